This is an optimization exercise on Yosys and OpenROAD, whose aim is small area, not a production implementation. Where RTL was checked, it was by simulation tests only, not by an equivalence proof against the original. The runs stand in the order in which they began. Some may have run side by side, so a run need not build on the results above it, and the first need not be the original design. The series may have gaps, and a smaller design here may also do less where the tests do not look. Only the layout flow was run in runs 2 and 3; the RTL was not checked for function there. Power figures rest on the tool's default switching activity, not on a simulated workload. The flow treats the clock pin as an ideal source, which a real chip does not have.

==> config.mk <==
export PLATFORM = sky130hd
export DESIGN_NAME = tcam_pmt
export DESIGN_NICKNAME = tcam_pmt
export VERILOG_FILES = /design/flow/design.v
export SDC_FILE = /design/flow/constraint.sdc
export NUM_CORES = 4
export LEC_CHECK = 0
export CAP_MARGIN = 20
export CORE_MARGIN = 2
export CORE_UTILIZATION = 35
export SLEW_MARGIN = 20
==> constraint.sdc <==
create_clock -name core_clock -period 5.0 [get_ports {clk}]
set_input_delay 1.0000 -clock core_clock [delete_from_list [all_inputs] [get_ports {clk}]]
set_output_delay 1.0000 -clock core_clock [all_outputs]
set_load 0.01 [all_outputs]
==> design.v <==
`timescale 1 ns/1 ps
module tcam_pmt #(
    parameter DATA_WIDTH = 32,       
    parameter ADDR_WIDTH = 5,        
    parameter DEPTH = 32             
) (
    input  wire                      clk,
    input  wire                      rst_n,
    input  wire                      wr_en,
    input  wire [ADDR_WIDTH-1:0]     wr_addr,
    input  wire [DATA_WIDTH-1:0]     wr_data,       
    input  wire [DATA_WIDTH-1:0]     wr_mask,       
    input  wire                      search_en,
    input  wire [DATA_WIDTH-1:0]     search_key,
    output reg  [DEPTH-1:0]          matchlines,    
    output reg                       match_found,
    output reg  [ADDR_WIDTH-1:0]     match_addr,    
    output wire [DEPTH-1:0]          entry_valid    
);
    reg [DATA_WIDTH-1:0] tcam_data [0:DEPTH-1];
    reg [DATA_WIDTH-1:0] tcam_mask [0:DEPTH-1];
    reg [DEPTH-1:0] valid_bits;
    wire [DEPTH-1:0] match_vector;
    integer i, j;
    always @(posedge clk or negedge rst_n) begin
        if (!rst_n) begin
            valid_bits <= {DEPTH{1'b0}};
            for (i = 0; i < DEPTH; i = i + 1) begin
                tcam_data[i] <= {DATA_WIDTH{1'b0}};
                tcam_mask[i] <= {DATA_WIDTH{1'b0}};
            end
        end else begin
            if (wr_en) begin
                tcam_data[wr_addr] <= wr_data;
                tcam_mask[wr_addr] <= wr_mask;
                valid_bits[wr_addr] <= 1'b1;
            end
        end
    end
    genvar k;
    generate
        for (k = 0; k < DEPTH; k = k + 1) begin : gen_match
            wire [DATA_WIDTH-1:0] xor_result;
            wire [DATA_WIDTH-1:0] masked_xor;
            wire entry_match;
            assign xor_result = search_key ^ tcam_data[k];
            assign masked_xor = xor_result & tcam_mask[k];
            assign entry_match = (masked_xor == {DATA_WIDTH{1'b0}}) && valid_bits[k];
            assign match_vector[k] = entry_match;
        end
    endgenerate
    always @(posedge clk or negedge rst_n) begin
        if (!rst_n) begin
            matchlines <= {DEPTH{1'b0}};
        end else begin
            if (search_en) begin
                matchlines <= match_vector;
            end else begin
                matchlines <= {DEPTH{1'b0}};
            end
        end
    end
    always @(posedge clk or negedge rst_n) begin
        if (!rst_n) begin
            match_found <= 1'b0;
            match_addr  <= {ADDR_WIDTH{1'b0}};
        end else begin
            match_found <= |matchlines;   
            match_addr <= {ADDR_WIDTH{1'b0}};
            for (j = DEPTH-1; j >= 0; j = j - 1) begin
                if (matchlines[j]) begin
                    match_addr <= j[ADDR_WIDTH-1:0];
                end
            end
        end
    end
    assign entry_valid = valid_bits;
endmodule
module priority_encoder #(
    parameter WIDTH = 32,
    parameter ADDR_WIDTH = 5
) (
    input  wire [WIDTH-1:0]      matchlines,
    output reg  [ADDR_WIDTH-1:0] match_addr,
    output wire                  match_found
);
    integer i;
    assign match_found = |matchlines;
    always @(*) begin
        match_addr = {ADDR_WIDTH{1'b0}};
        for (i = WIDTH-1; i >= 0; i = i - 1) begin
            if (matchlines[i]) begin
                match_addr = i[ADDR_WIDTH-1:0];
            end
        end
    end
endmodule
==> run.sh <==
#!/bin/bash
# synth_recipe.tcl (not shown) runs the flow's synth.tcl, then flattens the netlist and writes it again
# the make line also repeats each setting of config.mk as NAME=value (left out here)
make -C /OpenROAD-flow-scripts/flow DESIGN_CONFIG=/design/flow/config.mk WORK_HOME=/design/flow/orfs CLKGATE_MAP_FILE= SYNTH_SCRIPT=/design/flow/synth_recipe.tcl finish
==> results of run 1 <==
worst min path at each step:
stage                                          to                          start  slack [ps]
finish              tcam_mask[21][24]$_DFFE_PN0P_                          rst_n         110
global route        tcam_mask[21][24]$_DFFE_PN0P_                          rst_n         120
CTS                 tcam_mask[21][24]$_DFFE_PN0P_                          rst_n         100
detailed placement  tcam_mask[26][16]$_DFFE_PN0P_  tcam_mask[26][16]$_DFFE_PN0P_         480
global placement    tcam_mask[26][19]$_DFFE_PN0P_  tcam_mask[26][19]$_DFFE_PN0P_         470
floorplan           tcam_mask[26][16]$_DFFE_PN0P_  tcam_mask[26][16]$_DFFE_PN0P_         460
per-stage QoR:
| stage | hold slack, ps | setup slack (ps) | cell area [um2] | cells |
|---|---|---|---|---|
| 2_1_floorplan | 458 | 2130 | 93700 | 6540 |
| 3_3_place_gp | 471 | 722 | 99500 | 9940 |
| 3_5_place_dp | 476 | 709 | 99500 | 9940 |
| 4_1_cts | 95.3 | 1630 | 107000 | 10300 |
| 5_1_grt | 121 | 1450 | 107000 | 10400 |
| 6_report | 114 | 1500 | 107000 | 10400 |
cells by family (layout without fill, tap and decap cells):
family / Yosys count / in the layout
other: 0 / 23
adders and majority gates: 6 / 6
xor gates and xnor gates: 1029 / 1029
DFF: 2118 / 2118
muxes: 2048 / 2048
AOI/OAI and AO/OA: 536 / 536
buffers and inverters: 533 / 805
and+or+nand+nor: 270 / 270
report_power, final:
group | internal (uW) | total [uW] | switching, uW
logic | 4390 | 8450 | 4050
clock network | 9710 | 16800 | 7070
registers | 20500 | 22700 | 2220
total | 34600 | 47900 | 13300
metal layers:
layer  vias up  GRT usage (%)
met5         -              0
li1      23500              -
met4        22           6.95
met3       396           2.85
met1     30300           29.4
met2      1334           34.8
registers in the layout (all words and copies together), names as in the netlist:
name and count:
tcam_data 1024, tcam_mask 1024, matchlines 32, valid_bits 32, match_addr 5, match_found 1
placed cells by master (no fill, tap or decap), types with 4 or more instances in the layout:
cell type / n
a21oi_1: 6
nor3_1: 42
o21bai_1: 20
buf_4: 185
a22oi_1: 64
clkbuf_1: 57
a222oi_1: 32
diode_2: 23
a221oi_1: 194
nand2_1: 52
a21o_1: 12
nor4_1: 6
buf_12: 42
mux2_1: 28
a22o_1: 192
ha_1: 6
mux2_2: 2020
o21ai_0: 5
dfrtp_1: 2118
nand4_1: 97
clkbuf_16: 225
clkinv_2: 33
xor2_1: 1027
nor2_1: 24
clkdlybuf4s50_1: 118
buf_2: 45
nor2_4: 12
nand2_4: 18
clkbuf_8: 62
inv_6: 4
inv_1: 9
clkinv_8: 4
bufinv_16: 10
cell type report:
type / count / area, um2
fill: 24400 / 159000
clock buffer: 344 / 6700
antenna: 23 / 57.6
multi-input combinational: 3889 / 38400
timing repair buffer: 392 / 3690
clock inverter: 60 / 741
tap: 3533 / 4420
sequential: 2118 / 53000
inverter: 9 / 33.8
worst register-to-register path: stages, from the launching register on:
cell	delay [ps]
dfrtp_1	390
xor2_1	140
a22o_1	250
a221oi_1	390
nand4_1	520
nor3_1	740
==> run_results.csv, run 1 <==
group,metric,value,unit
cts,cts_tree,"yes",
layout,layout.nets,6745,
synthesis,synthMuxAreaShare,24.6,%
global_route,grt_first_pass_wirelength,421000,um
timing,slew_violations,0,
worst_setup_path,critPathMaxFanout,64,
synthesis,yosysTopAreaCellShare,56.6,%
cts,post_cts_resize_count,0,
synthesis,yosys-top-cells-area,"dfrtp_1 (57%), mux2_2 (24%), xor2_1 (9.6%), a221oi_1 (1.8%), a22o_1 (1.8%)",
pwr,total_power,47900,uW
floorplanning,die_w,521,um
worst_setup_path,ff2ff_path_depth,5,
timing,max_freq,286,MHz
timing,tightest_slew,1180,ps
global_route,grt_overflow,0,
route,dr.pass1.iters,6,
worst_setup_path,required,5720,ps
worst_setup_path,r2r_start,"tcam_data[14][23]$_DFFE_PN0P_",
synthesis,ys_warn_count,3,
route,wl,293000,um
worst_setup_path,r2r-end,"matchlines[14]$_DFF_PN0_",
worst_setup_path,crit_start,"wr_addr[3]",
worst_setup_path,crit_end,"tcam_mask[12][2]$_DFFE_PN0P_",
worst_setup_path,crit_chain,"clkdlybuf4s50_1 -> nand2_1 -> nor2_1 -> nand2_4 -> mux2_2",
route,drc,0,
synthesis,yosys.area.top_type,"dfrtp_1",
timing,rsz0062_at_grt,"false",
synthesis,async_reset_ff_share,100,%
route,dr_total_vias,55500,
synthesis,ys_top_cells_by_count,"dfrtp_1 (2,118), mux2_2 (2,020), xor2_1 (1,027)",
worst_setup_path,path_class,"in2reg",
synthesis,synth_top_family_by_area,"multiplexers",
route,postRouteAntennaNets,0,
route,viasPerCell,5.35,
floorplanning,rows,189,
synthesis,synthFlopType,"dfrtp_1",
timing,period_share,69.9,%
timing,fin_worst_skew,40.4,ps
route,m1WireLength,131000,um
timing,finalSetupViolCount,0,
route,route.detailed.wl_per_inst,28.2,um
cts,cts_hold_buffers,0,
floorplanning,start_util,35.3,%
synthesis,synth-compound-area-share,4.88,%
route,met2_length,139000,um
route,routed-wl-met3,13500,um
global_route,grt_usage,21.3,%
cts,clkLatencyLatePin,890,ps
cts,postCtsSetupRepairBufs,0,
floorplanning,io_pins,175,
timing,relSlewSlack,20.6,%
synthesis,synth_xor_area_share,9.62,%
cts,clockRootBuffer,"clkbuf_16",
layout,drive_gt1_share,39.3,%
timing,setup_tns,0,ps
route,drt_iter0_markers,3962,
synthesis,synth_fa_ha_area_share,0.0802,%
synthesis,seq_area_frac_synth,56.6,%
placement,placement.io_buffers,174,
cts,cts_made_buffers,224,
pwr,ir_worst_vdd,323,uV
cts,h-tree-depth,4,
layout,syn_to_final_growth,14.2,%
worst_setup_path,endpoint_kind,"flop",
global_route,grt_start_max_net_pins,138,
synthesis,syn_avg_cell_area,14.3,um2
global_route,antenna_found_initial,61,
cts,clk_pin_slew,60,ps
synthesis,synthSimpleGateAreaFrac,1.56,%
global_route,first_global_vias,57700,
status,outcome,"no timing/DRC/antenna violations",
worst_setup_path,slowest_stage,"nor2_1",
floorplanning,core_area,0.266,mm2
worst_setup_path,cp.arrival,4220,ps
timing,final-hold-violation-count,0,
layout,utilization,40.3,%
worst_setup_path,cpPeakStageDelay,800,ps
synthesis,synth.distinct_cells,46,
min_path,hp-class,"in2async",
route,top_layer,"met5",
pwr,p_leak,0.0496,uW
job,drv_cap,0,
floorplanning,die_h,521,um
worst_setup_path,critPathTopFamily,"simple AND/OR/NAND/NOR gates",
synthesis,synthCells,6540,
pwr,power_density,448,mW/mm2
placement,gp_congestion,0.839,
synthesis,synth_area,0.0937,mm2
cts,cts_sinks,2118,
cts,cts.path.max_buffers,3,
synthesis,synth_seq_cells,2118,
synthesis,synth.most_common_cell,"dfrtp_1",
worst_setup_path,reg2reg_setup_slack,2390,ps
worst_setup_path,path_depth,5,
synthesis,synth-edff-count,0,
floorplanning,die-area,0.272,mm2
timing,period_needed,3500,ps
worst_setup_path,cp_num_buf_inv,1,
synthesis,syn_nets,6651,
worst_setup_path,worst_setup_path_start_kind,"input pin",
placement,dpl.hpwl,184000,um
==> run 2, diff against run 1 <==
==> design.v (replaced) <==
`timescale 1 ns/1 ps
module tcam_pmt #(
    parameter DATA_WIDTH = 32,
    parameter ADDR_WIDTH = 5,
    parameter DEPTH = 32
) (
    input  wire                      clk,
    input  wire                      rst_n,
    input  wire                      wr_en,
    input  wire [ADDR_WIDTH-1:0]     wr_addr,
    input  wire [DATA_WIDTH-1:0]     wr_data,
    input  wire [DATA_WIDTH-1:0]     wr_mask,
    input  wire                      search_en,
    input  wire [DATA_WIDTH-1:0]     search_key,
    output reg  [DEPTH-1:0]          matchlines,
    output reg                       match_found,
    output reg  [ADDR_WIDTH-1:0]     match_addr,
    output wire [DEPTH-1:0]          entry_valid
);
    reg [DATA_WIDTH-1:0] no1 [0:DEPTH-1];
    reg [DATA_WIDTH-1:0] no0 [0:DEPTH-1];
    reg [DEPTH-1:0]      valid_bits;
    wire [DATA_WIDTH-1:0] wr_no1 = ~(wr_mask &  wr_data);
    wire [DATA_WIDTH-1:0] wr_no0 = ~(wr_mask & ~wr_data);
    integer i, j;
    always @(posedge clk) begin
        if (wr_en) begin
            no1[wr_addr] <= wr_no1;
            no0[wr_addr] <= wr_no0;
        end
    end
    always @(posedge clk or negedge rst_n) begin
        if (!rst_n)
            valid_bits <= {DEPTH{1'b0}};
        else if (wr_en)
            valid_bits[wr_addr] <= 1'b1;
    end
    wire [DEPTH-1:0] match_vector;
    wire [DATA_WIDTH-1:0] key_n = ~search_key;
    genvar k;
    generate
        for (k = 0; k < DEPTH; k = k + 1) begin : gen_match
            tcam_entry_cmp #(.W(DATA_WIDTH)) u_cmp (
                .no1(no1[k]), .no0(no0[k]), .key(search_key), .key_n(key_n),
                .valid(valid_bits[k]), .match(match_vector[k]));
        end
    endgenerate
    always @(posedge clk or negedge rst_n) begin
        if (!rst_n)
            matchlines <= {DEPTH{1'b0}};
        else
            matchlines <= search_en ? match_vector : {DEPTH{1'b0}};
    end
    always @(posedge clk or negedge rst_n) begin
        if (!rst_n) begin
            match_found <= 1'b0;
            match_addr  <= {ADDR_WIDTH{1'b0}};
        end else begin
            match_found <= |matchlines;
            match_addr <= {ADDR_WIDTH{1'b0}};
            for (j = DEPTH-1; j >= 0; j = j - 1)
                if (matchlines[j])
                    match_addr <= j[ADDR_WIDTH-1:0];
        end
    end
    assign entry_valid = valid_bits;
endmodule
module tcam_entry_cmp #(
    parameter W = 32
) (
    input  wire [W-1:0] no1,
    input  wire [W-1:0] no0,
    input  wire [W-1:0] key,
    input  wire [W-1:0] key_n,
    input  wire         valid,
    output wire         match
);
    wire [W-1:0]    miss;
    wire [W/16-1:0] miss16;
    genvar b;
    generate
        for (b = 0; b < W; b = b + 1) begin : gen_bit
            tcam_bit_miss u_bit (
                .no1(no1[b]), .no0(no0[b]), .key(key[b]), .key_n(key_n[b]),
                .miss(miss[b]));
        end
        for (b = 0; b < W/16; b = b + 1) begin : gen_blk
            tcam_any16 u_blk (.miss(miss[16*b+:16]), .any(miss16[b]));
        end
    endgenerate
    assign match = valid & ~|miss16;
endmodule
module tcam_bit_miss (
    input  wire no1,
    input  wire no0,
    input  wire key,
    input  wire key_n,
    output wire miss
);
    assign miss = ~((no1 | key) & (no0 | key_n));
endmodule
module tcam_any16 (
    input  wire [15:0] miss,
    output wire        any
);
    assign any = |miss;
endmodule
--- a/config.mk
+++ b/config.mk
@@ -9,3 +9,6 @@
 export CORE_MARGIN = 2
-export CORE_UTILIZATION = 35
+export CORE_UTILIZATION = 60
+export CTS_BUF_LIST = sky130_fd_sc_hd__clkbuf_8
+export CTS_CLUSTER_SIZE = 20
 export SLEW_MARGIN = 20
+export SYNTH_HIERARCHICAL = 1
==> run_results.csv, run 2 <==
group,metric,value,unit
min_path,hp-class,"in2async",
timing,tightest_slew,1330,ps
layout,top_regs,"no0 (1024), no1 (1024)",
floorplanning,die_h,355,um
cts,cts.path.max_buffers,4,
worst_setup_path,reg2reg_setup_slack,2680,ps
layout,stdcell_area,0.0865,mm2
global_route,antenna_found_initial,12,
cts,h-tree-depth,5,
worst_setup_path,cp_num_buf_inv,1,
worst_setup_path,r2r_start,"matchlines[11]$_DFF_PN0_",
pwr,p_leak,0.0302,uW
timing,period_share,70.1,%
layout,fillers,7661,
cts,cts_made_buffers,337,
timing,relSlewSlack,10.6,%
floorplanning,die_w,355,um
synthesis,synth.most_common_cell,"edfxtp_1",
layout,drive_gt1_share,17.3,%
worst_setup_path,crit_start,"matchlines[14]$_DFF_PN0_",
placement,placement.io_buffers,174,
cts,cts_sinks,2118,
placement,dpl-instance-area,0.0807,mm2
timing,hold_ws,421,ps
timing,max_freq,285,MHz
synthesis,syn_nets,3923,
placement,dpl.hpwl,135000,um
cts,post_cts_resize_count,0,
worst_setup_path,crit_chain,"clkdlybuf4s50_1",
pwr,power_density,402,mW/mm2
job,drv_cap,0,
worst_setup_path,cp.arrival,2500,ps
global_route,grt_usage,35.5,%
worst_setup_path,critPathTopFamily,"flip-flops",
synthesis,ys_top_cells_by_count,"edfxtp_1 (2,048), o22ai_1 (1,024), nor4_1 (263)",
layout,syn_to_final_growth,17.1,%
route,dr.pass1.iters,6,
layout,layout.nets,4761,
worst_setup_path,required,4000,ps
worst_setup_path,worst_setup_path_start_kind,"flop",
synthesis,yosysTopAreaCellShare,83.3,%
timing,slew_violations,0,
synthesis,yosys-top-cells-area,"edfxtp_1 (83%), o22ai_1 (8.7%), dfrtp_1 (2.4%), nor4_1 (2.2%), nor3b_2 (0.56%)",
cts,cts_hold_buffers,0,
layout,layout_commonest_cell,"edfxtp_1",
route,viasPerCell,6.80,
status,outcome,"no timing/DRC/antenna violations",
cts,cts_tree,"yes",
global_route,grt_start_max_net_pins,71,
layout,final_cell_mix,"edfxtp_1 (2,048), o22ai_1 (1,024), clkbuf_8 (352), buf_4 (311), nor4_1 (254)",
global_route,grt_first_pass_wirelength,310000,um
global_route,first_global_vias,42500,
timing,rsz0062_at_grt,"false",
route,route.detailed.wl_per_inst,34.5,um
floorplanning,core_area,0.122,mm2
route,wl,224000,um
timing,finalSetupViolCount,0,
floorplanning,io_pins,175,
worst_setup_path,endpoint_kind,"output pin",
worst_setup_path,critPathMaxFanout,6,
route,postRouteAntennaNets,0,
synthesis,syn_avg_cell_area,19.4,um2
pwr,ir_worst_vdd,322,uV
synthesis,synth_seq_cells,2118,
synthesis,ys_warn_count,7,
synthesis,synth_area,0.0738,mm2
synthesis,async_reset_ff_share,3.31,%
worst_setup_path,slowest_stage,"dfrtp_1",
global_route,grt_overflow,0,
placement,gp_congestion,0.976,
synthesis,yosys.area.top_type,"edfxtp_1",
floorplanning,start_util,60.6,%
placement,post-place-ws,800,ps
timing,period_needed,3500,ps
cts,clockRootBuffer,"clkbuf_8",
worst_setup_path,cpPeakStageDelay,800,ps
worst_setup_path,path_class,"reg2out",
pwr,total_power,34800,uW
floorplanning,rows,128,
timing,setup_slack,1500,ps
layout,seqCellArea,0.0633,mm2
route,drc,0,
synthesis,synthFlopType,"edfxtp_1",
timing,setup_tns,0,ps
synthesis,synth.distinct_cells,47,
synthesis,synthCells,3814,
cts,clkLatencyLatePin,1020,ps
route,drt_iter0_markers,6271,
route,dr_total_vias,44300,
timing,final-hold-violation-count,0,
cts,postCtsSetupRepairBufs,0,
timing,fin_worst_skew,39.5,ps
floorplanning,die-area,0.126,mm2
cts,clk_pin_slew,60,ps
layout,multi_input_area,0.0107,mm2
synthesis,seq_area_frac_synth,85.7,%
synthesis,synth-edff-count,2048,
-- run 2: changes by cell type in the layout (fill, tap and decap cells not counted), moves of 225 or more --
cell | before | now
clkbuf_16 | 225 | 0
clkbuf_8 | 62 | 352
dfrtp_1 | 2118 | 70
edfxtp_1 | 0 | 2048
mux2_2 | 2020 | 0
nor4_1 | 6 | 254
o22ai_1 | 0 | 1024
xor2_1 | 1027 | 0
-- run 2: layer usage --
layer | share of wire [%] | track usage, % | vias up
met3 | 13 | 11.1 | 410
met5 | 0.033 | 0 | -
met2 | 45 | 52.8 | 3056
met4 | 4.8 | 16.2 | 4
li1 | - | - | 18300
met1 | 37 | 48.8 | 22500
-- run 2: modules after synthesis, one instance, submodules excluded, a selection --
module,copies in the design,flops+latches
tcam_pmt,1,2118
tcam_any16,64,0
tcam_bit_miss,1024,0
-- run 2: worst paths after layout --
path | end | depth (start not counted)
min reg2reg | valid_bits[23]$_DFFE_PN0P_ | 1
max | matchlines[14] | 1
max reg2reg | match_addr[4]$_DFF_PN0_ | 3
min in group core_clock | matchlines[21]$_DFF_PN0_ | 2
min | valid_bits[21]$_DFFE_PN0P_ | 2
max in group asynchronous | valid_bits[13]$_DFFE_PN0P_ | 3
-- run 2: final cells by class --
| cell class | count | share of cell area [%] |
|---|---|---|
| antenna | 4 | 0.0116 |
| clock buffer | 352 | 5.60 |
| clock inverter | 221 | 1.05 |
| inverter | 43 | 0.187 |
| multi-input combinational | 1643 | 12.4 |
| sequential | 2118 | 73.1 |
| tap | 1625 | 2.35 |
| timing repair buffer | 509 | 5.27 |
-- run 2: cells by family (layout without fill, tap and decap cells) --
family | count (synthesis) | count (layout) | share of synthesized area [%]
other | 0 | 4 | 0
AOI/OAI and AO/OA | 1083 | 1083 | 9.27
and+or+nand+nor | 555 | 555 | 4.70
DFF | 2118 | 2118 | 85.7
adders and majority gates | 4 | 4 | 0.0678
xor gates and xnor gates | 1 | 1 | 0.0119
buffers and inverters | 53 | 1125 | 0.293
-- run 2: stage by stage --
stage	utilization, %	cells
floorplan	-	3814
global placement	66.2	5936
detailed placement	66.2	5936
CTS	70.9	6509
global route	71.0	6512
finish	71.0	6515
-- run 2: where the power goes --
part           total [uW]  internal [uW]  switching (uW)
logic                1850            635            1210
registers           20100          19700             331
clock network       12900           6510            6350
total               34800          26900            7890
==> run 3, diff against run 2 <==
--- a/config.mk
+++ b/config.mk
@@ -9,5 +9,6 @@
 export CORE_MARGIN = 2
-export CORE_UTILIZATION = 60
-export CTS_BUF_LIST = sky130_fd_sc_hd__clkbuf_8
-export CTS_CLUSTER_SIZE = 20
+export CORE_UTILIZATION = 70
+export CTS_BUF_LIST = sky130_fd_sc_hd__clkbuf_4
+export CTS_CLUSTER_SIZE = 16
+export PLACE_DENSITY = 0.8
 export SLEW_MARGIN = 20
==> run_results.csv, run 3 <==
group,metric,value,unit
status,outcome,"no timing/DRC/antenna violations",
pwr,power_density,408,mW/mm2
worst_setup_path,ff2ff_path_depth,5,
pwr,switchingPower,8010,uW
route,drc,0,
pwr,clock_power_share,37.5,%
route,route.detailed.wl_per_inst,33.3,um
global_route,first_global_vias,45700,
worst_setup_path,worst_setup_path_start_kind,"flop",
synthesis,synth.distinct_cells,47,
synthesis,synth.most_common_cell,"edfxtp_1",
worst_setup_path,cp.arrival,2670,ps
synthesis,synth_seq_cells,2118,
pwr,ir_worst_vdd,298,uV
layout,fillers,4718,
pwr,total_power,35000,uW
route,drt_iter0_markers,7817,
layout,drive_gt1_share,22.1,%
pwr,switching_share,22.9,%
timing,finalSetupViolCount,0,
timing,period_needed,3670,ps
layout,syn_to_final_growth,16.3,%
cts,postCtsSetupRepairBufs,0,
synthesis,ys_warn_count,7,
layout,stdcell_area,0.0859,mm2
floorplanning,die_h,329,um
timing,tightest_slew,1290,ps
synthesis,syn_avg_cell_area,19.4,um2
synthesis,synth-edff-count,2048,
worst_setup_path,required,4000,ps
placement,post-place-ws,652,ps
cts,clockRootBuffer,"clkbuf_4",
worst_setup_path,r2r_start,"matchlines[31]$_DFF_PN0_",
cts,cts_hold_buffers,1,
pwr,p_comb_share,5.2,%
pwr,power.share.sequential,57.2,%
worst_setup_path,cpPeakStageDelay,690,ps
worst_setup_path,crit_end,"matchlines[4]",
pwr,p_int,27000,uW
floorplanning,die-area,0.108,mm2
worst_setup_path,crit_start,"matchlines[4]$_DFF_PN0_",
global_route,grt_usage,40.6,%
worst_setup_path,critPathTopFamily,"flip-flops",
cts,cts_sinks,2118,
timing,rsz0062_at_grt,"false",
global_route,grt_start_max_net_pins,71,
layout,final_cell_mix,"edfxtp_1 (2,048), o22ai_1 (1,024), clkbuf_4 (709), buf_4 (273), nor4_1 (262)",
timing,final-hold-violation-count,0,
route,viasPerCell,7.18,
placement,dpl.hpwl,126000,um
cts,h-tree-depth,5,
min_path,hp-class,"in2reg",
global_route,grt_first_pass_wirelength,307000,um
worst_setup_path,reg2reg_setup_slack,2250,ps
floorplanning,core_area,0.105,mm2
layout,layout.nets,4860,
placement,dp_cells,5655,
synthesis,ys_top_cells_by_count,"edfxtp_1 (2,048), o22ai_1 (1,024), nor4_1 (263)",
worst_setup_path,crit_chain,"clkdlybuf4s50_1",
worst_setup_path,critPathMaxFanout,5,
route,wl,217000,um
timing,period_share,73.4,%
floorplanning,die_w,329,um
floorplanning,io_pins,175,
cts,clk_pin_slew,70,ps
timing,max_freq,272,MHz
synthesis,async_reset_ff_share,3.31,%
synthesis,syn_nets,3923,
worst_setup_path,cp_num_buf_inv,1,
global_route,grt_overflow,0,
cts,cts_made_buffers,484,
layout,layout_commonest_cell,"edfxtp_1",
worst_setup_path,slowest_stage,"dfrtp_1",
floorplanning,start_util,70.3,%
route,dr_total_vias,46800,
synthesis,synthFlopType,"edfxtp_1",
timing,relSlewSlack,13.2,%
cts,cts.path.max_buffers,4,
worst_setup_path,r2r-end,"match_addr[0]$_DFF_PN0_",
layout,top_regs,"no0 (1024), no1 (1024)",
cts,clkLatencyLatePin,1280,ps
cts,post_cts_resize_count,0,
synthesis,yosysTopAreaCellShare,83.3,%
global_route,antenna_found_initial,11,
timing,setup_slack,1330,ps
placement,dpl-instance-area,0.0798,mm2
timing,fin_worst_skew,116,ps
synthesis,synthCells,3814,
layout,fin_cells,6518,
timing,slew_violations,0,
floorplanning,rows,119,
synthesis,yosys.area.top_type,"edfxtp_1",
pwr,p_leak,0.0300,uW
job,drv_cap,0,
route,postRouteAntennaNets,0,
worst_setup_path,path_class,"reg2out",
placement,placement.io_buffers,174,
synthesis,yosys-top-cells-area,"edfxtp_1 (83%), o22ai_1 (8.7%), dfrtp_1 (2.4%), nor4_1 (2.2%), nor3b_2 (0.56%)",
cts,cts_tree,"yes",
worst_setup_path,endpoint_kind,"output pin",
synthesis,seq_area_frac_synth,85.7,%
route,dr.pass1.iters,9,
worst_setup_path,path_depth,1,
synthesis,synth_area,0.0738,mm2
placement,gp_congestion,0.976,
timing,setup_tns,0,ps
-- run 3: cell counts after synthesis --
No cell type changed its count.
-- run 3: worst min path at each step --
stage / slack (ps) / start / depth (start not counted) / endpoint
3_3_place_gp: 600 / valid_bits[18]$_DFFE_PN0P_ / 1 / valid_bits[18]$_DFFE_PN0P_
6_report: 200 / search_en / 3 / matchlines[4]$_DFF_PN0_
4_1_cts: 100 / search_en / 3 / matchlines[4]$_DFF_PN0_
3_5_place_dp: 610 / valid_bits[15]$_DFFE_PN0P_ / 1 / valid_bits[15]$_DFFE_PN0P_
5_1_grt: 140 / search_en / 3 / matchlines[4]$_DFF_PN0_
2_1_floorplan: 500 / valid_bits[13]$_DFFE_PN0P_ / 1 / valid_bits[13]$_DFFE_PN0P_
-- run 3: area by class of cell --
cell class / instances / area, um2 / share of cell area (%)
Antenna cell: 5 / 12.5 / 0.0146
Clock inverter: 148 / 681 / 0.793
Clock buffer: 709 / 5320 / 6.20
Timing Repair Buffer: 461 / 4040 / 4.71
Inverter: 43 / 161 / 0.188
Tap cell: 1391 / 1740 / 2.03
Multi-Input combinational cell: 1643 / 10700 / 12.4
Sequential cell: 2118 / 63300 / 73.7
-- run 3: kinds of logic after synthesis --
kind of cell / after synthesis / synth area share [%]
flops: 2118 / 85.7
buf+inv: 53 / 0.293
compound gates: 1083 / 9.27
simple gates: 555 / 4.70
xor+xnor: 1 / 0.0119
fa+ha+maj: 4 / 0.0678
-- run 3: modules after synthesis, one instance, submodules excluded, excerpt --
module         cell area, um2  cells inside  copies in the design
tcam_pmt                65000          2438                     1
tcam_any16               31.3             5                    64
tcam_bit_miss            6.26             1                  1024
-- run 3: power groups by stage --
stage | combinational, uW | sequential [uW] | clock, uW
6_report | 1840 | 20000 | 13100
4_1_cts | 1780 | 20000 | 13200
5_1_grt | 1890 | 20000 | 14100
3_3_place_gp | 1720 | 20400 | 0
3_5_place_dp | 1770 | 20400 | 0
2_1_floorplan | 710 | 20200 | 0
-- run 3: through the flow --
step | utilization (%) | hold WS, ps
after detailed placement | 76.1 | 611
after global routing | 81.8 | 141
after CTS | 81.8 | 103
after global placement | 76.0 | 599
after floorplan | - | 503
final | 81.8 | 199
-- run 3: metal layers --
metal  global-route usage (%)  wire [um]
met1                     52.3      66700
met3                     13.8      35100
met2                     59.0      97400
met5                    0.932        225
met4                     28.1      17500
==> run 4, diff against run 3 <==
--- a/design.v
+++ b/design.v
@@ -19,14 +19,25 @@
 );
-    reg [DATA_WIDTH-1:0] no1 [0:DEPTH-1];
-    reg [DATA_WIDTH-1:0] no0 [0:DEPTH-1];
-    reg [DEPTH-1:0]      valid_bits;
-    wire [DATA_WIDTH-1:0] wr_no1 = ~(wr_mask &  wr_data);
-    wire [DATA_WIDTH-1:0] wr_no0 = ~(wr_mask & ~wr_data);
-    integer i, j;
-    always @(posedge clk) begin
-        if (wr_en) begin
-            no1[wr_addr] <= wr_no1;
-            no0[wr_addr] <= wr_no0;
+    reg  [DEPTH-1:0]      valid_bits;
+    wire [DEPTH-1:0]      match_vector;
+    wire [2*DATA_WIDTH-1:0] wr_word = {~(wr_mask & ~wr_data), ~(wr_mask & wr_data)};
+    wire [DATA_WIDTH-1:0]   key_n   = ~search_key;
+    integer j;
+    genvar k;
+    generate
+        for (k = 0; k < DEPTH; k = k + 1) begin : gen_ent
+            reg  [2*DATA_WIDTH-1:0] pattern;
+            wire [2*DATA_WIDTH-1:0] pattern_d;
+            wire load = wr_en && (wr_addr == k);
+            tcam_hold #(.W(2*DATA_WIDTH)) u_hold (
+                .q(pattern), .keep(~load), .load(load), .w(wr_word),
+                .d(pattern_d));
+            always @(posedge clk)
+                pattern <= pattern_d;
+            wire [1:0] miss;
+            tcam_entry_cmp #(.W(DATA_WIDTH)) u_cmp (
+                .no1(pattern[DATA_WIDTH-1:0]), .no0(pattern[2*DATA_WIDTH-1:DATA_WIDTH]),
+                .key(search_key), .key_n(key_n), .miss(miss));
+            assign match_vector[k] = valid_bits[k] & ~|miss;
         end
-    end
+    endgenerate
     always @(posedge clk or negedge rst_n) begin
@@ -37,12 +48,2 @@
     end
-    wire [DEPTH-1:0] match_vector;
-    wire [DATA_WIDTH-1:0] key_n = ~search_key;
-    genvar k;
-    generate
-        for (k = 0; k < DEPTH; k = k + 1) begin : gen_match
-            tcam_entry_cmp #(.W(DATA_WIDTH)) u_cmp (
-                .no1(no1[k]), .no0(no0[k]), .key(search_key), .key_n(key_n),
-                .valid(valid_bits[k]), .match(match_vector[k]));
-        end
-    endgenerate
     always @(posedge clk or negedge rst_n) begin
@@ -67,2 +68,27 @@
 endmodule
+module tcam_hold #(
+    parameter W = 64
+) (
+    input  wire [W-1:0] q,
+    input  wire         keep,
+    input  wire         load,
+    input  wire [W-1:0] w,
+    output wire [W-1:0] d
+);
+    genvar b;
+    generate
+        for (b = 0; b < W; b = b + 1) begin : gen_bit
+            tcam_hold_bit u_bit (.q(q[b]), .keep(keep), .load(load), .w(w[b]), .d(d[b]));
+        end
+    endgenerate
+endmodule
+module tcam_hold_bit (
+    input  wire q,
+    input  wire keep,
+    input  wire load,
+    input  wire w,
+    output wire d
+);
+    assign d = (q & keep) | (w & load);
+endmodule
 module tcam_entry_cmp #(
@@ -74,7 +100,5 @@
     input  wire [W-1:0] key_n,
-    input  wire         valid,
-    output wire         match
+    output wire [1:0]   miss
 );
-    wire [W-1:0]    miss;
-    wire [W/16-1:0] miss16;
+    wire [W-1:0] bit_miss;
     genvar b;
@@ -84,9 +108,8 @@
                 .no1(no1[b]), .no0(no0[b]), .key(key[b]), .key_n(key_n[b]),
-                .miss(miss[b]));
+                .miss(bit_miss[b]));
         end
-        for (b = 0; b < W/16; b = b + 1) begin : gen_blk
-            tcam_any16 u_blk (.miss(miss[16*b+:16]), .any(miss16[b]));
+        for (b = 0; b < 2; b = b + 1) begin : gen_blk
+            tcam_any16 u_blk (.miss(bit_miss[16*b+:16]), .any(miss[b]));
         end
     endgenerate
-    assign match = valid & ~|miss16;
 endmodule
==> config.mk (replaced) <==
export PLATFORM = sky130hd
export DESIGN_NAME = tcam_pmt
export DESIGN_NICKNAME = tcam_pmt
export VERILOG_FILES = /design/flow/design.v
export SDC_FILE = /design/flow/constraint.sdc
export NUM_CORES = 4
export LEC_CHECK = 0
export CAP_MARGIN = 0
export CORE_MARGIN = 2
export CORE_UTILIZATION = 60
export CTS_BUF_LIST = sky130_fd_sc_hd__clkbuf_16
export CTS_CLUSTER_DIAMETER = 50
export CTS_CLUSTER_SIZE = 20
export SLEW_MARGIN = 0
export SYNTH_HIERARCHICAL = 1
==> run_results.csv, run 4 <==
group,metric,value,unit
synthesis,synth_seq_cells,2118,
route,m1WireLength,109000,um
worst_setup_path,crit_start,"matchlines[8]$_DFF_PN0_",
worst_setup_path,r2r_start,"matchlines[8]$_DFF_PN0_",
route,met2_length,115000,um
layout,drive_gt1_share,10.8,%
timing,finalSetupViolCount,0,
floorplanning,core_area,0.118,mm2
synthesis,synth.distinct_cells,41,
timing,rsz0062_at_grt,"false",
global_route,grt_usage,45.0,%
layout,utilization,70.7,%
cts,cts_sinks,2118,
placement,placement.io_buffers,174,
floorplanning,start_util,60.4,%
layout,stdcell_area,0.0832,mm2
layout,layout.nets,6654,
route,dr.pass1.iters,6,
placement,dpl.hpwl,168000,um
floorplanning,die_h,348,um
global_route,grt_first_pass_wirelength,401000,um
worst_setup_path,r2r-end,"match_addr[0]$_DFF_PN0_",
worst_setup_path,worst_setup_path_start_kind,"flop",
synthesis,syn_avg_cell_area,12.1,um2
global_route,antenna_found_initial,13,
worst_setup_path,cpPeakStageDelay,880,ps
layout,top_register,"gen_ent.pattern",
route,route.detailed.wl_per_inst,34.4,um
floorplanning,die-area,0.121,mm2
worst_setup_path,endpoint_kind,"flop",
timing,fin_worst_skew,26.3,ps
floorplanning,die_w,348,um
pwr,p_leak,0.0326,uW
synthesis,ys_top_cells_by_count,"a22o_1 (2,048), dfxtp_1 (2,048), o22ai_1 (1,024)",
synthesis,async_reset_ff_share,3.31,%
worst_setup_path,crit_chain,"nor3_1 -> buf_4 -> o21a_1 -> o2111ai_1 -> a221oi_1",
synthesis,synth-edff-count,0,
synthesis,ys_warn_count,7,
worst_setup_path,reg2reg_setup_slack,1440,ps
cts,cts.path.max_buffers,3,
pwr,power_density,526,mW/mm2
timing,period_share,71.2,%
route,top_layer,"met5",
job,drv_cap,1,
placement,gp_congestion,0.996,
cts,clkLatencyLatePin,810,ps
cts,cts_made_buffers,155,
timing,max_freq,281,MHz
route,wl,283000,um
worst_setup_path,path_class,"reg2reg",
cts,h-tree-depth,4,
synthesis,synth_area,0.0711,mm2
min_path,hp-class,"in2async",
timing,slew_violations,1,
cts,clk_pin_slew,80,ps
timing,setup_tns,0,ps
worst_setup_path,critPathMaxFanout,5,
global_route,first_global_vias,58300,
synthesis,syn_nets,5974,
pwr,ir_worst_vdd,391,uV
layout,largest_register_ffs,2048,
layout,top_regs,"gen_ent.pattern (2048), matchlines (32), valid_bits (32)",
cts,clockRootBuffer,"clkbuf_16",
worst_setup_path,ff2ff_path_depth,5,
global_route,grt_start_max_net_pins,65,
floorplanning,io_pins,175,
status,outcome,"finished with violations",
synthesis,yosys.area.top_type,"dfxtp_1",
route,postRouteAntennaNets,0,
floorplanning,rows,126,
cts,cts_tree,"yes",
synthesis,yosysTopAreaCellShare,57.7,%
route,routed-wl-met3,44900,um
cts,post_cts_resize_count,0,
worst_setup_path,crit_end,"match_addr[0]$_DFF_PN0_",
route,drt_iter0_markers,9057,
synthesis,seq_area_frac_synth,60.1,%
worst_setup_path,slowest_stage,"o2111ai_1",
worst_setup_path,cp.arrival,4200,ps
synthesis,synthCells,5863,
worst_setup_path,cp_num_buf_inv,1,
layout,syn_to_final_growth,17.0,%
layout,final_cell_mix,"a22o_1 (2,048), dfxtp_1 (2,048), o22ai_1 (1,024), buf_4 (337), nor4_1 (259)",
route,dr_total_vias,62800,
layout,fillers,8736,
synthesis,yosys-top-cells-area,"dfxtp_1 (58%), a22o_1 (25%), o22ai_1 (9.0%), dfrtp_1 (2.5%), nor4_1 (2.3%)",
worst_setup_path,critPathTopFamily,"compound AO/OA/AOI/OAI gates",
timing,period_needed,3560,ps
worst_setup_path,required,5630,ps
route,viasPerCell,7.65,
route,drc,0,
synthesis,synthFlopType,"dfxtp_1",
cts,postCtsSetupRepairBufs,0,
global_route,grt_overflow,0,
placement,dpl-instance-area,0.0780,mm2
timing,tightest_slew,1490,ps
worst_setup_path,path_depth,5,
status,so_faults,"max-capacitance violations",
cts,cts_hold_buffers,0,
timing,relSlewSlack,-0.0619,%
timing,final-hold-violation-count,0,
[run 4: changes by cell type in the layout (fill, tap and decap cells not counted), moves of 34 or more]
cell and delta:
a22o_1 +2048, buf_4 +64, clkbuf_16 +162, clkbuf_4 -709, clkinv_1 -115, dfxtp_1 +2048
edfxtp_1 -2048, nor2_4 -34
[run 4: area by class of cell]
| type | instances | area [um2] | share of cell area (%) |
|---|---|---|---|
| Multi-Input combinational cell | 3661 | 28300 | 34.0 |
| Clock inverter | 111 | 1160 | 1.40 |
| Inverter | 73 | 274 | 0.329 |
| Antenna cell | 13 | 32.5 | 0.0391 |
| Sequential cell | 2118 | 42800 | 51.4 |
| Timing Repair Buffer | 534 | 4710 | 5.66 |
| Tap cell | 1536 | 1920 | 2.31 |
| Clock buffer | 162 | 4050 | 4.87 |
[run 4: worst register-to-register path: stages (launching register included)]
cell	delay, ps
dfrtp_1	690
nor3_1	270
buf_4	240
o21a_1	580
o2111ai_1	880
a221oi_1	730
[run 4: metrics by stage]
stage               setup slack [ps]  std cells  power (uW)  hold WS, ps
global placement                 898       7922       30200          466
finish                          1440       8208       43800         84.5
global route                    1450       8203       45300         94.9
floorplan                        615       5863       28200          456
CTS                             1730       8195       43500         63.3
detailed placement               856       7922       30600          471
[run 4: worst min path at each step]
stage	end	slack, ps	cells after the start	start
floorplan	gen_ent[0].pattern[32]$_DFF_P_	460	1	gen_ent[0].pattern[32]$_DFF_P_
global placement	gen_ent[26].pattern[62]$_DFF_P_	470	1	gen_ent[26].pattern[62]$_DFF_P_
detailed placement	gen_ent[12].pattern[52]$_DFF_P_	470	1	gen_ent[12].pattern[52]$_DFF_P_
CTS	matchlines[0]$_DFF_PN0_	60	1	rst_n
global route	valid_bits[6]$_DFFE_PN0P_	90	1	rst_n
finish	matchlines[0]$_DFF_PN0_	80	1	rst_n
[run 4: cell families (layout without fill, tap and decap cells)]
kind of cell	count (synthesis)	in the layout	synth area share (%)
compound gates	3126	3126	34.8
xor+xnor	5	5	0.0616
fa+ha+maj	6	6	0.106
buf+inv	84	880	0.454
flops	2118	2118	60.1
mux	1	1	0.0141
other cells	0	13	0
simple gates	523	523	4.45
[run 4: modules after synthesis (local to each module, per instance), a selection]
| module | flops+latches | copies in the design | area, um2 |
|---|---|---|---|
| tcam_any16 | 0 | 64 | 31.3 |
| tcam_bit_miss | 0 | 1024 | 6.26 |
| tcam_hold_bit | 0 | 2048 | 8.76 |
| tcam_pmt | 2118 | 1 | 44800 |
[run 4: power by group]
part           internal [uW]  leakage (uW)  switching [uW]
Combinational           4400        0.0119            2840
Clock                   6740       0.00258            6490
Sequential             21000        0.0181            2340
Total                  32100        0.0326           11700
[run 4: routing by layer]
layer / vias up / track usage (%)
li1: 26300 / -
met1: 31200 / 60.9
met2: 4524 / 63.1
met3: 778 / 17.5
met4: 6 / 20.3
met5: - / 1.56
==> run 5, diff against run 4 <==
--- a/config.mk
+++ b/config.mk
@@ -7,3 +7,3 @@
 export LEC_CHECK = 0
-export CAP_MARGIN = 0
+export CAP_MARGIN = 20
 export CORE_MARGIN = 2
@@ -11,5 +11,5 @@
 export CTS_BUF_LIST = sky130_fd_sc_hd__clkbuf_16
-export CTS_CLUSTER_DIAMETER = 50
-export CTS_CLUSTER_SIZE = 20
-export SLEW_MARGIN = 0
+export CTS_CLUSTER_DIAMETER = 60
+export CTS_CLUSTER_SIZE = 30
+export SLEW_MARGIN = 20
 export SYNTH_HIERARCHICAL = 1
==> run_results.csv, run 5 <==
group,metric,value,unit
synthesis,yosysTopAreaCellShare,57.7,%
timing,relSlewSlack,15.9,%
layout,final_cell_mix,"a22o_1 (2,048), dfxtp_1 (2,048), o22ai_1 (1,024), buf_4 (337), nor4_1 (255)",
worst_setup_path,endpoint_kind,"flop",
synthesis,synthCells,5863,
synthesis,yosys-top-cells-area,"dfxtp_1 (58%), a22o_1 (25%), o22ai_1 (9.0%), dfrtp_1 (2.5%), nor4_1 (2.3%)",
worst_setup_path,r2r-end,"match_addr[0]$_DFF_PN0_",
worst_setup_path,r2r_start,"matchlines[8]$_DFF_PN0_",
synthesis,synthMuxAreaShare,0.0141,%
global_route,antenna_found_initial,17,
route,drt_iter0_markers,8723,
synthesis,synth_top_family_by_area,"compound AO/OA/AOI/OAI gates",
pwr,total_power,43200,uW
status,outcome,"no timing/DRC/antenna violations",
timing,period_needed,3610,ps
global_route,grt_overflow,0,
layout,top_regs,"gen_ent.pattern (2048), matchlines (32), valid_bits (32)",
placement,dpl.hpwl,168000,um
layout,syn_to_final_growth,16.6,%
global_route,grt_usage,44.9,%
global_route,grt_first_pass_wirelength,400000,um
job,drv_cap,0,
timing,rsz0062_at_grt,"false",
synthesis,yosys.area.top_type,"dfxtp_1",
floorplanning,start_util,60.4,%
worst_setup_path,ff2ff_path_depth,5,
timing,setup_tns,0,ps
synthesis,async_reset_ff_share,3.31,%
layout,layout.nets,6639,
layout,drive_gt1_share,10.7,%
timing,period_share,72.1,%
synthesis,ys_top_cells_by_count,"a22o_1 (2,048), dfxtp_1 (2,048), o22ai_1 (1,024)",
synthesis,synthFlopType,"dfxtp_1",
synthesis,syn_avg_cell_area,12.1,um2
timing,slew_violations,0,
synthesis,syn_nets,5974,
layout,largest_register_ffs,2048,
floorplanning,die_w,348,um
pwr,power_density,521,mW/mm2
worst_setup_path,cp.arrival,4370,ps
route,drc,0,
timing,tightest_slew,1250,ps
cts,cts_made_buffers,139,
route,postRouteAntennaNets,0,
cts,cts_tree,"yes",
layout,seqCellArea,0.0428,mm2
floorplanning,die-area,0.121,mm2
floorplanning,io_pins,175,
layout,utilization,70.4,%
placement,placement.io_buffers,174,
cts,cts_hold_buffers,0,
route,dr_total_vias,62600,
synthesis,synth-compound-area-share,34.8,%
route,route.detailed.wl_per_inst,34.5,um
floorplanning,core_area,0.118,mm2
timing,fin_worst_skew,24.3,ps
synthesis,synth_area,0.0711,mm2
timing,final-hold-violation-count,0,
route,dr.pass1.iters,10,
layout,top_register,"gen_ent.pattern",
pwr,ir_worst_vdd,406,uV
cts,clkLatencyLatePin,810,ps
pwr,p_leak,0.0324,uW
floorplanning,die_h,348,um
synthesis,synth_fa_ha_area_share,0.106,%
cts,h-tree-depth,4,
cts,cts_sinks,2118,
placement,gp_congestion,0.996,
floorplanning,rows,126,
layout,fillers,8789,
cts,clk_pin_slew,100,ps
global_route,first_global_vias,58100,
global_route,grt_start_max_net_pins,65,
layout,multi_input_area,0.0284,mm2
cts,cts.path.max_buffers,3,
cts,post_cts_resize_count,0,
route,viasPerCell,7.66,
timing,setup_slack,1390,ps
worst_setup_path,reg2reg_setup_slack,1770,ps
synthesis,ys_warn_count,7,
worst_setup_path,critPathMaxFanout,33,
worst_setup_path,required,5760,ps
cts,clockRootBuffer,"clkbuf_16",
min_path,hp-class,"in2async",
cts,postCtsSetupRepairBufs,0,
synthesis,synth_xor_area_share,0.0616,%
synthesis,synth_seq_cells,2118,
route,wl,282000,um
synthesis,synthSimpleGateAreaFrac,4.45,%
timing,finalSetupViolCount,0,
placement,post-place-ws,856,ps
synthesis,synth-edff-count,0,
synthesis,seq_area_frac_synth,60.1,%
synthesis,synth.distinct_cells,41,
timing,max_freq,277,MHz
worst_setup_path,worst_setup_path_start_kind,"input pin",
worst_setup_path,path_class,"in2reg",
## run 5: cell counts after synthesis
Identical to the previous run, type by type.
## run 5: worst max path at each step
| stage | endpoint | start | depth (start not counted) |
|---|---|---|---|
| global route | matchlines[24]$_DFF_PN0_ | search_key[20] | 8 |
| floorplan | gen_ent[2].pattern[0]$_DFF_P_ | wr_en | 6 |
| global placement | matchlines[18]$_DFF_PN0_ | search_key[4] | 7 |
| detailed placement | matchlines[24]$_DFF_PN0_ | search_key[20] | 8 |
| finish | matchlines[24]$_DFF_PN0_ | search_key[20] | 8 |
| CTS | matchlines[24]$_DFF_PN0_ | search_key[20] | 8 |
## run 5: through the flow
step	instances	cell area [um2]	hold slack [ps]
after detailed placement	7922	78000	471
final	8178	82900	73.6
after global placement	7922	78000	466
after CTS	8168	82800	53.2
after floorplan	5863	71100	456
after global routing	8170	82900	66.7
## run 5: logic make-up (layout without fill, tap and decap cells)
logic type,after synthesis,in the layout
other cells,0,9
fa+ha+maj,6,6
flops,2118,2118
buf+inv,84,854
simple gates,523,523
compound gates,3126,3126
mux,1,1
xor+xnor,5,5
## run 5: final cells by class
type,count,share of cell area (%)
Sequential cell,2118,51.6
Antenna cell,9,0.0272
Inverter,73,0.330
Tap cell,1536,2.32
Multi-Input combinational cell,3661,34.2
Clock buffer,144,4.35
Timing Repair Buffer,535,5.70
Clock inverter,102,1.50
## run 5: per-module statistics from Yosys, one instance, submodules excluded, excerpt
module,times used,cells,flops+latches
tcam_hold_bit,2048,1,0
tcam_bit_miss,1024,1,0
tcam_pmt,1,2471,2118
tcam_any16,64,5,0
## run 5: worst max-delay path: stages
cell and delay [ps]:
buf_2 430, inv_1 200, buf_4 500, o22ai_1 160
nor4_1 1060, nand4_1 370, nor4bb_1 430, buf_4 170
## run 5: per-layer routing
layer	GRT usage (%)	wire (um)	up-vias	part of all wire, %
met1	59.9	108000	31100	38
met5	0	168	-	0.060
met2	63.0	114000	4465	40
met3	19.3	45900	827	16
met4	20.1	14100	8	5.0
li1	-	-	26300	-
## run 5: where the power goes
| group | internal, uW | switching (uW) |
|---|---|---|
| clock network | 6220 | 6420 |
| registers | 21000 | 2330 |
| logic | 4410 | 2840 |
==> run 6, diff against run 5 <==
--- a/design.v
+++ b/design.v
@@ -35,3 +35,3 @@
                 pattern <= pattern_d;
-            wire [1:0] miss;
+            wire [3:0] miss;
             tcam_entry_cmp #(.W(DATA_WIDTH)) u_cmp (
@@ -100,5 +100,6 @@
     input  wire [W-1:0] key_n,
-    output wire [1:0]   miss
+    output wire [3:0]   miss
 );
-    wire [W-1:0] bit_miss;
+    wire [W-1:0]   bit_miss;
+    wire [W/2-1:0] none2;
     genvar b;
@@ -110,4 +111,7 @@
         end
-        for (b = 0; b < 2; b = b + 1) begin : gen_blk
-            tcam_any16 u_blk (.miss(bit_miss[16*b+:16]), .any(miss[b]));
+        for (b = 0; b < W/2; b = b + 1) begin : gen_pair
+            tcam_none2 u_pair (.miss(bit_miss[2*b+:2]), .none(none2[b]));
+        end
+        for (b = 0; b < 4; b = b + 1) begin : gen_blk
+            tcam_any8 u_blk (.none2(none2[4*b+:4]), .any(miss[b]));
         end
@@ -124,7 +128,13 @@
 endmodule
-module tcam_any16 (
-    input  wire [15:0] miss,
-    output wire        any
+module tcam_none2 (
+    input  wire [1:0] miss,
+    output wire       none
 );
-    assign any = |miss;
+    assign none = ~|miss;
 endmodule
+module tcam_any8 (
+    input  wire [3:0] none2,
+    output wire       any
+);
+    assign any = ~&none2;
+endmodule
==> run_results.csv, run 6 <==
group,metric,value,unit
worst_setup_path,path_class,"in2reg",
placement,dpl.hpwl,164000,um
route,viasPerCell,7.46,
timing,setup_tns,0,ps
cts,cts_hold_buffers,0,
pwr,p_leak,0.0325,uW
job,drv_cap,0,
synthesis,synthFlopType,"dfxtp_1",
cts,cts_tree,"yes",
layout,final_cell_mix,"a22o_1 (2,048), dfxtp_1 (2,048), o22ai_1 (1,024), nor2_1 (533), buf_4 (174)",
timing,tightest_slew,1250,ps
worst_setup_path,crit_chain,"clkdlybuf4s50_1 -> inv_1 -> ha_1 -> nand2_2 -> buf_4 -> clkinv_2 -> a22o_1",
route,drc,0,
cts,clk_pin_slew,90,ps
route,dr.pass1.iters,5,
synthesis,async_reset_ff_share,3.31,%
layout,top_register,"gen_ent.pattern",
worst_setup_path,endpoint_kind,"flop",
cts,h-tree-depth,4,
worst_setup_path,cpPeakStageDelay,970,ps
global_route,antenna_found_initial,26,
cts,cts_sinks,2118,
timing,rsz0062_at_grt,"false",
placement,dpl-instance-area,0.0777,mm2
floorplanning,io_pins,175,
worst_setup_path,cp_num_buf_inv,4,
floorplanning,die-area,0.123,mm2
synthesis,yosys-top-cells-area,"dfxtp_1 (57%), a22o_1 (25%), o22ai_1 (8.9%), nor2_1 (2.8%), dfrtp_1 (2.4%)",
worst_setup_path,critPathMaxFanout,65,
worst_setup_path,required,5680,ps
layout,drive_gt1_share,9.23,%
timing,max_freq,271,MHz
worst_setup_path,cp.arrival,4370,ps
route,postRouteAntennaNets,0,
cts,post_cts_resize_count,0,
route,route.detailed.wl_per_inst,33.5,um
placement,post-place-ws,982,ps
pwr,ir_worst_vdd,425,uV
placement,placement.io_buffers,174,
global_route,grt_first_pass_wirelength,401000,um
synthesis,synth_seq_cells,2118,
route,wl,284000,um
layout,layout.nets,6831,
placement,gp_congestion,0.960,
layout,syn_to_final_growth,14.8,%
timing,final-hold-violation-count,0,
timing,period_share,73.7,%
timing,relSlewSlack,16.8,%
worst_setup_path,r2r-end,"match_addr[0]$_DFF_PN0_",
pwr,power_density,525,mW/mm2
synthesis,syn_avg_cell_area,11.6,um2
floorplanning,rows,127,
worst_setup_path,ff2ff_path_depth,4,
synthesis,synth-edff-count,0,
floorplanning,die_h,351,um
placement,dp_cells,8189,
synthesis,yosysTopAreaCellShare,56.9,%
layout,largest_register_ffs,2048,
timing,finalSetupViolCount,0,
layout,stdcell_area,0.0827,mm2
synthesis,yosys.area.top_type,"dfxtp_1",
timing,fin_worst_skew,47.7,ps
global_route,first_global_vias,58400,
cts,postCtsSetupRepairBufs,0,
synthesis,synthCells,6213,
synthesis,synth.distinct_cells,41,
floorplanning,die_w,351,um
route,dr_total_vias,63100,
timing,slew_violations,0,
global_route,grt_start_max_net_pins,71,
worst_setup_path,r2r_start,"matchlines[8]$_DFF_PN0_",
layout,top_regs,"gen_ent.pattern (2048), matchlines (32), valid_bits (32)",
cts,cts_made_buffers,139,
route,drt_iter0_markers,8382,
synthesis,seq_area_frac_synth,59.3,%
worst_setup_path,reg2reg_setup_slack,1760,ps
synthesis,syn_nets,6324,
synthesis,ys_warn_count,7,
worst_setup_path,critPathTopFamily,"buffers and inverters",
layout,fin_cells,8454,
worst_setup_path,worst_setup_path_start_kind,"input pin",
timing,period_needed,3690,ps
floorplanning,core_area,0.119,mm2
timing,setup_slack,1310,ps
cts,cts.path.max_buffers,3,
worst_setup_path,slowest_stage,"clkinv_2",
synthesis,ys_top_cells_by_count,"a22o_1 (2,048), dfxtp_1 (2,048), o22ai_1 (1,024)",
floorplanning,start_util,60.3,%
cts,clockRootBuffer,"clkbuf_16",
status,outcome,"no timing/DRC/antenna violations",
global_route,grt_overflow,0,
global_route,grt_usage,44.7,%
cts,clkLatencyLatePin,830,ps
synthesis,synth_area,0.0721,mm2
timing,hold_ws,185,ps
min_path,hp-class,"in2async",
==> run 6: worst max-delay path by stage <==
stage / startpoint / endpoint / cells past startpoint / slack [ps]
3_5_place_dp: search_key[3] / matchlines[2]$_DFF_PN0_ / 7 / 980
3_3_place_gp: wr_addr[2] / gen_ent[4].pattern[12]$_DFF_P_ / 6 / 960
6_report: wr_addr[1] / gen_ent[28].pattern[44]$_DFF_P_ / 7 / 1310
5_1_grt: wr_addr[1] / gen_ent[28].pattern[42]$_DFF_P_ / 7 / 1240
2_1_floorplan: wr_en / gen_ent[2].pattern[0]$_DFF_P_ / 6 / 620
4_1_cts: valid_bits[20]$_DFFE_PN0P_ / entry_valid[20] / 1 / 1700
==> run 6: report_power, final <==
| group | switching (uW) | leakage (uW) | total, uW | internal (uW) |
|---|---|---|---|---|
| registers | 2460 | 0.0181 | 23400 | 21000 |
| clock network | 6480 | 0.00239 | 12800 | 6280 |
| logic | 2840 | 0.0120 | 7240 | 4400 |
| total | 11800 | 0.0325 | 43400 | 31700 |
==> run 6: routing by layer <==
| metal | GRT usage, % | wire length [um] | share of wire [%] |
|---|---|---|---|
| met5 | 0 | 335 | 0.12 |
| met1 | 59.5 | 109000 | 38 |
| met3 | 16.4 | 42600 | 15 |
| met2 | 63.8 | 116000 | 41 |
| met4 | 22.1 | 15700 | 5.5 |
==> run 6: area by class of cell <==
class                      instances  area, um2
tap                             1612       2020
clock inverter                   104       1160
multi-input combinational       4011      29300
sequential                      2118      42800
clock buffer                     150       3750
fill                            9108      36800
timing repair buffer             377       3480
inverter                          73        275
antenna                            9       22.5
==> run 6: through the flow <==
step	utilization [%]	total power [uW]
4_1_cts	69.1	43100
2_1_floorplan	-	28300
5_1_grt	69.2	44900
3_5_place_dp	65.0	30700
6_report	69.2	43400
3_3_place_gp	65.0	30400
==> run 6: kinds of logic after synthesis <==
| family | share of synthesized area, % |
|---|---|
| flops | 59.3 |
| fa+ha+maj | 0.104 |
| xor+xnor | 0.0608 |
| compound gates | 34.3 |
| buf+inv | 0.448 |
| mux | 0.0139 |
| simple gates | 5.72 |
==> run 6: Yosys stat by module (local to each module, per instance), excerpt <==
module | flip-flops and latches | cell area [um2]
tcam_hold_bit | 0 | 8.76
tcam_pmt | 2118 | 45000
tcam_none2 | 0 | 3.75
tcam_bit_miss | 0 | 6.26
tcam_any8 | 0 | 6.26
==> run 7, diff against run 6 <==
==> flow/run.sh (new file) <==
#!/bin/bash
# Layout flow: the standard ORFS flow (standard.sh, with the standard
# synthesis unchanged), with two changes passed to ORFS as its own variables:
#  - port buffers use a small buffer cell (buffer_ports -buffer_cell); every
#    input and output port still gets its buffer;
#  - clock tree synthesis runs without dummy loads, with the sink clustering
#    given here.
# make's full output goes to flow_make.log in the work folder; ORFS writes each
# step's own log under orfs/logs/.
set -euo pipefail
export BUFFER_PORTS_ARGS="-buffer_cell sky130_fd_sc_hd__buf_2"
export CTS_ARGS="-sink_clustering_enable -repair_clock_nets -sink_clustering_size 30 -sink_clustering_max_diameter 60 -buf_list sky130_fd_sc_hd__clkbuf_16 -dont_use_dummy_load"
bash standard.sh > flow_make.log 2>&1
==> standard.sh (new file) <==
#!/bin/bash
# synth_recipe.tcl (not shown) runs the flow's synth.tcl, then flattens the netlist and writes it again
# the make line also repeats each setting of config.mk as NAME=value (left out here)
make -C /OpenROAD-flow-scripts/flow DESIGN_CONFIG=/design/flow/config.mk WORK_HOME=/design/flow/orfs CLKGATE_MAP_FILE= SYNTH_SCRIPT=/design/flow/synth_recipe.tcl "${@:-finish}"
removed: run.sh
==> run_results.csv, run 7 <==
group,metric,value,unit
layout,drive_gt1_share,9.77,%
cts,postCtsSetupRepairBufs,0,
floorplanning,io_pins,175,
pwr,p_int,30200,uW
pwr,power_density,513,mW/mm2
cts,post_cts_resize_count,0,
layout,largest_register_ffs,2048,
synthesis,synthFlopType,"dfxtp_1",
worst_setup_path,worst_setup_path_start_kind,"input pin",
worst_setup_path,cpPeakStageDelay,990,ps
synthesis,ys_warn_count,7,
synthesis,synth_fa_ha_area_share,0.104,%
worst_setup_path,required,5690,ps
cts,h-tree-depth,4,
synthesis,synthCells,6213,
worst_setup_path,cp.arrival,4320,ps
layout,top_register,"gen_ent.pattern",
synthesis,yosys-top-cells-area,"dfxtp_1 (57%), a22o_1 (25%), o22ai_1 (8.9%), nor2_1 (2.8%), dfrtp_1 (2.4%)",
synthesis,yosysTopAreaCellShare,56.9,%
floorplanning,core_area,0.119,mm2
synthesis,synth_seq_cells,2118,
global_route,grt_usage,43.8,%
route,wl,279000,um
cts,cts.path.max_buffers,3,
worst_setup_path,slowest_stage,"or4b_2",
cts,cts_tree,"yes",
synthesis,synth_area,0.0721,mm2
worst_setup_path,crit_chain,"buf_2 -> inv_1 -> buf_4 -> buf_4 -> o22ai_1 -> nor2_1 -> nand4_1 -> or4b_2 -> nor3b_1",
floorplanning,die_h,351,um
layout,final_cell_mix,"a22o_1 (2,048), dfxtp_1 (2,048), o22ai_1 (1,024), nor2_1 (533), buf_2 (173)",
layout,top_regs,"gen_ent.pattern (2048), matchlines (32), valid_bits (32)",
timing,setup_tns,0,ps
cts,clockRootBuffer,"clkbuf_16",
timing,slew_violations,0,
timing,rsz0062_at_grt,"false",
job,drv_cap,0,
route,route.detailed.wl_per_inst,33.5,um
worst_setup_path,endpoint_kind,"flop",
status,outcome,"no timing/DRC/antenna violations",
placement,gp_congestion,1.02,
floorplanning,die_w,351,um
synthesis,ys_top_cells_by_count,"a22o_1 (2,048), dfxtp_1 (2,048), o22ai_1 (1,024)",
route,postRouteAntennaNets,0,
layout,layout.nets,6809,
timing,finalSetupViolCount,0,
cts,clk_pin_slew,90,ps
synthesis,synth-compound-area-share,34.3,%
worst_setup_path,cp_num_buf_inv,4,
pwr,p_comb_share,17.3,%
floorplanning,die-area,0.123,mm2
cts,cts_hold_buffers,0,
synthesis,synthSimpleGateAreaFrac,5.72,%
pwr,p_leak,0.0317,uW
placement,placement.io_buffers,174,
synthesis,synth_top_family_by_area,"compound AO/OA/AOI/OAI gates",
worst_setup_path,path_common_cell,"buf_4",
timing,relSlewSlack,19.2,%
global_route,grt_overflow,0,
timing,period_share,72.5,%
synthesis,seq_area_frac_synth,59.3,%
cts,cts_sinks,2118,
worst_setup_path,reg2reg_setup_slack,2280,ps
worst_setup_path,ff2ff_path_depth,5,
pwr,clock_power_share,25.6,%
floorplanning,start_util,60.3,%
floorplanning,rows,127,
timing,fin_worst_skew,52.8,ps
min_path,hp-class,"in2async",
cts,clkLatencyLatePin,820,ps
pwr,switchingPower,10900,uW
synthesis,synth_xor_area_share,0.0608,%
global_route,grt_first_pass_wirelength,396000,um
global_route,antenna_found_initial,34,
pwr,ir_worst_vdd,401,uV
global_route,grt_start_max_net_pins,66,
timing,final-hold-violation-count,0,
synthesis,yosys.area.top_type,"dfxtp_1",
cts,cts_made_buffers,140,
pwr,total_power,41100,uW
synthesis,synthMuxAreaShare,0.0139,%
worst_setup_path,r2r_start,"gen_ent[1].pattern[1]$_DFF_P_",
synthesis,syn_avg_cell_area,11.6,um2
route,drc,0,
synthesis,synth-edff-count,0,
timing,max_freq,276,MHz
placement,dpl.hpwl,166000,um
synthesis,synth.distinct_cells,41,
worst_setup_path,path_class,"in2reg",
route,viasPerCell,7.53,
timing,tightest_slew,1210,ps
worst_setup_path,critPathMaxFanout,19,
pwr,switching_share,26.5,%
worst_setup_path,critPathTopFamily,"simple AND/OR/NAND/NOR gates",
synthesis,syn_nets,6324,
route,dr_total_vias,62600,
route,dr.pass1.iters,8,
pwr,power.share.sequential,57.1,%
worst_setup_path,r2r-end,"matchlines[1]$_DFF_PN0_",
timing,period_needed,3620,ps
global_route,first_global_vias,58200,
synthesis,async_reset_ff_share,3.31,%
layout,syn_to_final_growth,11.3,%
route,drt_iter0_markers,8485,
## run 7: changes by cell type in the layout (fill, tap and decap cells not counted), sizes merged
cell | before | now
clkbuf | 150 | 141
clkdlybuf4s50 | 141 | 0
bufinv | 11 | 0
diode | 9 | 13
clkinvlp | 13 | 0
inv | 121 | 71
buf | 236 | 353
clkinv | 32 | 2
## run 7: worst max-delay path by stage
stage / from / endpoint / slack, ps / depth (start not counted)
global placement: search_key[4] / matchlines[1]$_DFF_PN0_ / 860 / 9
finish: search_key[4] / matchlines[1]$_DFF_PN0_ / 1380 / 9
global route: search_key[4] / matchlines[1]$_DFF_PN0_ / 1390 / 9
floorplan: wr_en / gen_ent[2].pattern[0]$_DFF_P_ / 620 / 6
detailed placement: search_key[4] / matchlines[1]$_DFF_PN0_ / 800 / 9
CTS: search_key[4] / matchlines[1]$_DFF_PN0_ / 1620 / 9
## run 7: cell families (layout without fill, tap and decap cells)
logic type | Yosys count | count (layout)
compound gates | 3126 | 3126
flops | 2118 | 2118
simple gates | 873 | 873
buf+inv | 84 | 567
fa+ha+maj | 6 | 6
xor+xnor | 5 | 5
mux | 1 | 1
other cells | 0 | 13
## run 7: worst reg2reg max path, cell delays in order, from the launching register on
cell	delay, ps
dfxtp_1	340
o22ai_1	80
nor2_1	330
nand4_1	620
or4b_2	990
nor3b_1	250
## run 7: Yosys stat by module, one instance, submodules excluded, excerpt
module | cells inside | cell area (um2) | copies in the design
tcam_any8 | 1 | 6.26 | 128
tcam_bit_miss | 1 | 6.26 | 1024
tcam_hold_bit | 1 | 8.76 | 2048
tcam_none2 | 1 | 3.75 | 512
tcam_pmt | 2501 | 45000 | 1
## run 7: metal layers
| layer | routed length [um] | vias up | GRT usage [%] | share of wire (%) |
|---|---|---|---|---|
| li1 | - | 26400 | - | - |
| met1 | 109000 | 31200 | 58.4 | 39 |
| met2 | 113000 | 4161 | 62.3 | 41 |
| met3 | 40500 | 800 | 16.5 | 15 |
| met4 | 15000 | 40 | 20.9 | 5.4 |
| met5 | 416 | - | 0.824 | 0.15 |
## run 7: layout make-up
cell class	instances	area (um2)
Multi-Input combinational cell	4011	29200
Antenna cell	13	32.5
Timing Repair Buffer	354	2360
Fill cell	9490	39300
Sequential cell	2118	42800
Clock buffer	140	3500
Tap cell	1612	2020
Inverter	73	279
## run 7: metrics by stage
step | hold WS [ps] | cell area [um2] | setup WS, ps | cells | utilization [%]
final | 219 | 80200 | 1380 | 8321 | 67.1
after global routing | 253 | 80200 | 1390 | 8311 | 67.1
after CTS | 211 | 80100 | 1620 | 8305 | 67.0
after detailed placement | 471 | 76600 | 801 | 8165 | 64.1
after global placement | 466 | 76600 | 865 | 8164 | 64.1
after floorplan | 456 | 72100 | 615 | 6213 | -
## run 7: power by group through the flow
stage | registers [uW] | logic [uW] | clock network [uW]
after detailed placement | 23600 | 6950 | 0
after global placement | 23500 | 6740 | 0
after CTS | 23300 | 6960 | 10500
final | 23500 | 7100 | 10500
after global routing | 23900 | 7590 | 11100
after floorplan | 22900 | 5390 | 0
==> run 8, diff against run 7 <==
--- a/config.mk
+++ b/config.mk
@@ -9,3 +9,3 @@
 export CORE_MARGIN = 2
-export CORE_UTILIZATION = 60
+export CORE_UTILIZATION = 72
 export CTS_BUF_LIST = sky130_fd_sc_hd__clkbuf_16
==> run_results.csv, run 8 <==
group,metric,value,unit
timing,finalSetupViolCount,0,
placement,dpl-instance-area,0.0762,mm2
worst_setup_path,endpoint_kind,"flop",
cts,cts_made_buffers,133,
layout,largest_register_ffs,2048,
placement,gp_congestion,0.981,
timing,max_freq,270,MHz
layout,final_cell_mix,"a22o_1 (2,048), dfxtp_1 (2,048), o22ai_1 (1,024), nor2_1 (533), buf_2 (173)",
route,viasPerCell,8.02,
synthesis,syn_avg_cell_area,11.6,um2
placement,dpl.hpwl,153000,um
synthesis,yosysTopAreaCellShare,56.9,%
timing,setup_slack,1300,ps
floorplanning,start_util,72.3,%
global_route,grt_first_pass_wirelength,386000,um
synthesis,ys_warn_count,7,
route,postRouteAntennaNets,0,
timing,fin_worst_skew,49.8,ps
layout,syn_to_final_growth,10.4,%
timing,tightest_slew,1240,ps
placement,post-place-ws,814,ps
layout,layout.nets,6795,
global_route,first_global_vias,60600,
timing,relSlewSlack,17.5,%
synthesis,synth-edff-count,0,
route,dr_total_vias,64100,
global_route,grt_usage,50.4,%
timing,slew_violations,0,
synthesis,yosys.area.top_type,"dfxtp_1",
layout,top_regs,"gen_ent.pattern (2048), matchlines (32), valid_bits (32)",
synthesis,syn_nets,6324,
timing,rsz0062_at_grt,"false",
cts,post_cts_resize_count,0,
worst_setup_path,slowest_stage,"or4b_2",
route,wl,268000,um
floorplanning,die_w,320,um
route,dr.pass1.iters,7,
worst_setup_path,critPathMaxFanout,33,
pwr,p_leak,0.0316,uW
worst_setup_path,ff2ff_path_depth,5,
synthesis,synthCells,6213,
worst_setup_path,cpPeakStageDelay,830,ps
global_route,grt_overflow,0,
placement,placement.io_buffers,174,
synthesis,synth.distinct_cells,41,
worst_setup_path,r2r-end,"matchlines[3]$_DFF_PN0_",
global_route,grt_start_max_net_pins,66,
min_path,hp-class,"in2async",
floorplanning,die_h,320,um
worst_setup_path,crit_chain,"buf_2 -> inv_1 -> buf_4 -> o22ai_1 -> nor2_1 -> nand4_1 -> or4b_2 -> nor3b_1",
worst_setup_path,required,5680,ps
layout,drive_gt1_share,9.23,%
layout,utilization,79.8,%
status,outcome,"no timing/DRC/antenna violations",
cts,cts_hold_buffers,0,
floorplanning,core_area,0.0997,mm2
pwr,ir_worst_vdd,417,uV
pwr,power_density,511,mW/mm2
timing,final-hold-violation-count,0,
job,drv_cap,0,
cts,cts_sinks,2118,
cts,cts.path.max_buffers,3,
floorplanning,rows,116,
timing,setup_tns,0,ps
cts,cts_tree,"yes",
synthesis,seq_area_frac_synth,59.3,%
timing,period_share,74.0,%
synthesis,synth_seq_cells,2118,
synthesis,yosys-top-cells-area,"dfxtp_1 (57%), a22o_1 (25%), o22ai_1 (8.9%), nor2_1 (2.8%), dfrtp_1 (2.4%)",
layout,stdcell_area,0.0795,mm2
synthesis,synth_area,0.0721,mm2
worst_setup_path,reg2reg_setup_slack,2380,ps
route,drc,0,
worst_setup_path,cp.arrival,4380,ps
global_route,antenna_found_initial,21,
cts,clockRootBuffer,"clkbuf_16",
cts,clk_pin_slew,110,ps
cts,postCtsSetupRepairBufs,0,
worst_setup_path,r2r_start,"gen_ent[3].pattern[1]$_DFF_P_",
layout,top_register,"gen_ent.pattern",
floorplanning,io_pins,175,
worst_setup_path,worst_setup_path_start_kind,"input pin",
timing,period_needed,3700,ps
synthesis,ys_top_cells_by_count,"a22o_1 (2,048), dfxtp_1 (2,048), o22ai_1 (1,024)",
route,route.detailed.wl_per_inst,33.6,um
worst_setup_path,path_class,"in2reg",
synthesis,async_reset_ff_share,3.31,%
cts,h-tree-depth,4,
route,drt_iter0_markers,9811,
cts,clkLatencyLatePin,780,ps
floorplanning,die-area,0.103,mm2
synthesis,synthFlopType,"dfxtp_1",
==> run 8: cell counts after synthesis <==
Identical to the previous run, type by type.
==> run 8: logic make-up (layout without fill, tap and decap cells) <==
kind of cell | after synthesis | count (layout) | synth area share (%)
AOI/OAI and AO/OA | 3126 | 3126 | 34.3
DFF | 2118 | 2118 | 59.3
and+or+nand+nor | 873 | 873 | 5.72
buffers and inverters | 84 | 553 | 0.448
adders and majority gates | 6 | 6 | 0.104
xor gates and xnor gates | 5 | 5 | 0.0608
muxes | 1 | 1 | 0.0139
other | 0 | 8 | 0
==> run 8: how the worst max path moves through the flow <==
| stage | from | end | slack [ps] | cells after the start |
|---|---|---|---|---|
| after floorplan | wr_en | gen_ent[2].pattern[0]$_DFF_P_ | 620 | 6 |
| after global placement | search_key[27] | matchlines[10]$_DFF_PN0_ | 850 | 8 |
| after detailed placement | search_key[30] | matchlines[0]$_DFF_PN0_ | 810 | 8 |
| after CTS | search_key[30] | matchlines[18]$_DFF_PN0_ | 1580 | 8 |
| after global routing | search_key[30] | matchlines[18]$_DFF_PN0_ | 1350 | 8 |
| final | search_key[30] | matchlines[18]$_DFF_PN0_ | 1300 | 8 |
==> run 8: cell type report <==
type	instances	area, um2
diodes	8	20.0
flip-flops and latches	2118	42800
inverters	73	278
multi-input cells	4011	29200
repair buffers	347	2360
fillers	6360	20200
well taps	1298	1620
clock buffers	133	3330
==> run 8: through the flow <==
stage | instances | hold slack (ps) | power, uW
after global routing | 7981 | 228 | 42100
final | 7988 | 229 | 40700
after detailed placement | 7846 | 471 | 30500
after global placement | 7846 | 466 | 30000
after floorplan | 6213 | 456 | 28300
after CTS | 7979 | 207 | 40300
==> run 8: worst max-delay path: cells and delay by family <==
family          cells  cell delay [ps]
compound gates      1              170
buf+inv             3             1430
simple gates        4             1750
==> run 8: layer usage <==
layer | routed length [um] | share of wire [%] | up-vias | global-route usage (%)
met5 | 637 | 0.24 | - | 2.65
li1 | - | - | 26400 | -
met4 | 21300 | 7.9 | 38 | 34.1
met3 | 44500 | 17 | 1289 | 20.6
met1 | 93500 | 35 | 31100 | 62.4
met2 | 108000 | 40 | 5241 | 71.9
==> run 8: per-module statistics from Yosys, one instance, submodules excluded, excerpt <==
module | cells inside | area [um2] | copies in the design | flip-flops and latches
tcam_none2 | 1 | 3.75 | 512 | 0
tcam_any8 | 1 | 6.26 | 128 | 0
tcam_pmt | 2501 | 45000 | 1 | 2118
tcam_hold_bit | 1 | 8.76 | 2048 | 0
tcam_bit_miss | 1 | 6.26 | 1024 | 0
==> run 8: where the power goes <==
part	switching (uW)	internal [uW]	total [uW]
clock	5400	4720	10100
sequential	2410	21000	23400
combinational	2880	4270	7160
total	10700	30000	40700
==> run 9, diff against run 8 <==
--- a/flow/run.sh
+++ b/flow/run.sh
@@ -11,3 +11,3 @@
 export BUFFER_PORTS_ARGS="-buffer_cell sky130_fd_sc_hd__buf_2"
-export CTS_ARGS="-sink_clustering_enable -repair_clock_nets -sink_clustering_size 30 -sink_clustering_max_diameter 60 -buf_list sky130_fd_sc_hd__clkbuf_16 -dont_use_dummy_load"
+export CTS_ARGS="-sink_clustering_enable -repair_clock_nets -sink_clustering_size 32 -sink_clustering_max_diameter 66 -buf_list sky130_fd_sc_hd__clkbuf_16 -dont_use_dummy_load"
 bash standard.sh > flow_make.log 2>&1
--- a/config.mk
+++ b/config.mk
@@ -9,3 +9,3 @@
 export CORE_MARGIN = 2
-export CORE_UTILIZATION = 72
+export CORE_UTILIZATION = 60
 export CTS_BUF_LIST = sky130_fd_sc_hd__clkbuf_16
==> run_results.csv, run 9 <==
group,metric,value,unit
status,outcome,"no timing/DRC/antenna violations",
worst_setup_path,required,5670,ps
cts,clkLatencyLatePin,820,ps
worst_setup_path,critPathMaxFanout,19,
cts,cts_sinks,2118,
route,route.detailed.wl_per_inst,33.4,um
worst_setup_path,crit_start,"search_key[4]",
timing,setup_tns,0,ps
synthesis,ys_top_cells_by_count,"a22o_1 (2,048), dfxtp_1 (2,048), o22ai_1 (1,024)",
global_route,grt_overflow,0,
pwr,ir_worst_vdd,406,uV
synthesis,synth_seq_cells,2118,
timing,fin_worst_skew,49.7,ps
cts,h-tree-depth,4,
floorplanning,rows,127,
timing,final-hold-violation-count,0,
synthesis,ys_warn_count,7,
layout,top_regs,"gen_ent.pattern (2048), matchlines (32), valid_bits (32)",
worst_setup_path,path_class,"in2reg",
worst_setup_path,worst_setup_path_start_kind,"input pin",
layout,top_register,"gen_ent.pattern",
timing,max_freq,277,MHz
placement,dpl-instance-area,0.0766,mm2
layout,layout.nets,6799,
timing,period_share,72.3,%
synthesis,async_reset_ff_share,3.31,%
synthesis,yosys-top-cells-area,"dfxtp_1 (57%), a22o_1 (25%), o22ai_1 (8.9%), nor2_1 (2.8%), dfrtp_1 (2.4%)",
route,viasPerCell,7.55,
cts,clk_pin_slew,80,ps
cts,post_cts_resize_count,0,
synthesis,syn_nets,6324,
synthesis,synth_area,0.0721,mm2
pwr,p_leak,0.0316,uW
floorplanning,core_area,0.119,mm2
job,drv_cap,0,
synthesis,seq_area_frac_synth,59.3,%
floorplanning,die_w,351,um
worst_setup_path,endpoint_kind,"flop",
global_route,grt_usage,43.8,%
cts,cts.path.max_buffers,3,
route,drt_iter0_markers,8346,
global_route,first_global_vias,58000,
worst_setup_path,reg2reg_setup_slack,2070,ps
timing,hold_ws,223,ps
worst_setup_path,r2r-end,"match_addr[0]$_DFF_PN0_",
synthesis,synth-edff-count,0,
worst_setup_path,cp.arrival,4290,ps
synthesis,synthFlopType,"dfxtp_1",
cts,clockRootBuffer,"clkbuf_16",
min_path,hp-class,"in2async",
placement,placement.io_buffers,174,
route,drc,0,
cts,postCtsSetupRepairBufs,0,
worst_setup_path,crit_end,"matchlines[1]$_DFF_PN0_",
layout,drive_gt1_share,9.63,%
layout,largest_register_ffs,2048,
route,wl,278000,um
placement,post-place-ws,801,ps
layout,stdcell_area,0.0800,mm2
timing,slew_violations,0,
global_route,grt_start_max_net_pins,66,
cts,cts_tree,"yes",
floorplanning,start_util,60.3,%
placement,dpl.hpwl,166000,um
synthesis,yosysTopAreaCellShare,56.9,%
timing,relSlewSlack,9.06,%
synthesis,synth.distinct_cells,41,
route,dr.pass1.iters,6,
synthesis,synthCells,6213,
placement,gp_congestion,1.02,
route,dr_total_vias,62800,
cts,cts_made_buffers,131,
worst_setup_path,ff2ff_path_depth,5,
pwr,power_density,509,mW/mm2
floorplanning,die_h,351,um
timing,period_needed,3620,ps
timing,rsz0062_at_grt,"false",
timing,setup_slack,1380,ps
synthesis,syn_avg_cell_area,11.6,um2
cts,cts_hold_buffers,0,
global_route,grt_first_pass_wirelength,395000,um
route,postRouteAntennaNets,0,
floorplanning,io_pins,175,
global_route,antenna_found_initial,32,
layout,final_cell_mix,"a22o_1 (2,048), dfxtp_1 (2,048), o22ai_1 (1,024), nor2_1 (533), buf_2 (173)",
layout,syn_to_final_growth,11.0,%
worst_setup_path,r2r_start,"matchlines[29]$_DFF_PN0_",
timing,tightest_slew,1360,ps
timing,finalSetupViolCount,0,
floorplanning,die-area,0.123,mm2
synthesis,yosys.area.top_type,"dfxtp_1",
-- run 9: cell types whose count changed in the layout (fill, tap and decap cells not counted), sizes merged --
cell	change
inv	+1
diode	+12
clkbuf	-2
buf	+6
clkinv	-1
-- run 9: where the power goes --
part / switching [uW] / internal [uW]
combinational: 2820 / 4270
clock: 5510 / 4660
sequential: 2480 / 21000
total: 10800 / 29900
-- run 9: worst max-delay path, stage by stage --
cell and delay [ps]:
buf_2 110, inv_1 670, buf_4 360, buf_4 170
o22ai_1 70, nor2_1 110, nand4_1 530, or4b_2 980
nor3b_1 260
-- run 9: how the worst min path moves through the flow --
| stage | startpoint | endpoint | slack [ps] | cells past startpoint |
|---|---|---|---|---|
| 2_1_floorplan | gen_ent[0].pattern[32]$_DFF_P_ | gen_ent[0].pattern[32]$_DFF_P_ | 460 | 1 |
| 3_3_place_gp | gen_ent[26].pattern[53]$_DFF_P_ | gen_ent[26].pattern[53]$_DFF_P_ | 470 | 1 |
| 3_5_place_dp | gen_ent[14].pattern[34]$_DFF_P_ | gen_ent[14].pattern[34]$_DFF_P_ | 470 | 1 |
| 4_1_cts | rst_n | match_addr[0]$_DFF_PN0_ | 210 | 1 |
| 5_1_grt | rst_n | match_addr[0]$_DFF_PN0_ | 270 | 1 |
| 6_report | rst_n | match_addr[0]$_DFF_PN0_ | 220 | 1 |
-- run 9: routing by layer --
layer  routed length, um  vias to the layer above  track usage (%)
li1                    -                    26400                -
met5                 329                        -             1.10
met3               40600                      795             15.5
met1              108000                    31300             58.8
met2              114000                     4218             62.5
met4               14400                       34             21.1
-- run 9: metrics by stage --
stage / power, uW / instances / util [%]
3_5_place_dp: 30600 / 8165 / 64.1
6_report: 40700 / 8318 / 66.9
2_1_floorplan: 28300 / 6213 / -
4_1_cts: 40400 / 8296 / 66.8
3_3_place_gp: 30300 / 8164 / 64.1
5_1_grt: 42200 / 8307 / 66.9
-- run 9: area by class of cell --
class                   instances  area, um2
clock buffers                 131       3280
diodes                         20       50.0
multi-input cells            4011      29200
well taps                    1612       2020
repair buffers                353       2350
inverters                      73        279
flip-flops and latches       2118      42800
fillers                      9492      39500
-- run 9: modules after synthesis, one instance, submodules excluded, a selection --
module         flops+latches  cells
tcam_bit_miss              0      1
tcam_hold_bit              0      1
tcam_pmt                2118   2501
tcam_none2                 0      1
tcam_any8                  0      1
-- run 9: logic make-up (layout without fill, tap and decap cells) --
group	Yosys count	in the layout	synth area share, %
AOI/OAI and AO/OA	3126	3126	34.3
DFF	2118	2118	59.3
and+or+nand+nor	873	873	5.72
buffers and inverters	84	557	0.448
adders and majority gates	6	6	0.104
xor gates and xnor gates	5	5	0.0608
muxes	1	1	0.0139
other	0	20	0
==> run 10, diff against run 9 <==
--- a/flow/run.sh
+++ b/flow/run.sh
@@ -11,3 +11,3 @@
 export BUFFER_PORTS_ARGS="-buffer_cell sky130_fd_sc_hd__buf_2"
-export CTS_ARGS="-sink_clustering_enable -repair_clock_nets -sink_clustering_size 32 -sink_clustering_max_diameter 66 -buf_list sky130_fd_sc_hd__clkbuf_16 -dont_use_dummy_load"
+export CTS_ARGS="-sink_clustering_enable -repair_clock_nets -sink_clustering_size 26 -sink_clustering_max_diameter 80 -buf_list sky130_fd_sc_hd__clkbuf_16 -dont_use_dummy_load"
 bash standard.sh > flow_make.log 2>&1
==> run_results.csv, run 10 <==
group,metric,value,unit
timing,period_needed,3580,ps
layout,utilization,66.1,%
layout,largest_register_ffs,2048,
layout,top_regs,"gen_ent.pattern (2048), matchlines (32), valid_bits (32)",
global_route,grt_first_pass_wirelength,394000,um
cts,post_cts_resize_count,0,
route,postRouteAntennaNets,0,
status,outcome,"no timing/DRC/antenna violations",
layout,fillers,9611,
synthesis,synth_seq_cells,2118,
layout,syn_to_final_growth,9.62,%
worst_setup_path,critPathMaxFanout,19,
synthesis,ys_warn_count,7,
timing,finalSetupViolCount,0,
pwr,power_density,496,mW/mm2
timing,period_share,71.6,%
synthesis,syn_avg_cell_area,11.6,um2
global_route,grt_start_max_net_pins,66,
cts,postCtsSetupRepairBufs,0,
layout,final_cell_mix,"a22o_1 (2,048), dfxtp_1 (2,048), o22ai_1 (1,024), nor2_1 (533), buf_2 (173)",
job,drv_cap,0,
worst_setup_path,endpoint_kind,"flop",
timing,relSlewSlack,8.19,%
pwr,ir_worst_vdd,338,uV
cts,clkLatencyLatePin,740,ps
timing,fin_worst_skew,51.0,ps
synthesis,synth-edff-count,0,
worst_setup_path,cpPeakStageDelay,880,ps
worst_setup_path,path_class,"in2reg",
worst_setup_path,required,5620,ps
synthesis,ys_top_cells_by_count,"a22o_1 (2,048), dfxtp_1 (2,048), o22ai_1 (1,024)",
cts,cts.path.max_buffers,3,
synthesis,yosys.area.top_type,"dfxtp_1",
floorplanning,rows,127,
cts,cts_sinks,2118,
placement,gp_congestion,1.02,
layout,layout.nets,6761,
worst_setup_path,r2r-end,"match_addr[0]$_DFF_PN0_",
global_route,grt_usage,43.4,%
timing,tightest_slew,1380,ps
floorplanning,io_pins,175,
worst_setup_path,cp.arrival,4200,ps
placement,dpl.hpwl,166000,um
placement,placement.io_buffers,174,
synthesis,synth.distinct_cells,41,
worst_setup_path,crit_chain,"buf_2 -> inv_1 -> buf_4 -> buf_4 -> o22ai_1 -> nor2_1 -> nand4_1 -> or4b_2 -> nor3b_1",
floorplanning,core_area,0.119,mm2
route,dr.pass1.iters,6,
worst_setup_path,critPathTopFamily,"simple AND/OR/NAND/NOR gates",
layout,multi_input_area,0.0292,mm2
synthesis,yosys-top-cells-area,"dfxtp_1 (57%), a22o_1 (25%), o22ai_1 (8.9%), nor2_1 (2.8%), dfrtp_1 (2.4%)",
synthesis,yosysTopAreaCellShare,56.9,%
worst_setup_path,worst_setup_path_start_kind,"input pin",
layout,seqCellArea,0.0428,mm2
min_path,hp-class,"in2async",
layout,top_register,"gen_ent.pattern",
pwr,p_leak,0.0312,uW
layout,fin_cells,8267,
placement,dp_cells,8165,
global_route,first_global_vias,57400,
cts,clockRootBuffer,"clkbuf_16",
synthesis,synth_area,0.0721,mm2
synthesis,synthFlopType,"dfxtp_1",
route,route.detailed.wl_per_inst,33.5,um
cts,h-tree-depth,3,
worst_setup_path,path_common_cell,"buf_4",
route,viasPerCell,7.53,
synthesis,async_reset_ff_share,3.31,%
route,drc,0,
worst_setup_path,ff2ff_path_depth,5,
worst_setup_path,reg2reg_setup_slack,2060,ps
cts,clk_pin_slew,100,ps
timing,slew_violations,0,
worst_setup_path,r2r_start,"matchlines[29]$_DFF_PN0_",
worst_setup_path,cp_num_buf_inv,4,
global_route,antenna_found_initial,33,
floorplanning,die_w,351,um
global_route,grt_overflow,0,
worst_setup_path,slowest_stage,"or4b_2",
layout,drive_gt1_share,9.12,%
route,drt_iter0_markers,8331,
synthesis,syn_nets,6324,
floorplanning,start_util,60.3,%
cts,cts_tree,"yes",
floorplanning,die-area,0.123,mm2
timing,max_freq,279,MHz
timing,setup_tns,0,ps
cts,cts_hold_buffers,0,
route,wl,277000,um
synthesis,seq_area_frac_synth,59.3,%
timing,final-hold-violation-count,0,
synthesis,synthCells,6213,
cts,cts_made_buffers,94,
route,dr_total_vias,62200,
timing,rsz0062_at_grt,"false",
floorplanning,die_h,351,um
==> run 10: where the power goes <==
part           internal (uW)  switching (uW)  leakage (uW)
clock                   3370            5260       0.00116
sequential             21000            2470        0.0181
combinational           4270            2810        0.0119
total                  28600           10500        0.0312
==> run 10: stage by stage <==
stage	power [uW]	setup WS, ps	hold WS (ps)	cell area (um2)
6_report	39200	1420	298	79000
4_1_cts	38800	1570	289	78900
3_3_place_gp	30300	865	466	76600
5_1_grt	40600	1360	325	79000
2_1_floorplan	28300	615	456	72100
3_5_place_dp	30600	801	471	76600
==> run 10: logic make-up (layout without fill, tap and decap cells) <==
logic type,after synthesis,in the layout,share of synthesized area [%]
adder cells (fa/ha/maj),6,6,0.104
AND/OR/NAND/NOR,873,873,5.72
multiplexers,1,1,0.0139
AO/OA/AOI/OAI,3126,3126,34.3
flip-flops,2118,2118,59.3
XOR/XNOR,5,5,0.0608
buffers and inverters,84,519,0.448
other,0,7,0
==> run 10: how the worst max path moves through the flow <==
stage / startpoint / to / slack [ps] / depth (start not counted)
after global routing: search_key[4] / matchlines[1]$_DFF_PN0_ / 1360 / 9
final: search_key[4] / matchlines[27]$_DFF_PN0_ / 1420 / 9
after detailed placement: search_key[4] / matchlines[1]$_DFF_PN0_ / 800 / 9
after floorplan: wr_en / gen_ent[2].pattern[0]$_DFF_P_ / 620 / 6
after global placement: search_key[4] / matchlines[1]$_DFF_PN0_ / 860 / 9
after CTS: search_key[4] / matchlines[1]$_DFF_PN0_ / 1570 / 9
==> run 10: layout make-up <==
| type | instances | area share, % |
|---|---|---|
| antenna | 7 | 0.0222 |
| multi-input combinational | 4011 | 37.0 |
| tap | 1612 | 2.55 |
| inverter | 73 | 0.353 |
| sequential | 2118 | 54.1 |
| timing repair buffer | 352 | 2.95 |
| clock buffer | 94 | 2.98 |
==> run 10: per-layer routing <==
metal / track usage [%] / share of wire, % / vias up
met5: 0 / 0.096 / -
met4: 19.4 / 5.3 / 38
met3: 16.0 / 15 / 741
met2: 62.2 / 41 / 4101
met1: 58.5 / 39 / 31000
li1: - / - / 26300
==> run 10: Yosys stat by module (local to each module, per instance), a selection <==
module | cells inside | flip-flops and latches | area (um2)
tcam_any8 | 1 | 0 | 6.26
tcam_bit_miss | 1 | 0 | 6.26
tcam_hold_bit | 1 | 0 | 8.76
tcam_none2 | 1 | 0 | 3.75
tcam_pmt | 2501 | 2118 | 45000
==> run 11, diff against run 10 <==
--- a/flow/run.sh
+++ b/flow/run.sh
@@ -11,3 +11,3 @@
 export BUFFER_PORTS_ARGS="-buffer_cell sky130_fd_sc_hd__buf_2"
-export CTS_ARGS="-sink_clustering_enable -repair_clock_nets -sink_clustering_size 26 -sink_clustering_max_diameter 80 -buf_list sky130_fd_sc_hd__clkbuf_16 -dont_use_dummy_load"
+export CTS_ARGS="-sink_clustering_enable -repair_clock_nets -sink_clustering_size 30 -sink_clustering_max_diameter 100 -buf_list sky130_fd_sc_hd__clkbuf_16 -dont_use_dummy_load"
 bash standard.sh > flow_make.log 2>&1
==> run_results.csv, run 11 <==
group,metric,value,unit
cts,clockRootBuffer,"clkbuf_16",
route,drc,0,
worst_setup_path,path_common_cell,"buf_4",
global_route,first_global_vias,57200,
timing,period_share,73.2,%
layout,largest_register_ffs,2048,
floorplanning,io_pins,175,
worst_setup_path,critPathMaxFanout,19,
synthesis,synth_top_family_by_area,"compound AO/OA/AOI/OAI gates",
cts,h-tree-depth,3,
layout,fin_cells,8258,
worst_setup_path,required,5640,ps
global_route,grt_overflow,0,
floorplanning,rows,127,
layout,top_register,"gen_ent.pattern",
synthesis,synth_xor_area_share,0.0608,%
cts,postCtsSetupRepairBufs,0,
placement,gp_congestion,1.02,
worst_setup_path,ff2ff_path_depth,5,
route,drt_iter0_markers,8841,
synthesis,syn_avg_cell_area,11.6,um2
synthesis,synthMuxAreaShare,0.0139,%
route,viasPerCell,7.54,
placement,dpl.hpwl,166000,um
route,m1WireLength,110000,um
pwr,p_int,28200,uW
pwr,switchingPower,10400,uW
floorplanning,core_area,0.119,mm2
route,met2_length,113000,um
pwr,ir_worst_vdd,311,uV
floorplanning,die_h,351,um
floorplanning,die_w,351,um
worst_setup_path,reg2reg_setup_slack,2140,ps
global_route,antenna_found_initial,25,
synthesis,ys_top_cells_by_count,"a22o_1 (2,048), dfxtp_1 (2,048), o22ai_1 (1,024)",
synthesis,synth_fa_ha_area_share,0.104,%
cts,post_cts_resize_count,0,
route,dr_total_vias,62300,
layout,layout.nets,6749,
route,postRouteAntennaNets,0,
floorplanning,start_util,60.3,%
layout,drive_gt1_share,8.95,%
synthesis,yosysTopAreaCellShare,56.9,%
status,outcome,"no timing/DRC/antenna violations",
cts,clk_pin_slew,120,ps
pwr,p_leak,0.0310,uW
pwr,power.share.sequential,60.8,%
pwr,clock_power_share,20.8,%
synthesis,synth.distinct_cells,41,
placement,dp_cells,8165,
cts,cts_tree,"yes",
synthesis,synth_area,0.0721,mm2
min_path,hp-class,"in2async",
pwr,switching_share,27.0,%
synthesis,yosys.area.top_type,"dfxtp_1",
global_route,grt_start_max_net_pins,66,
route,dr.pass1.iters,6,
cts,cts_made_buffers,80,
layout,syn_to_final_growth,9.21,%
timing,max_freq,273,MHz
synthesis,syn_nets,6324,
placement,dpl-instance-area,0.0766,mm2
layout,top_regs,"gen_ent.pattern (2048), matchlines (32), valid_bits (32)",
timing,rsz0062_at_grt,"false",
layout,stdcell_area,0.0787,mm2
synthesis,seq_area_frac_synth,59.3,%
layout,final_cell_mix,"a22o_1 (2,048), dfxtp_1 (2,048), o22ai_1 (1,024), nor2_1 (533), buf_2 (173)",
timing,hold_ws,286,ps
timing,finalSetupViolCount,0,
worst_setup_path,cpPeakStageDelay,980,ps
synthesis,async_reset_ff_share,3.31,%
pwr,p_comb_share,18.4,%
synthesis,ys_warn_count,7,
route,wl,277000,um
global_route,grt_usage,43.4,%
timing,relSlewSlack,13.5,%
synthesis,synthCells,6213,
floorplanning,die-area,0.123,mm2
route,routed-wl-met3,39700,um
cts,cts_sinks,2118,
timing,tightest_slew,1300,ps
worst_setup_path,r2r-end,"match_addr[0]$_DFF_PN0_",
placement,placement.io_buffers,174,
worst_setup_path,r2r_start,"matchlines[29]$_DFF_PN0_",
pwr,power_density,490,mW/mm2
worst_setup_path,crit_chain,"buf_2 -> inv_1 -> buf_4 -> buf_4 -> o22ai_1 -> nor2_1 -> nand4_1 -> or4b_2 -> nor3b_1",
timing,slew_violations,0,
synthesis,yosys-top-cells-area,"dfxtp_1 (57%), a22o_1 (25%), o22ai_1 (8.9%), nor2_1 (2.8%), dfrtp_1 (2.4%)",
route,route.detailed.wl_per_inst,33.5,um
worst_setup_path,endpoint_kind,"flop",
job,drv_cap,0,
worst_setup_path,slowest_stage,"or4b_2",
route,top_layer,"met5",
timing,final-hold-violation-count,0,
synthesis,synth_seq_cells,2118,
synthesis,synth-compound-area-share,34.3,%
synthesis,synthFlopType,"dfxtp_1",
timing,setup_tns,0,ps
worst_setup_path,path_class,"in2reg",
cts,cts_hold_buffers,0,
worst_setup_path,cp.arrival,4310,ps
synthesis,synth-edff-count,0,
timing,fin_worst_skew,42.9,ps
cts,clkLatencyLatePin,740,ps
synthesis,synthSimpleGateAreaFrac,5.72,%
global_route,grt_first_pass_wirelength,393000,um
cts,cts.path.max_buffers,3,
timing,period_needed,3660,ps
worst_setup_path,worst_setup_path_start_kind,"input pin",
## run 11: cell counts after synthesis
Identical to the previous run, type by type.
## run 11: worst max-delay path, delay by kind of cell
family / cells / cell delay [ps]
buf+inv: 4 / 1320
simple gates: 4 / 1880
compound gates: 1 / 80
## run 11: cell families after synthesis
logic type               after synthesis
multiplexers                           1
AO/OA/AOI/OAI                       3126
flip-flops                          2118
XOR/XNOR                               5
adder cells (fa/ha/maj)                6
buffers and inverters                 84
AND/OR/NAND/NOR                      873
## run 11: layout make-up
class / instances / area (um2)
antenna: 10 / 25.0
clock buffer: 80 / 2000
fill: 9663 / 40800
inverter: 73 / 278
multi-input combinational: 4011 / 29200
sequential: 2118 / 42800
tap: 1612 / 2020
timing repair buffer: 354 / 2380
## run 11: worst max-delay path by stage
stage | from | end
6_report | search_key[4] | matchlines[1]$_DFF_PN0_
3_5_place_dp | search_key[4] | matchlines[1]$_DFF_PN0_
2_1_floorplan | wr_en | gen_ent[2].pattern[0]$_DFF_P_
3_3_place_gp | search_key[4] | matchlines[1]$_DFF_PN0_
5_1_grt | search_key[4] | matchlines[1]$_DFF_PN0_
4_1_cts | search_key[4] | matchlines[1]$_DFF_PN0_
## run 11: power by group through the flow
stage / Clock (uW) / Sequential, uW / Combinational [uW]
2_1_floorplan: 0 / 22900 / 5390
3_3_place_gp: 0 / 23500 / 6740
3_5_place_dp: 0 / 23600 / 6950
4_1_cts: 8000 / 23300 / 6960
5_1_grt: 8540 / 23800 / 7590
6_report: 8030 / 23400 / 7090
## run 11: per-module statistics from Yosys, one instance, submodules excluded, excerpt
module | copies in the design | flops+latches | cells inside
tcam_any8 | 128 | 0 | 1
tcam_bit_miss | 1024 | 0 | 1
tcam_hold_bit | 2048 | 0 | 1
tcam_none2 | 512 | 0 | 1
tcam_pmt | 1 | 2118 | 2501
## run 11: metal layers
metal,global-route usage (%),vias up
met5,0,-
met4,19.4,20
met3,15.5,737
met2,61.8,4044
met1,59.0,31200
li1,-,26300
## run 11: per-stage QoR
stage	total power, uW	worst slack (ps)	utilization (%)
after floorplan	28300	615	-
after detailed placement	30600	801	64.1
after global placement	30300	865	64.1
after global routing	40000	1310	65.8
after CTS	38300	1550	65.8
final	38600	1340	65.9

==> what the ideal ports hide <==
In the flow no input, the clock included, has a driving cell. The finished layouts below were timed again as built, in two steps.
Step 1 assumes that a clkbuf_16 drives the clock port and a buf_2 every other input.
Step 2 also shifts input and output timing later by t, the mid clock arrival at the registers, as if the neighbouring blocks saw the same clock.
Slacks: no drivers / after step 1 / after step 2; pairs: no drivers / after step 1.
run	t (ns)	setup WS [ns]	worst register clock-pin slew, ns
run 1	0.957	1.503 / 1.502 / 0.545	0.06 / 0.06
run 2	1.073	1.497 / 1.418 / 0.734	0.07 / 0.07
run 3	1.329	1.330 / 1.256 / 0.418	0.09 / 0.09
run 4	0.880	1.438 / 1.438 / 0.633	0.08 / 0.08
run 5	0.889	1.394 / 1.463 / 0.574	0.11 / 0.11
run 6	0.895	1.313 / 1.298 / 0.402	0.11 / 0.11
run 7	0.869	1.377 / 1.426 / 0.557	0.11 / 0.11
run 8	0.835	1.299 / 1.360 / 0.525	0.11 / 0.11
run 9	0.871	1.384 / 1.436 / 0.565	0.11 / 0.11
run 10	0.800	1.420 / 1.470 / 0.670	0.11 / 0.11
run 11	0.802	1.339 / 1.388 / 0.586	0.12 / 0.12
The setup slack of run 1, which loses most, moves by -0.001 ns with the drivers and by -0.958 ns with both steps.
